What follows belongs to an exercise in optimizing a design on an open flow for small area; a production flow would make more cautious choices.
RTL that was checked went through simulation tests only; none was proved equivalent to the original.
The runs stand in the order in which they began. Some may have run side by side, so a run need not build on the results above it, and the first need not be the original design.
Not every run is shown, and edits may drop behaviour that the tests do not exercise.
Only the layout flow was run in runs 2 to 4; the RTL was not checked for function there.

==> design/flow/config.mk <==
export PLATFORM = sky130hd
export DESIGN_NAME = fib_table
export DESIGN_NICKNAME = fib_table
export VERILOG_FILES = /design/flow/design.v
export SDC_FILE = /design/flow/constraint.sdc
export NUM_CORES = 8
export LEC_CHECK = 0
export CAP_MARGIN = 20
export CORE_MARGIN = 2
export CORE_UTILIZATION = 40
export SETUP_SLACK_MARGIN = 1.0
export SLEW_MARGIN = 50
==> design/flow/constraint.sdc <==
create_clock -name core_clock -period 7.0 [get_ports {clk}]
set_input_delay 1.4000 -clock core_clock [delete_from_list [all_inputs] [get_ports {clk}]]
set_output_delay 1.4000 -clock core_clock [all_outputs]
set_load 0.01 [all_outputs]
==> design/flow/design.v <==
module hash(data, hash, clk, rst);
input [63:0]data;
input rst;
input clk;
output reg [5:0]hash;
parameter reset = 0, hashing = 1;
reg state;
reg next_state;
integer ii;
always @* begin
	next_state = state;
	case(state)
		reset: begin
			hash = 10'd0;
			next_state = hashing;
		end
		hashing: begin
			hash = 10'd0;
			if(data[0]) begin
					hash = hash ^ 6'b101001;
			end
			if(data[1]) begin
					hash = hash ^ 6'b011011;
			end
			if(data[2]) begin
					hash = hash ^ 6'b000010;
			end
			if(data[3]) begin
					hash = hash ^ 6'b010110;
			end
			if(data[4]) begin
					hash = hash ^ 6'b000100;
			end
			if(data[5]) begin
					hash = hash ^ 6'b100101;
			end
			if(data[6]) begin
					hash = hash ^ 6'b010100;
			end
			if(data[7]) begin
					hash = hash ^ 6'b110011;
			end
			if(data[8]) begin
					hash = hash ^ 6'b100111;
			end
			if(data[9]) begin
					hash = hash ^ 6'b001011;
			end
			if(data[10]) begin
					hash = hash ^ 6'b110111;
			end
			if(data[11]) begin
					hash = hash ^ 6'b111010;
			end
			if(data[12]) begin
					hash = hash ^ 6'b000101;
			end
			if(data[13]) begin
					hash = hash ^ 6'b011111;
			end
			if(data[14]) begin
					hash = hash ^ 6'b101111;
			end
			if(data[15]) begin
					hash = hash ^ 6'b001101;
			end
			if(data[16]) begin
					hash = hash ^ 6'b100100;
			end
			if(data[17]) begin
					hash = hash ^ 6'b101100;
			end
			if(data[18]) begin
					hash = hash ^ 6'b101010;
			end
			if(data[19]) begin
					hash = hash ^ 6'b011010;
			end
			if(data[20]) begin
					hash = hash ^ 6'b110000;
			end
			if(data[21]) begin
					hash = hash ^ 6'b100001;
			end
			if(data[22]) begin
					hash = hash ^ 6'b101010;
			end
			if(data[23]) begin
					hash = hash ^ 6'b000111;
			end
			if(data[24]) begin
					hash = hash ^ 6'b111111;
			end
			if(data[25]) begin
					hash = hash ^ 6'b011111;
			end
			if(data[26]) begin
					hash = hash ^ 6'b101001;
			end
			if(data[27]) begin
					hash = hash ^ 6'b001101;
			end
			if(data[28]) begin
					hash = hash ^ 6'b001111;
			end
			if(data[29]) begin
					hash = hash ^ 6'b001111;
			end
			if(data[30]) begin
					hash = hash ^ 6'b011001;
			end
			if(data[31]) begin
					hash = hash ^ 6'b011111;
			end
			if(data[32]) begin
					hash = hash ^ 6'b001100;
			end
			if(data[33]) begin
					hash = hash ^ 6'b000110;
			end
			if(data[34]) begin
					hash = hash ^ 6'b001101;
			end
			if(data[35]) begin
					hash = hash ^ 6'b011000;
			end
			if(data[36]) begin
					hash = hash ^ 6'b010010;
			end
			if(data[37]) begin
					hash = hash ^ 6'b011111;
			end
			if(data[38]) begin
					hash = hash ^ 6'b101001;
			end
			if(data[39]) begin
					hash = hash ^ 6'b001010;
			end
			if(data[40]) begin
					hash = hash ^ 6'b010000;
			end
			if(data[41]) begin
					hash = hash ^ 6'b100111;
			end
			if(data[42]) begin
					hash = hash ^ 6'b001100;
			end
			if(data[43]) begin
					hash = hash ^ 6'b101011;
			end
			if(data[44]) begin
					hash = hash ^ 6'b111010;
			end
			if(data[45]) begin
					hash = hash ^ 6'b110101;
			end
			if(data[46]) begin
					hash = hash ^ 6'b101111;
			end
			if(data[47]) begin
					hash = hash ^ 6'b100010;
			end
			if(data[48]) begin
					hash = hash ^ 6'b001011;
			end
			if(data[49]) begin
					hash = hash ^ 6'b110010;
			end
			if(data[50]) begin
					hash = hash ^ 6'b101000;
			end
			if(data[51]) begin
					hash = hash ^ 6'b100000;
			end
			if(data[52]) begin
					hash = hash ^ 6'b000110;
			end
			if(data[53]) begin
					hash = hash ^ 6'b100000;
			end
			if(data[54]) begin
					hash = hash ^ 6'b110101;
			end
			if(data[55]) begin
					hash = hash ^ 6'b100100;
			end
			if(data[56]) begin
					hash = hash ^ 6'b000100;
			end
			if(data[57]) begin
					hash = hash ^ 6'b001011;
			end
			if(data[58]) begin
					hash = hash ^ 6'b001000;
			end
			if(data[59]) begin
					hash = hash ^ 6'b100001;
			end
			if(data[60]) begin
					hash = hash ^ 6'b010110;
			end
			if(data[61]) begin
					hash = hash ^ 6'b001010;
			end
			if(data[62]) begin
					hash = hash ^ 6'b111010;
			end
			if(data[63]) begin
					hash = hash ^ 6'b001000;
			end
		end
		default: begin
			hash = 10'd0;
			next_state = hashing;
		end
	endcase
end
always @(posedge clk, posedge rst) begin
	if(rst) begin	
		state <= reset;
	end
	else begin
		state <= next_state;
	end
end
endmodule
module fib_table(
    input [63:0] pit_in_prefix,
    input [7:0] pit_in_metadata,
    input rejected,
    input fib_out_bit,
    input start_send_to_pit,
    input [7:0] data_PIT_to_FIB,
    input RX_valid,
    input [7:0] data_SPI_to_FIB,
    input clk,
    input rst,
    output reg [63:0] pit_out_prefix,
    output reg prefix_ready,
    output reg [7:0] pit_out_metadata,
    output reg [7:0] data_FIB_to_PIT,
    output reg FIB_to_SPI_data_flag,  
    output reg [7:0] data_FIB_to_SPI
);
localparam HIGH = 1, LOW = 0;
reg [63:0] hashTable[63:0];
reg [63:0] hash_prefix_in;
reg [5:0] saved_hash_in;
wire [5:0] hash_value_in;
hash HASH_INCOMING(hash_prefix_in, hash_value_in, clk, rst);
parameter wait_state = 0, receive_metadata = 1, receive_prefix = 2, receive_data = 3, wait_for_response = 4, pass_data_to_pit = 5, get_hash_to_save_to_fib = 6, save_data_to_fib = 7;
reg [2:0] incoming_data_state;
reg [2:0] incoming_data_next_state;
reg [63:0] prefix_from_SPI;
reg [7:0] metadata_from_SPI;
reg [255:0] data_from_SPI;
reg isInterestPacket;
reg [2:0] prefix_byte_count;
reg [4:0] data_byte_count;
always @* begin
    incoming_data_next_state = 0;
    hash_prefix_in = 0;
    case (incoming_data_state)
        wait_state: begin
            if (RX_valid) begin
                incoming_data_next_state = receive_metadata;
            end
            else begin
                incoming_data_next_state = wait_state;
            end
        end 
        receive_metadata: begin
            incoming_data_next_state = receive_prefix;
        end
        receive_prefix: begin
            if(prefix_byte_count == 0) begin
                if (isInterestPacket) begin
                    incoming_data_next_state = get_hash_to_save_to_fib;
                end	
                else begin
                    incoming_data_next_state = receive_data;
                end
            end
            else begin
                incoming_data_next_state = receive_prefix;  
            end
        end
        receive_data: begin
            if(data_byte_count == 0) begin
                incoming_data_next_state = wait_for_response;
            end
            else begin
                incoming_data_next_state = receive_data;
            end
        end
        wait_for_response: begin
            if (rejected) begin
                incoming_data_next_state = get_hash_to_save_to_fib;
            end
            else if (start_send_to_pit) begin
                incoming_data_next_state = pass_data_to_pit;
            end
            else begin
                incoming_data_next_state = wait_for_response;
            end
        end
        pass_data_to_pit: begin
            if (data_byte_count == 0) begin
                incoming_data_next_state = get_hash_to_save_to_fib;
            end
            else begin
                incoming_data_next_state = pass_data_to_pit;
            end
        end
        get_hash_to_save_to_fib: begin
            hash_prefix_in = prefix_from_SPI;
            incoming_data_next_state = save_data_to_fib;
        end
        save_data_to_fib: begin
            incoming_data_next_state = wait_state;
        end
        default: begin
            incoming_data_next_state = wait_state;
        end
    endcase
end
integer i;
always@(posedge clk, posedge rst) begin
    if (rst) begin
        for (i=0; i<64; i=i+1) 
            hashTable[i] <= 10'b0000000000;
        incoming_data_state <= wait_state;
        prefix_from_SPI <= 0;
        metadata_from_SPI <= 0;
        data_from_SPI <= 0;
        prefix_byte_count <= 0;
        data_byte_count <= 0;
        isInterestPacket <= 0;
        saved_hash_in <= 0;
        prefix_ready <= 0;
        pit_out_metadata <= 0;
        pit_out_prefix <= 0;
        data_FIB_to_PIT <= 0;
    end
    else begin
        case (incoming_data_state)
            wait_state: begin
                prefix_byte_count <= 7;
                data_byte_count <= 31;
                isInterestPacket <= LOW;  
                incoming_data_state <= incoming_data_next_state;
            end
			receive_metadata: begin
				metadata_from_SPI <= data_SPI_to_FIB;
                isInterestPacket <= data_SPI_to_FIB[6];  
				incoming_data_state <= incoming_data_next_state;
			end
			receive_prefix: begin
                if(prefix_byte_count == 0) begin
                    if (isInterestPacket) begin
                        prefix_ready <= HIGH;
                        pit_out_metadata <= metadata_from_SPI;
                        pit_out_prefix <= (prefix_from_SPI << 8) + data_SPI_to_FIB;  
                    end	
                end
                prefix_from_SPI <= (prefix_from_SPI << 8) + data_SPI_to_FIB;
                prefix_byte_count <= prefix_byte_count - 1;
                incoming_data_state <= incoming_data_next_state;
			end
			receive_data: begin
                if (data_byte_count == 0) begin
                    prefix_ready <= HIGH;
                    pit_out_metadata <= metadata_from_SPI;
                    pit_out_prefix <= prefix_from_SPI;
                end
                data_from_SPI <= (data_from_SPI << 8) + data_SPI_to_FIB;
                data_byte_count <= data_byte_count - 1;
                incoming_data_state <= incoming_data_next_state;
			end 
            wait_for_response: begin
                prefix_ready <= LOW;
                incoming_data_state <= incoming_data_next_state;
                data_byte_count <= 31;
            end
            pass_data_to_pit: begin
                data_FIB_to_PIT <= data_from_SPI[255:248];
                data_from_SPI <= data_from_SPI << 8;
                data_byte_count <= data_byte_count - 1;
                incoming_data_state <= incoming_data_next_state;
            end
            get_hash_to_save_to_fib: begin
                prefix_ready <= LOW;
                saved_hash_in <= hash_value_in;
                incoming_data_state <= incoming_data_next_state;
            end
            save_data_to_fib: begin
                hashTable[metadata_from_SPI[5:0]][saved_hash_in] <= HIGH;
                incoming_data_state <= incoming_data_next_state;
            end
            default: begin
                incoming_data_state <= incoming_data_next_state;
            end
        endcase
    end
end
reg [63:0] hash_prefix_out;
reg [5:0] saved_hash_out;
wire [5:0] hash_value_out;
hash HASH_OUTGOING(hash_prefix_out, hash_value_out, clk, rst);
parameter get_hash = 1, check_for_valid_prefix = 2, send_meta_data_to_spi = 3, send_total_prefix_to_spi = 4, send_longest_prefix_to_spi = 5, receive_data_from_PIT = 6, send_data_to_spi = 7;
reg [2:0] outgoing_state;
reg [2:0] outgoing_next_state;
reg [63:0] prefix;
reg [5:0] length_of_prefix;
reg [7:0] metadata;
reg hashtable_value;
reg [63:0] total_prefix;
reg [2:0] longest_matching_prefix_count;
reg [2:0] total_prefix_count;
reg [255:0] data_to_send;
reg data_packet;
reg [4:0] pit_input_byte_counter;
reg [4:0] fib_to_spi_data_count;
always @* begin
    hashtable_value = 0;
    outgoing_next_state = 0;
    hash_prefix_out = 0;
    case (outgoing_state)
        wait_state: begin
            if (fib_out_bit && !start_send_to_pit) begin
                outgoing_next_state = get_hash;
            end
            else if(fib_out_bit && start_send_to_pit) begin
                outgoing_next_state = receive_data_from_PIT;
            end
            else begin
                outgoing_next_state = wait_state;
            end
        end
        get_hash: begin
            hash_prefix_out = prefix;
            outgoing_next_state = check_for_valid_prefix;
        end
        check_for_valid_prefix: begin
            hashtable_value = hashTable[length_of_prefix][saved_hash_out];
            if (hashtable_value) begin
                outgoing_next_state = send_meta_data_to_spi;
            end
            else if (length_of_prefix == 0) begin
                outgoing_next_state = send_meta_data_to_spi;
            end 
            else begin
                outgoing_next_state = get_hash;
            end
        end
        send_meta_data_to_spi: begin
            outgoing_next_state = send_total_prefix_to_spi;
        end
        send_total_prefix_to_spi: begin
            if (total_prefix_count == 0) begin
                if (data_packet) begin
                    outgoing_next_state = send_data_to_spi;
                end
                else begin
                    outgoing_next_state = send_longest_prefix_to_spi; 
                end 
            end
            else begin
                outgoing_next_state = send_total_prefix_to_spi;
            end
        end
        send_longest_prefix_to_spi: begin
            if (longest_matching_prefix_count == 0) begin
                outgoing_next_state = wait_state;
            end
            else begin
                outgoing_next_state = send_longest_prefix_to_spi;
            end
        end
        receive_data_from_PIT: begin
            if (pit_input_byte_counter == 0) begin
                outgoing_next_state = send_meta_data_to_spi;
            end
            else begin
                outgoing_next_state = receive_data_from_PIT;
            end
        end
        send_data_to_spi: begin
            if (fib_to_spi_data_count == 0) begin
                outgoing_next_state = wait_state;
            end
            else begin
                outgoing_next_state = send_data_to_spi;
            end
        end
        default: begin
            outgoing_next_state = wait_state;
        end
    endcase
end
always @(posedge clk, posedge rst) begin
	if (rst) begin
		outgoing_state <= LOW;
        prefix <= LOW;
        metadata <= LOW;
        saved_hash_out <= LOW;
        total_prefix <= LOW;
        total_prefix_count <= LOW;
        longest_matching_prefix_count <= LOW;
        data_packet <= LOW;
        data_to_send <= LOW;
        pit_input_byte_counter <= LOW;
        fib_to_spi_data_count <= LOW;
        FIB_to_SPI_data_flag <= LOW;
        length_of_prefix <= LOW;
        data_FIB_to_SPI <= LOW;
    end
    else begin
        case (outgoing_state)
            wait_state: begin
                prefix <= pit_in_prefix;
                length_of_prefix <= pit_in_metadata[5:0];
                outgoing_state <= outgoing_next_state;
                total_prefix <= pit_in_prefix;
                metadata <= pit_in_metadata;
                total_prefix_count <= 7;
                longest_matching_prefix_count <= 7;
                data_packet <= LOW;
                pit_input_byte_counter <= 31;
                fib_to_spi_data_count <= 31;
            end
            get_hash: begin
                saved_hash_out <= hash_value_out;
                outgoing_state <= outgoing_next_state;
            end
            check_for_valid_prefix: begin
                if (outgoing_next_state != send_meta_data_to_spi) begin
                    prefix[length_of_prefix] <= 0;
                    length_of_prefix <= length_of_prefix - 1;
                    outgoing_state <= outgoing_next_state;
                end
                else begin
                    FIB_to_SPI_data_flag <= HIGH;
                    outgoing_state <= outgoing_next_state;
                end
            end
            send_meta_data_to_spi: begin
                FIB_to_SPI_data_flag <= LOW;
                data_FIB_to_SPI <= metadata;
                outgoing_state <= outgoing_next_state;
            end
            send_total_prefix_to_spi: begin
                data_FIB_to_SPI <= total_prefix[63:56];  
                total_prefix <= total_prefix << 8;
                outgoing_state <= outgoing_next_state;
                total_prefix_count <= total_prefix_count - 1;
            end
            send_longest_prefix_to_spi: begin
                data_FIB_to_SPI <= prefix[63:56];  
                prefix <= prefix << 8;
                outgoing_state <= outgoing_next_state;
                longest_matching_prefix_count <= longest_matching_prefix_count - 1;
            end
            receive_data_from_PIT: begin
                if (pit_input_byte_counter == 0) begin
                    FIB_to_SPI_data_flag <= HIGH;
                end
                data_packet <= HIGH;
                data_to_send <= (data_to_send << 8) + data_PIT_to_FIB;
                outgoing_state <= outgoing_next_state;
                pit_input_byte_counter <= pit_input_byte_counter - 1;
            end
            send_data_to_spi: begin
                data_FIB_to_SPI <= data_to_send[255:248];     
                data_to_send <= data_to_send << 8;
                outgoing_state <= outgoing_next_state;
                fib_to_spi_data_count <= fib_to_spi_data_count - 1;
            end
            default: begin
                outgoing_state <= outgoing_next_state;
            end
    endcase
    end
end
endmodule
==> design/flow/run.sh <==
#!/bin/bash
# synth_recipe.tcl (not shown) runs the flow's synth.tcl, then flattens the netlist and writes it again
# the make line also repeats each setting of config.mk as NAME=value (left out here)
make -C /OpenROAD-flow-scripts/flow DESIGN_CONFIG=/design/flow/config.mk WORK_HOME=/design/flow/orfs CLKGATE_MAP_FILE= SYNTH_SCRIPT=/design/flow/synth_recipe.tcl finish
==> summary.txt, run 1 <==
Route
  – DRC: 0
  – Via count: around 170k
  – Drt initial violations: approximately 29,000
  – Routed len/inst: between 40 and 50 um
  – Routed Antenna Nets: 0
  – Drt total wl: about 990 mm
  – Vias/cell: roughly 7.0
  – Drt pass-1 iters: 9

STA
  – Rel. slew slack: 39.2%
  – Worst-Margin Slew: 0.888 ns
  – Fmax: around 160 MHz
  – Final Cycle Share: approximately 90%
  – Final setup margin: a little over 0.7 ns
  – RSZ-0062 raised after global routing: false
  – Layout Skew: approximately 0.081 ns
  – Final Hold Fails: 0
  – Crit path time final: approximately 6.3 ns
  – Final setup viols: 0
  – Final Max Tran Viols: 0

Min path
  – Min-Delay Startpoint: data_from_SPI[156]
  – Hold Path Depth: 2
  – Hold path endpoint: data_from_SPI[164]
  – Hold/Removal Path Class: reg2reg

Setup path
  – WP data required: 7.98 ns
  – CP peak stage delay: approximately 0.66 ns
  – CP arrival: slightly above 7 ns
  – R2R Setup Slk: 0.72 ns
  – Reg2reg end: prefix[61]
  – RR Startpoint: length_of_prefix[0]
  – Worst Path Max Fanout: 63
  – Setup crit start kind: flop
  – Worst Reg-to-Reg Cells: 17
  – Crit-path cells: inv_1, ha_2, buf_4, and2_4, buf_6, and3_1, a2111oi_1, nand3_1, or4_4, nor4_4, o21bai_1, a311oi_1, o32ai_2, a311o_2, or2_2, buf_12, a31o_2
  – CP Capture Type: flop
  – Crit path max-delay cell type: or4_4
  – WS Path Type: reg2reg

Layout
  – Nets: 17,325
  – Share of layout cells above drive strength 1: 14.6%
  – Commonest non-fill, non-tap cell in the layout: dfrtp_1
  – Most frequent cells in the layout: 4,946 x dfrtp_1, 2,756 x a21o_1, 1,410 x a22oi_1
  – Area growth syn-to-layout: 18.4%
  – Final core utilization: between 40% and 50%

Clock network
  – Cts-stage hold buffer count: 0
  – Sink Count: 4,957
  – TritonCTS clock tree: built
  – Clock Latency Late Sink: between 1 and 1.5 ns
  – Htree depth: 6
  – Num CTS Buffers: 536
  – Clock root cell: clkbuf_16
  – CTS Buffer Depth: 4
  – Worst-path clk slew: approximately 0.06 ns

Synth
  – Sequential share of the synthesized area: between 60 and 70%
  – Compound-gate portion of the synthesized area: 24.4%
  – Yosys warns: 3
  – Post-Syn Area per Cell: roughly 12 um^2
  – EDFF count, synth: 0
  – Post-synthesis mux area share: 2.50%
  – Mapped Cells: approximately 17,000
  – Largest family of logic cells by synthesized area: compound AO/OA/AOI/OAI gates
  – XOR/XNOR share of the synthesized area: 1.06%
  – Distinct cells, synth: 88
  – Syn Std Cell Area: about 0.2 mm^2
  – Post-Synth Simple-Gate Area: 7.53%
  – Ys flop type: dfrtp_1
  – Async SR Flop Fraction: 100%
  – Synth Register Bits: between 4,000 and 5,000
  – Synthesized-area fraction occupied by adder cells: less than 1%
  – Mapped Nets: ~17,000

Run status
  – Status: complete, no violations

Global routing
  – Vias in the first global route: 160,338
  – First-pass GRT wire length: around 1400 mm
  – Largest net degree at the start of global routing: 138
  – Global route overflow: 0
  – Initial antenna violation count: ~110
  – Gr usage total: between 30% and 40%

Place
  – Post-Place Setup Slack: approximately 0.33 ns
  – Port buffer count: about 180
  – GP Congestion: ~1
  – Hpwl dp: 596 mm

Floorplan
  – Io pins: 184
  – DIE HEIGHT: just over 700 um
  – Die X: between 700 and 800 um
  – Core region area: between 0.5 and 0.6 mm^2
  – Die area: 0.512 mm^2
  – Starting density of the core: about two fifths
  – Num rows: 261

Run
  – Max-cap viol count: 0
## worst max path at each step
stage / from / end / slack [ns]
finish: length_of_prefix[0] / prefix[61] / 0.72
global route: length_of_prefix[0] / prefix[62] / 0.99
CTS: length_of_prefix[0] / prefix[61] / 1.01
detailed placement: length_of_prefix[0] / prefix[61] / 0.33
global placement: length_of_prefix[5] / prefix[60] / -0.17
floorplan: rst / FIB_to_SPI_data_flag / -63.53
## cell usage after synthesis, types with 223 or more instances
cell type / number / share of area [%]
dfrtp_1: 4957 / 61
nand3_1: 438 / 1.1
o21bai_1: 1339 / 5.0
nand4_1: 286 / 0.88
a21o_1: 2760 / 10
clkbuf_1: 1357 / 2.5
and3_1: 370 / 1.1
a22oi_1: 1410 / 5.2
mux2_2: 357 / 2.0
o21ai_0: 223 / 0.55
nor2_1: 347 / 0.64
nand2_1: 1375 / 2.5
## per-stage QoR
stage,hold WS [ns],TNS (ns),cell area (um^2),cells
after floorplan,0.420,-,202000,17110
after global placement,0.429,-9.46,216000,23168
after detailed placement,0.435,0,221000,23355
after CTS,0.428,0,239000,24296
after global routing,0.455,0,239000,24322
final,0.434,0,240000,24467
## logic make-up (layout without fill, tap and decap cells)
kind of cell | Yosys count | in the layout
simple gates | 3196 | 3196
compound gates | 6618 | 6618
xor+xnor | 241 | 241
mux | 461 | 461
fa+ha+maj | 18 | 18
other cells | 1 | 151
flops | 4957 | 4957
buf+inv | 1618 | 2119
## routing by layer
layer | GRT usage (%) | share of wire, % | up-vias
met4 | 26.8 | 9.0 | 52
met2 | 50.4 | 39 | 17366
met3 | 17.6 | 17 | 4995
met1 | 48.2 | 35 | 86891
met5 | 1.01 | 0.092 | -
li1 | - | - | 62794
## state kept, by name, summed over array words and instances (netlist names), 64 cells and up
signal / cells
total_prefix: 64
data_to_send: 256
pit_out_prefix: 64
prefix: 64
hashTable: 4096
data_from_SPI: 256
prefix_from_SPI: 64
## critical path: cells and delay by family (launching register included)
family | cells | cell delay (ns)
AND/OR/NAND/NOR | 6 | 2.29
flip-flops | 1 | 0.45
buffers and inverters | 4 | 0.96
AO/OA/AOI/OAI | 6 | 2.02
adder cells (fa/ha/maj) | 1 | 0.37
## what timing repair did
| item | 4_1_cts | 5_1_grt |
|---|---|---|
| endpoints found under the setup margin | 71 | 71 |
| buffers inserted | 5 | 5 |
| gates resized for setup | 36 | 31 |
| gates cloned | 0 | 0 |
| pin swaps | 3 | 3 |
## final cells by class
type	instances	area, um^2
clock buffers	785	15800
fillers	44939	265000
well taps	6706	8390
flip-flops and latches	4957	124000
repair buffers	1140	14100
multi-input cells	10535	74800
diodes	150	375
clock inverters	151	2020
inverters	43	165
Power of run 1 is not shown: the default activity estimate is doubtful for this run.
==> inputs of run 2 (changes only) <==
==> design/flow/design.v (replaced) <==
module hash(data, hash);
input [63:0] data;
output [5:0] hash;
assign hash[0] = data[0] ^ data[1] ^ data[5] ^ data[7] ^ data[8] ^ data[9] ^ data[10] ^ data[12] ^ data[13] ^ data[14] ^ data[15] ^ data[21] ^ data[23] ^ data[24] ^ data[25] ^ data[26] ^ data[27] ^ data[28] ^ data[29] ^ data[30] ^ data[31] ^ data[34] ^ data[37] ^ data[38] ^ data[41] ^ data[43] ^ data[45] ^ data[46] ^ data[48] ^ data[54] ^ data[57] ^ data[59];
assign hash[1] = data[1] ^ data[2] ^ data[3] ^ data[7] ^ data[8] ^ data[9] ^ data[10] ^ data[11] ^ data[13] ^ data[14] ^ data[18] ^ data[19] ^ data[22] ^ data[23] ^ data[24] ^ data[25] ^ data[28] ^ data[29] ^ data[31] ^ data[33] ^ data[36] ^ data[37] ^ data[39] ^ data[41] ^ data[43] ^ data[44] ^ data[46] ^ data[47] ^ data[48] ^ data[49] ^ data[52] ^ data[57] ^ data[60] ^ data[61] ^ data[62];
assign hash[2] = data[3] ^ data[4] ^ data[5] ^ data[6] ^ data[8] ^ data[10] ^ data[12] ^ data[13] ^ data[14] ^ data[15] ^ data[16] ^ data[17] ^ data[23] ^ data[24] ^ data[25] ^ data[27] ^ data[28] ^ data[29] ^ data[31] ^ data[32] ^ data[33] ^ data[34] ^ data[37] ^ data[41] ^ data[42] ^ data[45] ^ data[46] ^ data[52] ^ data[54] ^ data[55] ^ data[56] ^ data[60];
assign hash[3] = data[0] ^ data[1] ^ data[9] ^ data[11] ^ data[13] ^ data[14] ^ data[15] ^ data[17] ^ data[18] ^ data[19] ^ data[22] ^ data[24] ^ data[25] ^ data[26] ^ data[27] ^ data[28] ^ data[29] ^ data[30] ^ data[31] ^ data[32] ^ data[34] ^ data[35] ^ data[37] ^ data[38] ^ data[39] ^ data[42] ^ data[43] ^ data[44] ^ data[46] ^ data[48] ^ data[50] ^ data[57] ^ data[58] ^ data[61] ^ data[62] ^ data[63];
assign hash[4] = data[1] ^ data[3] ^ data[6] ^ data[7] ^ data[10] ^ data[11] ^ data[13] ^ data[19] ^ data[20] ^ data[24] ^ data[25] ^ data[30] ^ data[31] ^ data[35] ^ data[36] ^ data[37] ^ data[40] ^ data[44] ^ data[45] ^ data[49] ^ data[54] ^ data[60] ^ data[62];
assign hash[5] = data[0] ^ data[5] ^ data[7] ^ data[8] ^ data[10] ^ data[11] ^ data[14] ^ data[16] ^ data[17] ^ data[18] ^ data[20] ^ data[21] ^ data[22] ^ data[24] ^ data[26] ^ data[38] ^ data[41] ^ data[43] ^ data[44] ^ data[45] ^ data[46] ^ data[47] ^ data[49] ^ data[50] ^ data[51] ^ data[53] ^ data[54] ^ data[55] ^ data[59] ^ data[62];
endmodule
module hash_const(idx, val);
input [5:0] idx;
output reg [5:0] val;
always @* begin
    case (idx)
        6'd0: val = 6'b101001;
        6'd1: val = 6'b011011;
        6'd2: val = 6'b000010;
        6'd3: val = 6'b010110;
        6'd4: val = 6'b000100;
        6'd5: val = 6'b100101;
        6'd6: val = 6'b010100;
        6'd7: val = 6'b110011;
        6'd8: val = 6'b100111;
        6'd9: val = 6'b001011;
        6'd10: val = 6'b110111;
        6'd11: val = 6'b111010;
        6'd12: val = 6'b000101;
        6'd13: val = 6'b011111;
        6'd14: val = 6'b101111;
        6'd15: val = 6'b001101;
        6'd16: val = 6'b100100;
        6'd17: val = 6'b101100;
        6'd18: val = 6'b101010;
        6'd19: val = 6'b011010;
        6'd20: val = 6'b110000;
        6'd21: val = 6'b100001;
        6'd22: val = 6'b101010;
        6'd23: val = 6'b000111;
        6'd24: val = 6'b111111;
        6'd25: val = 6'b011111;
        6'd26: val = 6'b101001;
        6'd27: val = 6'b001101;
        6'd28: val = 6'b001111;
        6'd29: val = 6'b001111;
        6'd30: val = 6'b011001;
        6'd31: val = 6'b011111;
        6'd32: val = 6'b001100;
        6'd33: val = 6'b000110;
        6'd34: val = 6'b001101;
        6'd35: val = 6'b011000;
        6'd36: val = 6'b010010;
        6'd37: val = 6'b011111;
        6'd38: val = 6'b101001;
        6'd39: val = 6'b001010;
        6'd40: val = 6'b010000;
        6'd41: val = 6'b100111;
        6'd42: val = 6'b001100;
        6'd43: val = 6'b101011;
        6'd44: val = 6'b111010;
        6'd45: val = 6'b110101;
        6'd46: val = 6'b101111;
        6'd47: val = 6'b100010;
        6'd48: val = 6'b001011;
        6'd49: val = 6'b110010;
        6'd50: val = 6'b101000;
        6'd51: val = 6'b100000;
        6'd52: val = 6'b000110;
        6'd53: val = 6'b100000;
        6'd54: val = 6'b110101;
        6'd55: val = 6'b100100;
        6'd56: val = 6'b000100;
        6'd57: val = 6'b001011;
        6'd58: val = 6'b001000;
        6'd59: val = 6'b100001;
        6'd60: val = 6'b010110;
        6'd61: val = 6'b001010;
        6'd62: val = 6'b111010;
        6'd63: val = 6'b001000;
        default: val = 6'b000000;
    endcase
end
endmodule
module fib_table(
    input [63:0] pit_in_prefix,
    input [7:0] pit_in_metadata,
    input rejected,
    input fib_out_bit,
    input start_send_to_pit,
    input [7:0] data_PIT_to_FIB,
    input RX_valid,
    input [7:0] data_SPI_to_FIB,
    input clk,
    input rst,
    output reg [63:0] pit_out_prefix,
    output reg prefix_ready,
    output reg [7:0] pit_out_metadata,
    output reg [7:0] data_FIB_to_PIT,
    output FIB_to_SPI_data_flag,
    output reg [7:0] data_FIB_to_SPI
);
reg [4095:0] table_bits;
wire         table_we;
wire [5:0]   table_wrow;
wire [5:0]   table_wcol;
integer ti;
always @(posedge clk) begin
    for (ti = 0; ti < 4096; ti = ti + 1)
        table_bits[ti] <= (table_bits[ti] & ~rst) |
                          (table_we && table_wrow == ti[11:6] && table_wcol == ti[5:0]);
end
localparam I_WAIT = 3'd0, I_META = 3'd1, I_PFX = 3'd2, I_DATA = 3'd3,
           I_RESP = 3'd4, I_PASS = 3'd5, I_HASH = 3'd6, I_SAVE = 3'd7;
reg [2:0]   ist;
reg [4:0]   icnt;           
reg [7:0]   meta_in;        
reg [63:0]  pfx_ring;       
reg [255:0] din_ring;       
reg [4:0]   din_ptr;        
reg [5:0]   hash_in;
wire icnt_end = (icnt == 5'd7);
wire [5:0] hash_in_value;
hash HASH_INCOMING(.data(pit_out_prefix), .hash(hash_in_value));
assign table_we   = (ist == I_SAVE);
assign table_wrow = pit_out_metadata[5:0];
assign table_wcol = hash_in;
always @(posedge clk, posedge rst) begin
    if (rst) begin
        ist <= I_WAIT;
        prefix_ready <= 1'b0;
        pit_out_prefix <= 64'd0;
        pit_out_metadata <= 8'd0;
        data_FIB_to_PIT <= 8'd0;
    end
    else begin
        prefix_ready <= icnt_end && ((ist == I_PFX && meta_in[6]) || ist == I_DATA);
        if (icnt_end && ist == I_PFX && meta_in[6]) begin
            pit_out_metadata <= meta_in;
            pit_out_prefix <= {pfx_ring[55:0], data_SPI_to_FIB};
        end
        if (icnt_end && ist == I_DATA) begin
            pit_out_metadata <= meta_in;
            pit_out_prefix <= {pfx_ring[55:0], pfx_ring[63:56]};
        end
        if (ist == I_PASS)
            data_FIB_to_PIT <= din_ring[din_ptr*8 +: 8];
        case (ist)
            I_WAIT: if (RX_valid) ist <= I_META;
            I_META: ist <= I_PFX;
            I_PFX:  if (icnt_end) ist <= meta_in[6] ? I_HASH : I_DATA;
            I_DATA: if (icnt_end) ist <= I_RESP;
            I_RESP: if (rejected) ist <= I_HASH;
                    else if (start_send_to_pit) ist <= I_PASS;
            I_PASS: if (icnt_end) ist <= I_HASH;
            I_HASH: ist <= I_SAVE;
            default: ist <= I_WAIT;
        endcase
    end
end
always @(posedge clk) begin
    if (ist == I_WAIT)
        icnt <= 5'd0;
    else if (ist == I_PFX || ist == I_DATA || ist == I_PASS)
        icnt <= icnt + 5'd1;
    if (ist == I_META)
        meta_in <= data_SPI_to_FIB;
    pfx_ring <= {pfx_ring[55:0], (ist == I_PFX) ? data_SPI_to_FIB : pfx_ring[63:56]};
    din_ring <= {(ist == I_DATA) ? data_SPI_to_FIB : din_ring[7:0], din_ring[255:8]};
    if (ist == I_DATA)
        din_ptr <= 5'd0;
    else if (ist == I_RESP)
        din_ptr <= din_ptr - 5'd1;
    if (ist == I_HASH)
        hash_in <= hash_in_value;
end
localparam O_WAIT = 3'd0, O_GETHASH = 3'd1, O_CHECK = 3'd2, O_META = 3'd3,
           O_TOTAL = 3'd4, O_LONGEST = 3'd5, O_RECV = 3'd6, O_DATA = 3'd7;
reg [2:0]   ost;
reg [4:0]   ocnt;           
reg [63:0]  req_prefix;     
reg [7:0]   req_meta;
reg [5:0]   len;            
reg [5:0]   hash_out;       
reg         data_packet;
reg [255:0] dout_ring;      
assign FIB_to_SPI_data_flag = (ost == O_META);
wire [5:0] hash_req_value;
hash HASH_OUTGOING(.data(pit_in_prefix), .hash(hash_req_value));
wire [5:0] hash_bit_value;
hash_const HASH_BIT(.idx(len), .val(hash_bit_value));
wire hit = table_bits[{len, hash_out}];
wire search_done = hit || (len == 6'd0);
wire [2:0] byte_idx = ~ocnt[2:0];
wire [7:0] req_byte = req_prefix[byte_idx*8 +: 8];
reg [7:0] short_byte;
integer bj;
always @* begin
    for (bj = 0; bj < 8; bj = bj + 1)
        short_byte[bj] = req_byte[bj] &
                         ~(({byte_idx, bj[2:0]} > len) && ({byte_idx, bj[2:0]} <= req_meta[5:0]));
end
always @(posedge clk, posedge rst) begin
    if (rst) begin
        ost <= O_WAIT;
        data_FIB_to_SPI <= 8'd0;
    end
    else begin
        case (ost)
            O_WAIT:    if (fib_out_bit) ost <= start_send_to_pit ? O_RECV : O_GETHASH;
            O_GETHASH: ost <= O_CHECK;
            O_CHECK:   ost <= search_done ? O_META : O_GETHASH;
            O_META:    ost <= O_TOTAL;
            O_TOTAL:   if (ocnt[2:0] == 3'd7) ost <= data_packet ? O_DATA : O_LONGEST;
            O_LONGEST: if (ocnt[2:0] == 3'd7) ost <= O_WAIT;
            O_RECV:    if (ocnt == 5'd31) ost <= O_META;
            default:   if (ocnt == 5'd7) ost <= O_WAIT;
        endcase
        case (ost)
            O_META:    data_FIB_to_SPI <= req_meta;
            O_TOTAL:   data_FIB_to_SPI <= req_byte;
            O_LONGEST: data_FIB_to_SPI <= short_byte;
            O_DATA:    data_FIB_to_SPI <= dout_ring[23*8 +: 8];
            default:   ;
        endcase
    end
end
always @(posedge clk) begin
    if (ost == O_WAIT) begin
        req_prefix <= pit_in_prefix;
        req_meta <= pit_in_metadata;
        data_packet <= 1'b0;
    end
    else if (ost == O_RECV)
        data_packet <= 1'b1;
    if (ost == O_WAIT)
        ocnt <= 5'd0;
    else if (ost == O_TOTAL || ost == O_LONGEST || ost == O_RECV || ost == O_DATA)
        ocnt <= ocnt + 5'd1;
    if (ost == O_WAIT) begin
        len <= pit_in_metadata[5:0];
        hash_out <= hash_req_value;
    end
    else if (ost == O_CHECK && !search_done) begin
        len <= len - 6'd1;
        hash_out <= hash_out ^ (req_prefix[len] ? hash_bit_value : 6'd0);
    end
    dout_ring <= {(ost == O_RECV) ? data_PIT_to_FIB : dout_ring[7:0], dout_ring[255:8]};
end
endmodule
==> run 2 against run 1 <==
  * Still clean on timing, DRC and antenna
  * Design area down 11%
  * Flip-flop and latch count shrank 70
  * Clock skew shrank 0.031 ns
  * First-iteration DRC count is 34% lower
  * Fmax grew 2.1%
  * Highest routed layer unchanged
==> summary.txt, run 2 <==
Setup path
  – WS Path Type: reg2reg
  – WP data required: 7.94 ns (-0.04 ns)
  – CP arrival: 7.09 ns (-0.16 ns)
  – Worst Reg-to-Reg Cells: 20 (+3)
  – Crit path max-delay cell type: edfxtp_1
  – Crit-path cells: buf_4, nor2b_4, buf_8, buf_12, a31oi_1, a41oi_1, buf_4, a211o_1, nor4_4, a221oi_2, buf_4, nor2_4, or2_1, mux2_4, nand2_4, ha_1, xnor2_1, nor3_1, or4_1, o2111a_1
  – Setup crit start kind: flop
  – RR Startpoint: hash_out[4]
  – Worst Path Max Fanout: 16 (-75%)
  – CP most frequent cell: buf_4
  – CP peak stage delay: 0.80 ns (+0.14 ns)
  – Setup crit start: hash_out[4]
  – CP Capture Type: flop

Layout
  – Nets: 14,035 (-19%)
  – Leading registers by flop count: table_bits: 4096 flops, din_ring: 256 flops, dout_ring: 256 flops
  – Commonest non-fill, non-tap cell in the layout: dfxtp_1
  – # fillers: 40,003 (-11%)
  – Most frequent cells in the layout: 4,691 x dfxtp_1, 4,097 x o2bb2ai_1, 1,040 x mux4_2
  – Max FFs per register: 4,096 (unchanged)
  – Final Cell Area: 0.212 mm^2 (-11%)
  – Most flops, register: table_bits
  – Share of layout cells above drive strength 1: 20.7% (+6.1 points)
  – Area growth syn-to-layout: 15.6%

Global routing
  – Largest net degree at the start of global routing: 165 (+20%)
  – Initial antenna violation count: 54 (-53%)
  – First-pass GRT wire length: 980 mm (-28%)
  – Vias in the first global route: 127,264 (-21%)
  – Gr usage total: 28.9% (-9.0 points)
  – Global route overflow: 0 (unchanged)

Place
  – Port buffer count: 183 (unchanged)
  – GP Congestion: 0.918 (-7.9%)
  – Placed Area: 0.194 mm^2 (-12%)
  – Hpwl dp: 403 mm (-32%)

Synth
  – Synthesized-area fraction occupied by adder cells: 0.170% (+0.059 points)
  – Sequential share of the synthesized area: 54.0% (-7.3 points)
  – Synth cell count leaders: 4,694 x dfxtp_1, 4,097 x o2bb2ai_1, 1,389 x clkbuf_1, 1,040 x mux4_2, 389 x nand2_1
  – Synth area leaders: dfxtp_1 51%, o2bb2ai_1 20%, mux4_2 13%
  – XOR/XNOR share of the synthesized area: 1.05% (-0.0080 points)
  – Post-Synth Simple-Gate Area: 2.23% (-5.3 points)
  – Largest area contributor in the netlist: dfxtp_1
  – Synth Register Bits: 4,887 (-1.4%)
  – Post-Syn Area per Cell: 13.0 um^2 (+9.5%)
  – Yosys warns: 2 (-1)
  – Syn Std Cell Area: 0.184 mm^2 (-9.2%)
  – Compound-gate portion of the synthesized area: 22.7% (-1.7 points)
  – Async SR Flop Fraction: 1.94% (-98 points)
  – EDFF count, synth: 98 (+98)
  – Yosys top cell area share: 51.1% (-10 points)
  – Ys flop type: dfxtp_1
  – Largest family of logic cells by synthesized area: compound AO/OA/AOI/OAI gates
  – Mapped Nets: 14,310 (-17%)
  – Mapped Cells: 14,191 (-17%)
  – Most common cell in the synthesized netlist: dfxtp_1
  – Post-synthesis mux area share: 15.5% (+13 points)
  – Distinct cells, synth: 97 (+10%)

Min path
  – Hold/Removal Path Class: reg2reg
  – Min-Delay Startpoint: dout_ring[115]
  – Hold Path Depth: 0 (-2)

Route
  – Drt pass-1 iters: 6 (-3)
  – Drt initial violations: 19,104 (-34%)
  – DRC: 0 (unchanged)
  – Drt total wl: 697 mm (-30%)
  – Routed Antenna Nets: 0 (unchanged)
  – Vias/cell: 6.56 (-6.8%)
  – Via count: 134,135 (-22%)
  – Routed len/inst: 34.1 um (-16%)

Floorplan
  – Die area: 0.465 mm^2 (-9.1%)
  – Num rows: 248 (-5.0%)
  – DIE HEIGHT: 682 um (-4.7%)
  – Io pins: 184 (unchanged)
  – Core region area: 0.457 mm^2 (-9.5%)
  – Die X: 682 um (-4.7%)
  – Starting density of the core: 40.2% (+0.12 points)

STA
  – Rel. slew slack: 43.3% (+4.0 points)
  – Worst-Margin Slew: 0.847 ns (-0.0411 ns)
  – Layout Skew: 0.0509 ns (-0.0305 ns)
  – Final setup viols: 0 (unchanged)
  – Fmax: 163 MHz (+2.1%)
  – RSZ-0062 raised after global routing: true
  – Final Hold Fails: 0 (unchanged)
  – Final Max Tran Viols: 0 (unchanged)
  – Crit path time final: 6.14 ns (-0.132 ns)
  – Final Cycle Share: 87.8% (-1.9 points)

Clock network
  – Num CTS Buffers: 520 (-3.0%)
  – Clock Latency Late Sink: 1.08 ns (-0.05 ns)
  – Sink Count: 4,887 (-1.4%)
  – Worst-path clk slew: 0.06 ns (about the same)
  – Htree depth: 6 (unchanged)
  – CTS Buffer Depth: 4 (unchanged)
  – TritonCTS clock tree: built
  – Clock root cell: clkbuf_16

Run
  – Max-cap viol count: 0 (unchanged)

Run status
  – Status: complete, no violations
==> run 2: worst max-delay path, delay by kind of cell, from the launching register on <==
kind	cells	cell delay, ns
mux	1	0.33
compound gates	5	1.25
xor+xnor	1	0.15
buf+inv	5	1.44
fa+ha+maj	1	0.26
flops	1	0.80
simple gates	7	1.59
==> run 2: kinds of logic after synthesis <==
family          after synthesis
simple gates                881
xor+xnor                    220
flops                      4887
fa+ha+maj                    25
compound gates             4900
mux                        1533
buf+inv                    1745
==> run 2: final cells by class <==
class	instances	area (um^2)	area share, %
Sequential cell	4887	99300	46.7
Multi-Input combinational cell	7559	78000	36.7
Clock buffer	761	15200	7.13
Timing Repair Buffer	911	10000	4.72
Tap cell	6125	7660	3.61
Clock inverter	158	2050	0.967
Inverter	37	188	0.0883
Antenna cell	23	57.6	0.0271
==> run 2: final timing paths <==
kind	endpoint	slack [ns]
setup / recovery	hash_bit_value[2]	0.86
hold / removal	dout_ring[107]	0.31
hold reg to reg	dout_ring[107]	0.31
max in group asynchronous	data_FIB_to_SPI[6]	4.37
min in group asynchronous	pit_out_metadata[6]	1.64
setup reg to reg	hash_bit_value[2]	0.86
==> run 2: metal layers <==
layer | global-route usage (%) | wire length [um] | up-vias
met5 | 0 | 191 | -
met4 | 13.6 | 38100 | 24
met3 | 7.12 | 79000 | 1780
met2 | 42.4 | 298000 | 8185
met1 | 39.8 | 282000 | 68523
li1 | - | - | 55623
==> run 2: timing repair <==
action / CTS / global route
setup endpoints to repair: 7 / 6
pin swaps: 5 / 10
hold buffers: 0 / 0
gates resized for setup: 36 / 52
cloned: 11 / 4
setup buffers: 21 / 9
==> run 2: stage by stage <==
stage               setup WS, ns  setup TNS (ns)  std cells  utilization (%)  hold WS, ns
global route               0.962               0      20441             46.5        0.318
finish                     0.857               0      20461             46.5        0.315
CTS                         1.00               0      20418             46.3        0.314
global placement          -0.340           -1.39      19414             42.0        0.310
floorplan                   1.15               0      14191                -        0.310
detailed placement       -0.0447         -0.0626      19467             42.4        0.312
Power of run 2 is not shown: the default activity estimate is doubtful for this run.
==> inputs of run 3 (changes only) <==
--- a/design/flow/design.v
+++ b/design/flow/design.v
@@ -101,3 +101,3 @@
 );
-reg [4095:0] table_bits;
+reg [4095:0] table_empty;
 wire         table_we;
@@ -108,4 +108,4 @@
     for (ti = 0; ti < 4096; ti = ti + 1)
-        table_bits[ti] <= (table_bits[ti] & ~rst) |
-                          (table_we && table_wrow == ti[11:6] && table_wcol == ti[5:0]);
+        table_empty[ti] <= (table_empty[ti] | rst) &
+                           ~(table_we && table_wrow == ti[11:6] && table_wcol == ti[5:0]);
 end
@@ -190,3 +190,13 @@
 hash_const HASH_BIT(.idx(len), .val(hash_bit_value));
-wire hit = table_bits[{len, hash_out}];
+reg  [63:0] rd_col_sel, rd_row_sel, rd_row_hit;
+integer ri, rj;
+always @* begin
+    for (rj = 0; rj < 64; rj = rj + 1) begin
+        rd_col_sel[rj] = (hash_out == rj[5:0]);
+        rd_row_sel[rj] = (len == rj[5:0]);
+    end
+    for (ri = 0; ri < 64; ri = ri + 1)
+        rd_row_hit[ri] = |(~table_empty[ri*64 +: 64] & rd_col_sel);
+end
+wire hit = |(rd_row_hit & rd_row_sel);
 wire search_done = hit || (len == 6'd0);
--- a/design/flow/config.mk
+++ b/design/flow/config.mk
@@ -7,6 +7,7 @@
 export LEC_CHECK = 0
-export CAP_MARGIN = 20
+export CAP_MARGIN = 10
 export CORE_MARGIN = 2
-export CORE_UTILIZATION = 40
-export SETUP_SLACK_MARGIN = 1.0
-export SLEW_MARGIN = 50
+export CORE_UTILIZATION = 55
+export CTS_BUF_LIST = sky130_fd_sc_hd__clkbuf_4 sky130_fd_sc_hd__clkbuf_8
+export SETUP_SLACK_MARGIN = 0
+export SLEW_MARGIN = 10
==> run 3 against run 2 <==
  * Now fails the layout checks on negative setup slack
  * Area after synthesis decreased by 5.0%
  * Die area decreased by 31%
  * Clock skew increased by 0.028 ns
  * Core utilization increased by 17 points
  * Global-route usage increased by 23 points
  * Design area decreased by 6.1%
==> summary.txt, run 3 <==
Run status
  – Status: failed layout checks
  – Checks failing in the layout checks: negative setup slack

Layout
  – Area growth syn-to-layout: 14.3%
  – Max FFs per register: 4,032 (-1.6%)
  – Final core utilization: 63.3% (+17 points)
  – Share of layout cells above drive strength 1: 14.8% (-5.9 points)
  – Commonest non-fill, non-tap cell in the layout: dfxtp_1
  – Most frequent cells in the layout: 4,628 x dfxtp_1, 2,221 x nor2_1, 2,109 x o22a_1
  – Nets: 17,830 (+27%)
  – Leading registers by flop count: table_empty: 4032 flops, din_ring: 256 flops, dout_ring: 256 flops
  – Final Non-Filler Cells: 22,549 (+10%)
  – Most flops, register: table_empty

STA
  – Worst hold margin: 0.311 ns (-0.00360 ns)
  – Final Max Tran Viols: 0 (unchanged)
  – Worst-Margin Slew: 1.45 ns (+0.599 ns)
  – Crit path time final: 7.37 ns (+1.23 ns)
  – TNS Setup: -1.59 ns (-1.59 ns)
  – Layout Skew: 0.0788 ns (+0.0280 ns)
  – Final setup margin: -0.368 ns (-1.23 ns)
  – Final Hold Fails: 0 (unchanged)
  – Final setup viols: 6 (+6)
  – Fmax: 136 MHz (-17%)
  – Final Cycle Share: 105% (+18 points)
  – RSZ-0062 raised after global routing: false
  – Rel. slew slack: 2.84% (-40 points)

Clock network
  – CTS Buffer Depth: 4 (unchanged)
  – Clock root cell: clkbuf_8
  – Clock Latency Late Sink: 1.39 ns (+0.31 ns)
  – Worst-path clk slew: 0.06 ns (about the same)
  – TritonCTS clock tree: built
  – Htree depth: 6 (unchanged)
  – Num CTS Buffers: 758 (+46%)
  – Sink Count: 4,823 (-1.3%)

Route
  – Via count: 167,037 (+25%)
  – Routed len/inst: 38.9 um (+14%)
  – Drt initial violations: 36,328 (+90%)
  – Routed Antenna Nets: 0 (unchanged)
  – Drt total wl: 878 mm (+26%)
  – Vias/cell: 7.41 (+13%)
  – Drt pass-1 iters: 9 (+3)
  – DRC: 0 (unchanged)

Global routing
  – Largest net degree at the start of global routing: 214 (+30%)
  – Initial antenna violation count: 102 (+89%)
  – Global route overflow: 0 (unchanged)
  – Gr usage total: 51.8% (+23 points)
  – Vias in the first global route: 147,097 (+16%)
  – First-pass GRT wire length: 1180 mm (+20%)

Synth
  – Synth area leaders: dfxtp_1 53%, o22a_1 11%, a21oi_1 5.9%
  – Syn Std Cell Area: 0.175 mm^2 (-5.0%)
  – EDFF count, synth: 98 (unchanged)
  – Post-Syn Area per Cell: 9.76 um^2 (-25%)
  – Synth Register Bits: 4,823 (-1.3%)
  – Yosys top cell area share: 53.1% (+2.0 points)
  – Largest area contributor in the netlist: dfxtp_1
  – Most common cell in the synthesized netlist: dfxtp_1
  – Yosys warns: 2 (unchanged)
  – Mapped Cells: 17,891 (+26%)
  – Synth cell count leaders: 4,630 x dfxtp_1, 2,322 x nor2_1, 2,109 x o22a_1, 2,062 x a21oi_1, 1,384 x clkbuf_1
  – Distinct cells, synth: 102 (+5.2%)
  – Mapped Nets: 18,010 (+26%)
  – Sequential share of the synthesized area: 56.1% (+2.1 points)
  – Ys flop type: dfxtp_1
  – Async SR Flop Fraction: 1.97% (+0.026 points)

Setup path
  – Setup crit start kind: flop
  – Worst Path Buf+Inv: 6 (+1)
  – Crit-path cells: buf_12, nor2_4, buf_4, nand2_4, buf_4, o22ai_1, nor4_1, nand3_1, o31ai_1, o2111ai_1, nor3_4, buf_4, o311a_2, a21oi_2, mux2i_1, inv_1, ha_1, inv_1, or4_1, o31ai_1, a2111oi_0, o31a_1
  – CP Capture Type: flop
  – Crit path max-delay cell type: o31ai_1
  – Worst Path Max Fanout: 41 (+25)
  – WP data required: 8.21 ns (+0.27 ns)
  – CP most frequent cell: buf_4
  – WS Path Type: reg2reg
  – CP delay by family, top: simple AND/OR/NAND/NOR gates
  – CP arrival: 8.58 ns (+1.49 ns)
  – CP peak stage delay: 0.66 ns (-0.14 ns)

Floorplan
  – Starting density of the core: 55.3% (+15 points)
  – Die area: 0.322 mm^2 (-31%)
  – Num rows: 206 (-17%)
  – Io pins: 184 (unchanged)
  – Die X: 567 um (-17%)
  – Core region area: 0.315 mm^2 (-31%)
  – DIE HEIGHT: 567 um (-17%)

Place
  – Placed insts: 21,105 (+8.4%)
  – Port buffer count: 183 (unchanged)
  – Hpwl dp: 515 mm (+28%)
  – GP Congestion: 0.984 (+7.2%)

Min path
  – Hold/Removal Path Class: reg2reg

Run
  – Max-cap viol count: 0 (unchanged)
==> run 3: changes by cell type in the layout (fill, tap and decap cells not counted), sizes merged, moves of 189 or more <==
| cell | before | now |
|---|---|---|
| o22a | 8 | 2109 |
| nor3 | 55 | 1109 |
| nor4 | 18 | 442 |
| mux2i | 373 | 153 |
| a21oi | 122 | 2062 |
| o22ai | 79 | 1229 |
| a22oi | 192 | 3 |
| nor2 | 145 | 2323 |
| clkbuf | 766 | 1240 |
| mux4 | 1040 | 105 |
| o2bb2ai | 4097 | 4 |
==> run 3: cells by family (layout without fill, tap and decap cells) <==
group | after synthesis | in the layout | share of synthesized area (%)
DFF | 4823 | 4823 | 56.1
xor gates and xnor gates | 213 | 213 | 1.08
other | 0 | 98 | 0
and+or+nand+nor | 4751 | 4753 | 12.6
buffers and inverters | 1938 | 2336 | 4.47
adders and majority gates | 25 | 25 | 0.179
AOI/OAI and AO/OA | 5763 | 5763 | 22.5
muxes | 378 | 378 | 3.01
==> run 3: final timing paths <==
check | slack, ns | from | end | cells past startpoint
worst max-delay path | -0.37 | hash_out[0] | hash_bit_value[1] | 22
worst min-delay path | 0.31 | dout_ring[129] | dout_ring[121] | 0
worst max register to register | -0.37 | hash_out[0] | hash_bit_value[1] | 22
worst min register to register | 0.31 | dout_ring[129] | dout_ring[121] | 0
max in group asynchronous | 4.84 | rst | data_FIB_to_SPI[3] | 3
min in group asynchronous | 0.85 | rst | data_FIB_to_PIT[2] | 2
==> run 3: area by class of cell <==
class                   instances  area [um^2]
flip-flops and latches       4823        98000
clock buffers                1240        15100
well taps                    4160         5200
diodes                         98          245
repair buffers                963         9110
clock inverters               100         1020
inverters                      33          134
multi-input cells           11132        70800
fillers                     26848       116000
==> run 3: per-layer routing <==
layer	vias to the layer above	global-route usage [%]	wire length, um
met1	81267	67.7	318000
met3	4109	22.7	151000
met4	53	35.4	74000
met2	15918	67.9	334000
met5	-	0.178	544
li1	65690	-	-
==> run 3: what timing repair did <==
action | CTS | global route
endpoints found under the hold margin | 0 | 0
gates resized for setup | 1 | 10
hold buffers | 0 | 0
setup endpoints to repair | 6 | 6
gates cloned | 0 | 2
buffers inserted | 0 | 4
pin swaps | 0 | 2
==> run 3: metrics by stage <==
| stage | setup WS, ns | instance area [um^2] |
|---|---|---|
| final | -0.368 | 200000 |
| after global routing | 0.0140 | 199000 |
| after CTS | 0.0602 | 199000 |
| after detailed placement | -0.332 | 183000 |
| after global placement | -0.278 | 183000 |
| after floorplan | 1.61 | 175000 |
Power of run 3 is not shown: the default activity estimate is doubtful for this run.
==> inputs of run 4 (changes only) <==
--- a/design/flow/design.v
+++ b/design/flow/design.v
@@ -12,72 +12,15 @@
 input [5:0] idx;
-output reg [5:0] val;
-always @* begin
-    case (idx)
-        6'd0: val = 6'b101001;
-        6'd1: val = 6'b011011;
-        6'd2: val = 6'b000010;
-        6'd3: val = 6'b010110;
-        6'd4: val = 6'b000100;
-        6'd5: val = 6'b100101;
-        6'd6: val = 6'b010100;
-        6'd7: val = 6'b110011;
-        6'd8: val = 6'b100111;
-        6'd9: val = 6'b001011;
-        6'd10: val = 6'b110111;
-        6'd11: val = 6'b111010;
-        6'd12: val = 6'b000101;
-        6'd13: val = 6'b011111;
-        6'd14: val = 6'b101111;
-        6'd15: val = 6'b001101;
-        6'd16: val = 6'b100100;
-        6'd17: val = 6'b101100;
-        6'd18: val = 6'b101010;
-        6'd19: val = 6'b011010;
-        6'd20: val = 6'b110000;
-        6'd21: val = 6'b100001;
-        6'd22: val = 6'b101010;
-        6'd23: val = 6'b000111;
-        6'd24: val = 6'b111111;
-        6'd25: val = 6'b011111;
-        6'd26: val = 6'b101001;
-        6'd27: val = 6'b001101;
-        6'd28: val = 6'b001111;
-        6'd29: val = 6'b001111;
-        6'd30: val = 6'b011001;
-        6'd31: val = 6'b011111;
-        6'd32: val = 6'b001100;
-        6'd33: val = 6'b000110;
-        6'd34: val = 6'b001101;
-        6'd35: val = 6'b011000;
-        6'd36: val = 6'b010010;
-        6'd37: val = 6'b011111;
-        6'd38: val = 6'b101001;
-        6'd39: val = 6'b001010;
-        6'd40: val = 6'b010000;
-        6'd41: val = 6'b100111;
-        6'd42: val = 6'b001100;
-        6'd43: val = 6'b101011;
-        6'd44: val = 6'b111010;
-        6'd45: val = 6'b110101;
-        6'd46: val = 6'b101111;
-        6'd47: val = 6'b100010;
-        6'd48: val = 6'b001011;
-        6'd49: val = 6'b110010;
-        6'd50: val = 6'b101000;
-        6'd51: val = 6'b100000;
-        6'd52: val = 6'b000110;
-        6'd53: val = 6'b100000;
-        6'd54: val = 6'b110101;
-        6'd55: val = 6'b100100;
-        6'd56: val = 6'b000100;
-        6'd57: val = 6'b001011;
-        6'd58: val = 6'b001000;
-        6'd59: val = 6'b100001;
-        6'd60: val = 6'b010110;
-        6'd61: val = 6'b001010;
-        6'd62: val = 6'b111010;
-        6'd63: val = 6'b001000;
-        default: val = 6'b000000;
-    endcase
-end
+output [5:0] val;
+wire [63:0] col0 = 64'h0a416a64ffa0f7a3;
+wire [63:0] col1 = 64'h7213dab2b3cc6f8e;
+wire [63:0] col2 = 64'h11d06627bb83f578;
+wire [63:0] col3 = 64'he6055cedff4eea03;
+wire [63:0] col4 = 64'h50423138c3182cca;
+wire [63:0] col5 = 64'h48eefa4005774da1;
+assign val[0] = col0[idx];
+assign val[1] = col1[idx];
+assign val[2] = col2[idx];
+assign val[3] = col3[idx];
+assign val[4] = col4[idx];
+assign val[5] = col5[idx];
 endmodule
@@ -101,3 +44,3 @@
 );
-reg [4095:0] table_empty;
+reg [4095:64] table_empty;
 wire         table_we;
@@ -107,3 +50,3 @@
 always @(posedge clk) begin
-    for (ti = 0; ti < 4096; ti = ti + 1)
+    for (ti = 64; ti < 4096; ti = ti + 1)
         table_empty[ti] <= (table_empty[ti] | rst) &
@@ -119,3 +62,2 @@
 reg [4:0]   din_ptr;        
-reg [5:0]   hash_in;
 wire icnt_end = (icnt == 5'd7);
@@ -125,3 +67,3 @@
 assign table_wrow = pit_out_metadata[5:0];
-assign table_wcol = hash_in;
+assign table_wcol = hash_in_value;    
 always @(posedge clk, posedge rst) begin
@@ -172,4 +114,2 @@
         din_ptr <= din_ptr - 5'd1;
-    if (ist == I_HASH)
-        hash_in <= hash_in_value;
 end
@@ -190,13 +130,17 @@
 hash_const HASH_BIT(.idx(len), .val(hash_bit_value));
-reg  [63:0] rd_col_sel, rd_row_sel, rd_row_hit;
+reg  [63:0] rd_col_sel;
+reg  [63:1] rd_row_sel, rd_row_hit;
 integer ri, rj;
 always @* begin
-    for (rj = 0; rj < 64; rj = rj + 1) begin
+    for (rj = 0; rj < 64; rj = rj + 1)
         rd_col_sel[rj] = (hash_out == rj[5:0]);
-        rd_row_sel[rj] = (len == rj[5:0]);
-    end
-    for (ri = 0; ri < 64; ri = ri + 1)
+    for (ri = 1; ri < 64; ri = ri + 1) begin
+        rd_row_sel[ri] = (len == ri[5:0]);
         rd_row_hit[ri] = |(~table_empty[ri*64 +: 64] & rd_col_sel);
-end
-wire hit = |(rd_row_hit & rd_row_sel);
+    end
+end
+reg hit;
+always @(posedge clk)
+    hit <= |(rd_row_hit & rd_row_sel) ||
+           (table_we && table_wrow == len && table_wcol == hash_out);
 wire search_done = hit || (len == 6'd0);
==> design/flow/flow/run.sh (new file) <==
#!/bin/bash
# Layout flow: the standard flow (standard.sh) with two changes:
#  - ABC maps the logic for area (flow/abc_area.script) instead of for speed;
#    everything else in synthesis is synth_recipe.tcl unchanged;
#  - clock tree synthesis without dummy loads, with larger sink clusters.
# Each tool's output stays in ORFS's own logs under orfs/logs; make's output
# goes to standard.log.
set -euo pipefail
W=$PWD
{ head -n 1 synth_recipe.tcl
  echo "proc abc {args} { set i [lsearch -exact \$args -script]; if {\$i >= 0} { lset args [expr {\$i + 1}] $W/flow/abc_area.script }; yosys abc {*}\$args }"
  tail -n +2 synth_recipe.tcl; } > area_synth.tcl
bash standard.sh SYNTH_SCRIPT=$W/area_synth.tcl \
  "CTS_ARGS=-sink_clustering_enable -repair_clock_nets -dont_use_dummy_load -sink_clustering_size 14 -sink_clustering_max_diameter 50 -buf_list sky130_fd_sc_hd__clkbuf_8" \
  finish > standard.log 2>&1
==> design/flow/flow/abc_area.script (new file) <==
&get -n
&st
&syn2
&dch -f
&nf -a -R 1000
&put
==> design/flow/standard.sh (new file) <==
#!/bin/bash
# synth_recipe.tcl (not shown) runs the flow's synth.tcl, then flattens the netlist and writes it again
# the make line also repeats each setting of config.mk as NAME=value (left out here)
make -C /OpenROAD-flow-scripts/flow DESIGN_CONFIG=/design/flow/config.mk WORK_HOME=/design/flow/orfs CLKGATE_MAP_FILE= SYNTH_SCRIPT=/design/flow/synth_recipe.tcl "${@:-finish}"
--- a/design/flow/config.mk
+++ b/design/flow/config.mk
@@ -9,5 +9,4 @@
 export CORE_MARGIN = 2
-export CORE_UTILIZATION = 55
-export CTS_BUF_LIST = sky130_fd_sc_hd__clkbuf_4 sky130_fd_sc_hd__clkbuf_8
-export SETUP_SLACK_MARGIN = 0
+export CORE_UTILIZATION = 45
+export SETUP_SLACK_MARGIN = 0.2
 export SLEW_MARGIN = 10
removed: design/flow/run.sh
==> run 4 against run 3 <==
  * Worst setup slack better by 1.1 ns
  * Worst hold slack worse by 0.022 ns
  * The layout fails its checks (max-capacitance violations, max-slew violations)
  * Largest cell class unchanged
  * Area after synthesis decreased by 8.2%
==> summary.txt, run 4 <==
Global routing
  – Most utilized layer in the global route result: met2
  – Gr usage total: 39.2% (-13 points)
  – Initial antenna violation count: 54 (-47%)
  – Global route overflow: 0 (unchanged)
  – Vias in the first global route: 131,203 (-11%)
  – Met2 Usage GRT: 55.2% (-13 points)
  – Largest net degree at the start of global routing: 229 (+7.0%)
  – First-pass GRT wire length: 1020 mm (-13%)
  – Met3 Resource Use GR: 11.8% (-11 points)
  – Met1 Track Usage GR: 52.4% (-15 points)

Synth
  – Distinct cells, synth: 52 (-49%)
  – Mapped Nets: 15,107 (-16%)
  – Yosys warns: 1 (-1)
  – Async SR Flop Fraction: 1.97% (+0.0045 points)
  – Post-Syn Area per Cell: 10.7 um^2 (+9.6%)
  – Yosys top cell area share: 57.8% (+4.7 points)
  – XOR/XNOR share of the synthesized area: 1.12% (+0.034 points)
  – Largest family of logic cells by synthesized area: compound AO/OA/AOI/OAI gates
  – Synthesized-area fraction occupied by adder cells: 0.211% (+0.032 points)
  – Synth cell count leaders: 4,625 x dfxtp_1, 2,270 x nor2_1, 2,115 x o22a_1, 2,046 x a21oi_1, 1,904 x o22ai_1
  – Sequential share of the synthesized area: 61.0% (+4.9 points)
  – EDFF count, synth: 92 (-6.1%)
  – Post-Synth Simple-Gate Area: 9.05% (-3.6 points)
  – Most common cell in the synthesized netlist: dfxtp_1
  – Compound-gate portion of the synthesized area: 26.6% (+4.0 points)
  – Synth Register Bits: 4,812 (-0.23%)
  – Largest area contributor in the netlist: dfxtp_1
  – Post-synthesis mux area share: 1.99% (-1.0 points)
  – Mapped Cells: 14,986 (-16%)
  – Ys flop type: dfxtp_1
  – Synth area leaders: dfxtp_1 58%, o22a_1 12%, o22ai_1 7.4%
  – Syn Std Cell Area: 0.160 mm^2 (-8.2%)

Floorplan
  – Die area: 0.361 mm^2 (+12%)
  – Starting density of the core: 45.1% (-10 points)
  – Num rows: 219 (+6.3%)
  – DIE HEIGHT: 601 um (+5.9%)
  – Io pins: 184 (unchanged)
  – Core region area: 0.355 mm^2 (+13%)
  – Die X: 601 um (+5.9%)

STA
  – Final setup viols: 0 (-6)
  – Crit path time final: 6.25 ns (-1.12 ns)
  – Final Hold Fails: 0 (unchanged)
  – Final Cycle Share: 89.3% (-16 points)
  – Final Max Tran Viols: 2 (+2)
  – Layout Skew: 0.143 ns (+0.0638 ns)
  – RSZ-0062 raised after global routing: false
  – Rel. slew slack: -5.91% (-8.7 points)
  – TNS Setup: 0 ns (+1.59 ns)
  – Fmax: 160 MHz (+18%)
  – Worst-Margin Slew: 1.57 ns (+0.128 ns)

Clock network
  – Clock root cell: clkbuf_8
  – # Post-CTS Setup Buffers: 0 (unchanged)
  – TritonCTS clock tree: built
  – CTS Buffer Depth: 4 (unchanged)
  – Htree depth: 5 (-1)
  – Clock Latency Late Sink: 1.26 ns (-0.13 ns)
  – Sink Count: 4,812 (-0.23%)
  – Cts-stage hold buffer count: 0 (unchanged)
  – Num CTS Buffers: 463 (-39%)
  – Post_cts resized: 0 (-1)
  – Worst-path clk slew: 0.09 ns (+0.03 ns)

Run
  – Max-cap viol count: 1 (+1)

Route
  – DRC: 0 (unchanged)
  – Via count: 147,436 (-12%)
  – Drt total wl: 745 mm (-15%)
  – Routed Antenna Nets: 0 (unchanged)
  – Routed len/inst: 35.5 um (-8.8%)
  – Drt initial violations: 27,316 (-25%)
  – Drt pass-1 iters: 9 (unchanged)
  – Vias/cell: 7.02 (-5.2%)

Setup path
  – CP delay by family, top: simple AND/OR/NAND/NOR gates
  – R2R Setup Slk: 0.75 ns (+1.12 ns)
  – Crit-path cells: nor2b_1, buf_4, and3b_1, nand3_4, buf_4, o22ai_1, nor4_1, nand4_1, nor3_1, nor3_1, nor3_1, nand4_1, nor3_1, nand2_1
  – RR Startpoint: hash_out[4]
  – Worst Path Max Fanout: 25 (-39%)
  – WP data required: 8.12 ns (-0.09 ns)
  – Crit path max-delay cell type: nor3_1
  – CP arrival: 7.37 ns (-1.21 ns)
  – Setup crit start kind: flop
  – CP Capture Type: flop
  – Worst Reg-to-Reg Cells: 14 (-36%)
  – CP peak stage delay: 1.04 ns (+0.38 ns)
  – CP most frequent cell: nor3_1
  – WS Path Type: reg2reg
  – Reg2reg end: hit
  – Worst Path Buf+Inv: 2 (-4)

Min path
  – Hold path endpoint: pfx_ring[32]
  – Hold/Removal Path Class: reg2reg
  – Hold Path Depth: 0 (unchanged)
  – Min-Delay Startpoint: pfx_ring[24]

Place
  – Port buffer count: 183 (unchanged)
  – GP Congestion: 0.943 (-4.1%)
  – Hpwl dp: 446 mm (-13%)

Layout
  – Share of layout cells above drive strength 1: 8.63% (-6.2 points)
  – Max FFs per register: 4,032 (unchanged)
  – # fillers: 32,977 (+23%)
  – Most frequent cells in the layout: 4,622 x dfxtp_1, 2,172 x nor2_1, 2,115 x o22a_1
  – Area growth syn-to-layout: 13.3%
  – Most flops, register: table_empty
  – Nets: 16,331 (-8.4%)
  – Commonest non-fill, non-tap cell in the layout: dfxtp_1
  – Leading registers by flop count: table_empty: 4032 flops, din_ring: 256 flops, dout_ring: 256 flops

Run status
  – Status: failed layout checks
  – Checks failing in the layout checks: max-capacitance violations, max-slew violations
-- run 4: worst max-delay path by stage --
stage / from / endpoint / slack (ns) / depth (start not counted)
2_1_floorplan: ost[0] / hash_out[5] / 1.61 / 3
3_3_place_gp: hash_out[4] / hit / 1.15 / 14
3_5_place_dp: hash_out[4] / hit / 1.23 / 14
4_1_cts: hash_out[4] / hit / 1.26 / 14
5_1_grt: hash_out[4] / hit / 1.04 / 14
6_report: hash_out[4] / hit / 0.75 / 14
-- run 4: cells by family (layout without fill, tap and decap cells) --
kind of cell,count (synthesis),count (layout)
flip-flops,4812,4812
multiplexers,199,199
other,0,43
AND/OR/NAND/NOR,3380,3380
adder cells (fa/ha/maj),27,27
XOR/XNOR,203,203
AO/OA/AOI/OAI,6326,6326
buffers and inverters,39,1261
-- run 4: cell type report --
| class | instances | area (um^2) | area share [%] |
|---|---|---|---|
| Timing Repair Buffer | 759 | 7300 | 4.02 |
| Sequential cell | 4812 | 97700 | 53.8 |
| Inverter | 39 | 149 | 0.0820 |
| Antenna cell | 43 | 108 | 0.0593 |
| Clock buffer | 463 | 6370 | 3.51 |
| Tap cell | 4751 | 5940 | 3.28 |
| Multi-Input combinational cell | 10135 | 63900 | 35.2 |
-- run 4: metal layers --
layer  vias to the layer above  wire (um)
met5                         -        342
met4                        26      53700
met3                      2565     104000
met2                     11491     303000
met1                     72905     284000
li1                      60449          -
-- run 4: per-stage QoR --
step	cell area (um^2)	hold WS, ns	cells	worst slack (ns)	utilization (%)
5_1_grt	181000	0.305	20966	1.04	51.1
2_1_floorplan	160000	0.310	14986	1.61	-
4_1_cts	181000	0.291	20958	1.26	51.1
6_report	182000	0.289	21002	0.748	51.1
3_5_place_dp	175000	0.312	20495	1.23	49.3
3_3_place_gp	175000	0.310	20492	1.15	49.3
Power of run 4 is not shown: the default activity estimate is doubtful for this run.
==> inputs of run 5 (changes only) <==
--- a/design/flow/design.v
+++ b/design/flow/design.v
@@ -48,7 +48,8 @@
 wire [5:0]   table_wcol;
-integer ti;
+wire [63:0]  table_wmask = 64'd1 << table_wcol;
+integer tr;
 always @(posedge clk) begin
-    for (ti = 64; ti < 4096; ti = ti + 1)
-        table_empty[ti] <= (table_empty[ti] | rst) &
-                           ~(table_we && table_wrow == ti[11:6] && table_wcol == ti[5:0]);
+    for (tr = 1; tr < 64; tr = tr + 1)
+        table_empty[tr*64 +: 64] <= (table_empty[tr*64 +: 64] | {64{rst}}) &
+                                    ~({64{table_we && table_wrow == tr[5:0]}} & table_wmask);
 end
@@ -130,8 +131,6 @@
 hash_const HASH_BIT(.idx(len), .val(hash_bit_value));
-reg  [63:0] rd_col_sel;
+wire [63:0] rd_col_sel = 64'd1 << hash_out;
 reg  [63:1] rd_row_sel, rd_row_hit;
-integer ri, rj;
+integer ri;
 always @* begin
-    for (rj = 0; rj < 64; rj = rj + 1)
-        rd_col_sel[rj] = (hash_out == rj[5:0]);
     for (ri = 1; ri < 64; ri = ri + 1) begin
--- a/design/flow/config.mk
+++ b/design/flow/config.mk
@@ -7,3 +7,3 @@
 export LEC_CHECK = 0
-export CAP_MARGIN = 10
+export CAP_MARGIN = 30
 export CORE_MARGIN = 2
@@ -11,2 +11,2 @@
 export SETUP_SLACK_MARGIN = 0.2
-export SLEW_MARGIN = 10
+export SLEW_MARGIN = 30
==> run 5 against run 4 <==
  * Now clean on timing, DRC and antenna
  * Non-clock buffer count shrank 26
  * Wire length is 0.17% higher
  * Fmax down 2.5%
  * Synthesized cell count up 0.25%
  * Critical path depth grew 1
  * Core utilization up 0.18 points
  * Critical path type unchanged
==> summary.txt, run 5 <==
Run status
  – Status: complete, no violations

Layout
  – Final core utilization: 51.3% (+0.18 points)
  – Leading registers by flop count: table_empty: 4032 flops, din_ring: 256 flops, dout_ring: 256 flops
  – Most flops, register: table_empty
  – Max FFs per register: 4,032 (unchanged)
  – Nets: 16,350 (+0.12%)
  – Most frequent cells in the layout: 4,622 x dfxtp_1, 2,264 x o22a_1, 2,222 x nor2_1
  – Share of layout cells above drive strength 1: 8.63% (about the same)
  – Commonest non-fill, non-tap cell in the layout: dfxtp_1
  – Final Non-Filler Cells: 21,024 (+0.10%)
  – Area growth syn-to-layout: 13.5%

STA
  – Layout Skew: 0.162 ns (+0.0198 ns)
  – Crit path time final: 6.41 ns (+0.163 ns)
  – Final setup viols: 0 (unchanged)
  – Rel. slew slack: 21.2% (+27 points)
  – Final Hold Fails: 0 (unchanged)
  – RSZ-0062 raised after global routing: false
  – TNS Setup: 0 ns (unchanged)
  – Fmax: 156 MHz (-2.5%)
  – Worst-Margin Slew: 1.18 ns (-0.393 ns)
  – Final Cycle Share: 91.6% (+2.3 points)
  – Final setup margin: 0.585 ns (-0.163 ns)
  – Final Max Tran Viols: 0 (-2)

Route
  – Vias/cell: 7.03 (+0.14%)
  – Routed Antenna Nets: 0 (unchanged)
  – DRC: 0 (unchanged)
  – Via count: 147,795 (+0.24%)
  – Drt total wl: 747 mm (+0.17%)
  – Drt pass-1 iters: 8 (-1)
  – Routed len/inst: 35.5 um (about the same)
  – Drt initial violations: 27,460 (+0.53%)

Global routing
  – Largest net degree at the start of global routing: 232 (+1.3%)
  – Gr usage total: 39.2% (+0.078 points)
  – Global route overflow: 0 (unchanged)
  – Initial antenna violation count: 46 (-15%)
  – First-pass GRT wire length: 1030 mm (+0.25%)
  – Vias in the first global route: 132,325 (+0.86%)

Run
  – Max-cap viol count: 0 (-1)

Synth
  – Largest area contributor in the netlist: dfxtp_1
  – Post-Syn Area per Cell: 10.7 um^2 (+0.16%)
  – Synth area leaders: dfxtp_1 58%, o22a_1 12%, a21oi_1 6.3%
  – EDFF count, synth: 92 (unchanged)
  – Distinct cells, synth: 52 (unchanged)
  – Mapped Cells: 15,023 (+0.25%)
  – Async SR Flop Fraction: 1.97% (unchanged)
  – Ys flop type: dfxtp_1
  – Synth Register Bits: 4,812 (unchanged)
  – Mapped Nets: 15,144 (+0.24%)
  – Synth cell count leaders: 4,625 x dfxtp_1, 2,324 x nor2_1, 2,264 x o22a_1, 2,036 x a21oi_1, 1,604 x o22ai_1
  – Yosys warns: 1 (unchanged)
  – Syn Std Cell Area: 0.161 mm^2 (+0.40%)
  – Sequential share of the synthesized area: 60.7% (-0.25 points)
  – Yosys top cell area share: 57.5% (-0.23 points)
  – Most common cell in the synthesized netlist: dfxtp_1

Setup path
  – Setup crit start kind: flop
  – CP peak stage delay: 0.81 ns (-0.23 ns)
  – Worst Path Buf+Inv: 2 (unchanged)
  – CP Capture Type: flop
  – CP arrival: 7.50 ns (+0.13 ns)
  – WS Path Type: reg2reg
  – WP data required: 8.08 ns (-0.04 ns)
  – Crit path max-delay cell type: o21ai_0
  – Crit-path cells: nor2b_1, buf_4, and3_1, nand2_4, buf_12, o22ai_1, or4_1, nor4_1, nand4_1, nor3_1, o221ai_1, o21ai_0, nand4_1, nor3_1, o41ai_1
  – Worst Path Max Fanout: 27 (+8.0%)
  – CP delay by family, top: simple AND/OR/NAND/NOR gates

Floorplan
  – Starting density of the core: 45.2% (+0.078 points)
  – DIE HEIGHT: 602 um (+0.20%)
  – Io pins: 184 (unchanged)
  – Core region area: 0.356 mm^2 (+0.23%)
  – Die X: 602 um (+0.20%)
  – Die area: 0.362 mm^2 (+0.40%)
  – Num rows: 219 (unchanged)

Place
  – GP Congestion: 0.951 (+0.81%)
  – Post-Place Setup Slack: 1.23 ns (+0.000800 ns)
  – Hpwl dp: 440 mm (-1.4%)
  – Port buffer count: 183 (unchanged)
  – Placed insts: 20,499 (+0.020%)

Clock network
  – Htree depth: 5 (unchanged)
  – Worst-path clk slew: 0.10 ns (about the same)
  – Num CTS Buffers: 471 (+1.7%)
  – Sink Count: 4,812 (unchanged)
  – CTS Buffer Depth: 4 (unchanged)
  – # Post-CTS Setup Buffers: 0 (unchanged)
  – Clock Latency Late Sink: 1.30 ns (+0.04 ns)
  – Clock root cell: clkbuf_8
  – Cts-stage hold buffer count: 0 (unchanged)
  – TritonCTS clock tree: built
  – Post_cts resized: 0 (unchanged)

Min path
  – Hold/Removal Path Class: reg2reg
[run 5: final cells by class]
class	instances	area, um^2
multi-input cells	10181	64900
diodes	46	115
repair buffers	733	7260
clock buffers	471	6480
flip-flops and latches	4812	97700
inverters	30	115
well taps	4751	5940
fillers	32505	173000
[run 5: metal layers]
metal  wire length [um]  vias up  part of all wire [%]  track usage (%)
met5                342        -                 0.046            0.132
met4              54500       38                   7.3             24.5
met3             107000     2726                    14             12.3
li1                   -    60438                     -                -
met1             285000    72870                    38             52.6
met2             299000    11723                    40             54.6
[run 5: cell families (layout without fill, tap and decap cells)]
group,after synthesis,in the layout,share of synthesized area [%]
DFF,4812,4812,60.7
other,0,46,0
and+or+nand+nor,3438,3438,9.01
adders and majority gates,27,27,0.210
xor gates and xnor gates,211,211,1.15
muxes,200,200,1.99
AOI/OAI and AO/OA,6305,6305,26.8
buffers and inverters,30,1234,0.0700
[run 5: final timing paths]
check | startpoint | to | slack [ns] | depth (start not counted)
max | hash_out[3] | hit | 0.59 | 15
max reg2reg | hash_out[3] | hit | 0.59 | 15
min | dout_ring[136] | dout_ring[128] | 0.26 | 0
min in group asynchronous | rst | data_FIB_to_PIT[5] | 0.75 | 2
min reg2reg | dout_ring[136] | dout_ring[128] | 0.26 | 0
max in group asynchronous | rst | pit_out_metadata[0] | 5.09 | 3
[run 5: through the flow]
stage / hold slack (ns) / cell area, um^2
after floorplan: 0.310 / 161000
after global placement: 0.310 / 175000
after detailed placement: 0.312 / 176000
after CTS: 0.267 / 182000
after global routing: 0.279 / 182000
final: 0.257 / 183000
Power of run 5 is not shown: default switching activity piles up to over one toggle a cycle in this logic, so the estimate is an artifact.
==> inputs of run 6 (changes only) <==
--- a/design/flow/config.mk
+++ b/design/flow/config.mk
@@ -10,2 +10,3 @@
 export CORE_UTILIZATION = 45
+export PLACE_DENSITY = 0.7
 export SETUP_SLACK_MARGIN = 0.2
==> run 6 against run 5 <==
  * Design area shrank 0.36%
  * Highest routed layer unchanged
  * Register-to-register slack lost 0.03 ns
  * Die area is the same
  * First-iteration DRC count grew 13%
  * Still clean
  * Global-route usage shrank 1.8 points
  * Area after synthesis is the same
  * Via count grew 1.5%
  * Clock-buffer cell count shrank 47
  * Largest cell class unchanged
  * Sequential share of layout area grew 0.19 points
  * Critical path type unchanged
  * Worst setup slack lost 0.025 ns
  * Worst hold slack gained 0.035 ns
==> summary.txt, run 6 <==
Clock network
  – Htree depth: 5 (unchanged)
  – Cts-stage hold buffer count: 0 (unchanged)
  – Num CTS Buffers: 424 (-10%)
  – # Post-CTS Setup Buffers: 0 (unchanged)
  – Clock root cell: clkbuf_8
  – CTS Buffer Depth: 4 (unchanged)
  – Clock Latency Late Sink: 1.26 ns (-0.04 ns)
  – TritonCTS clock tree: built
  – Sink Count: 4,812 (unchanged)
  – Worst-path clk slew: 0.10 ns (about the same)
  – Post_cts resized: 0 (unchanged)

Layout
  – Nets: 16,306 (-0.27%)
  – Max FFs per register: 4,032 (unchanged)
  – Most flops, register: table_empty
  – Leading registers by flop count: table_empty: 4032 flops, din_ring: 256 flops, dout_ring: 256 flops
  – Final Non-Filler Cells: 21,001 (-0.11%)
  – Final core utilization: 51.1% (-0.18 points)
  – Area growth syn-to-layout: 13.1%
  – Most frequent cells in the layout: 4,622 x dfxtp_1, 2,264 x o22a_1, 2,225 x nor2_1
  – Share of layout cells above drive strength 1: 8.36% (-0.27 points)
  – Commonest non-fill, non-tap cell in the layout: dfxtp_1

Global routing
  – Gr usage total: 37.4% (-1.8 points)
  – Global route overflow: 0 (unchanged)
  – Vias in the first global route: 133,656 (+1.0%)
  – Initial antenna violation count: 61 (+33%)
  – First-pass GRT wire length: 990 mm (-3.5%)
  – Largest net degree at the start of global routing: 255 (+9.9%)

Floorplan
  – Die area: 0.362 mm^2 (unchanged)
  – Starting density of the core: 45.2% (unchanged)
  – Die X: 602 um (unchanged)
  – Core region area: 0.356 mm^2 (unchanged)
  – Num rows: 219 (unchanged)
  – Io pins: 184 (unchanged)
  – DIE HEIGHT: 602 um (unchanged)

Setup path
  – Crit path max-delay cell type: nor4_1
  – Worst Path Max Fanout: 18 (-33%)
  – R2R Setup Slk: 0.56 ns (-0.03 ns)
  – Crit-path cells: nand2b_1, nor2_1, nand2_4, buf_4, o22ai_1, nor4_1, nand4_1, o21ai_0, o311ai_0, nor4_1, buf_4, nand4_1, nor3_1, o41ai_1
  – CP arrival: 7.53 ns (+0.03 ns)
  – CP Capture Type: flop
  – CP peak stage delay: 0.75 ns (-0.06 ns)
  – Worst Reg-to-Reg Cells: 14 (-1)
  – Worst Path Buf+Inv: 2 (unchanged)
  – RR Startpoint: hash_out[5]
  – WS Path Type: reg2reg
  – Setup crit start kind: flop
  – WP data required: 8.09 ns (about the same)
  – CP delay by family, top: simple AND/OR/NAND/NOR gates
  – Reg2reg end: hit
  – Setup crit start: hash_out[5]

Place
  – Hpwl dp: 422 mm (-4.0%)
  – Port buffer count: 183 (unchanged)
  – Placed insts: 20,505 (+0.029%)
  – GP Congestion: 0.959 (+0.92%)

Min path
  – Hold Path Depth: 0 (unchanged)
  – Hold path endpoint: din_ring[169]
  – Min-Delay Startpoint: din_ring[177]
  – Hold/Removal Path Class: reg2reg

Route
  – Vias/cell: 7.14 (+1.6%)
  – Drt pass-1 iters: 9 (+1)
  – Routed Antenna Nets: 0 (unchanged)
  – Routed len/inst: 34.0 um (-4.3%)
  – DRC: 0 (unchanged)
  – Via count: 149,973 (+1.5%)
  – Drt total wl: 714 mm (-4.4%)
  – Drt initial violations: 31,074 (+13%)

Synth
  – Mapped Nets: 15,144 (unchanged)
  – Largest area contributor in the netlist: dfxtp_1
  – Synth area leaders: dfxtp_1 58%, o22a_1 12%, a21oi_1 6.3%
  – Post-Syn Area per Cell: 10.7 um^2 (unchanged)
  – Distinct cells, synth: 52 (unchanged)
  – Mapped Cells: 15,023 (unchanged)
  – Synth Register Bits: 4,812 (unchanged)
  – Sequential share of the synthesized area: 60.7% (unchanged)
  – Syn Std Cell Area: 0.161 mm^2 (unchanged)
  – EDFF count, synth: 92 (unchanged)
  – Synth cell count leaders: 4,625 x dfxtp_1, 2,324 x nor2_1, 2,264 x o22a_1, 2,036 x a21oi_1, 1,604 x o22ai_1
  – Yosys warns: 1 (unchanged)
  – Ys flop type: dfxtp_1
  – Most common cell in the synthesized netlist: dfxtp_1
  – Yosys top cell area share: 57.5% (unchanged)
  – Async SR Flop Fraction: 1.97% (unchanged)

STA
  – Final Max Tran Viols: 0 (unchanged)
  – Final Cycle Share: 92.0% (+0.36 points)
  – TNS Setup: 0 ns (unchanged)
  – RSZ-0062 raised after global routing: false
  – Crit path time final: 6.44 ns (+0.0255 ns)
  – Fmax: 155 MHz (-0.40%)
  – Worst hold margin: 0.293 ns (+0.0353 ns)
  – Final setup viols: 0 (unchanged)
  – Rel. slew slack: 20.1% (-1.2 points)
  – Final Hold Fails: 0 (unchanged)
  – Layout Skew: 0.120 ns (-0.0421 ns)
  – Worst-Margin Slew: 1.20 ns (+0.0144 ns)

Run status
  – Status: complete, no violations

Run
  – Max-cap viol count: 0 (unchanged)
[run 6: cell counts after synthesis]
Identical to the previous run, type by type.
[run 6: through the flow]
step / setup WS, ns / cell area, um^2
2_1_floorplan: 1.62 / 161000
3_3_place_gp: 1.17 / 175000
3_5_place_dp: 1.27 / 176000
4_1_cts: 1.18 / 182000
5_1_grt: 0.782 / 182000
6_report: 0.560 / 182000
[run 6: logic make-up after synthesis]
group                    Yosys count  synth area share (%)
buffers and inverters             30                0.0700
multiplexers                     200                  1.99
flip-flops                      4812                  60.7
XOR/XNOR                         211                  1.15
AO/OA/AOI/OAI                   6305                  26.8
adder cells (fa/ha/maj)           27                 0.210
AND/OR/NAND/NOR                 3438                  9.01
[run 6: cell type report]
class | count | area [um^2]
well taps | 4751 | 5940
flip-flops and latches | 4812 | 97700
diodes | 67 | 168
repair buffers | 736 | 7410
inverters | 30 | 115
clock buffers | 424 | 5840
fillers | 31940 | 174000
multi-input cells | 10181 | 64700
[run 6: worst max-delay path by stage]
| stage | endpoint | slack (ns) | cells past startpoint |
|---|---|---|---|
| after floorplan | hash_out[4] | 1.62 | 3 |
| after global placement | hit | 1.17 | 13 |
| after detailed placement | hit | 1.27 | 14 |
| after CTS | hit | 1.18 | 14 |
| after global routing | hit | 0.78 | 14 |
| final | hit | 0.56 | 14 |
[run 6: routing by layer]
layer	wire length [um]	global-route usage, %
met5	474	0.132
met4	62200	27.1
met3	118000	15.0
met2	280000	51.0
met1	253000	47.4
Power of run 6 is left out for the same reason.
==> inputs of run 7 (changes only) <==
--- a/design/flow/flow/run.sh
+++ b/design/flow/flow/run.sh
@@ -4,3 +4,4 @@
 #    everything else in synthesis is synth_recipe.tcl unchanged;
-#  - clock tree synthesis without dummy loads, with larger sink clusters.
+#  - clock tree synthesis without dummy loads, with larger sink clusters;
+#  - port buffers use the smallest buffer cell (buf_1).
 # Each tool's output stays in ORFS's own logs under orfs/logs; make's output
@@ -14,2 +15,3 @@
   "CTS_ARGS=-sink_clustering_enable -repair_clock_nets -dont_use_dummy_load -sink_clustering_size 14 -sink_clustering_max_diameter 50 -buf_list sky130_fd_sc_hd__clkbuf_8" \
+  "BUFFER_PORTS_ARGS=-buffer_cell sky130_fd_sc_hd__buf_1" \
   finish > standard.log 2>&1
==> design/flow/flow/abc_area.script (replaced) <==
&get -n
&st
&syn2
&dch -f
&nf -a -R 2000 -C 24
&put
==> run 7 against run 6 <==
  * Still clean on timing, DRC and antenna
  * Core utilization about the same
  * First-iteration DRC count up 11%
  * Sequential share of layout area rose by 0.44 points
  * Design area fell by 0.82%
  * Register-to-register slack improved by 0.05 ns
  * Flip-flop and latch count is the same
  * Die area is 0.63% lower
  * Critical path depth increased by 2
  * Non-clock buffer count is 99 higher
  * Fmax rose by 0.77%
  * Clock skew rose by 0.018 ns
  * Critical path type unchanged
  * Highest routed layer unchanged
==> summary.txt, run 7 <==
Global routing
  – Met2 Usage GRT: 53.1% (+2.1 points)
  – First-pass GRT wire length: 1040 mm (+4.8%)
  – Gr usage total: 40.1% (+2.7 points)
  – Vias in the first global route: 136,656 (+2.2%)
  – Met3 Resource Use GR: 17.7% (+2.6 points)
  – Global route overflow: 0 (unchanged)
  – Largest net degree at the start of global routing: 242 (-5.1%)
  – Met1 Track Usage GR: 50.2% (+2.8 points)
  – Most utilized layer in the global route result: met2
  – Initial antenna violation count: 76 (+25%)

STA
  – RSZ-0062 raised after global routing: false
  – Fmax: 156 MHz (+0.77%)
  – TNS Setup: 0 ns (unchanged)
  – Crit path time final: 6.39 ns (-0.0495 ns)
  – Final Max Tran Viols: 0 (unchanged)
  – Final setup viols: 0 (unchanged)
  – Final Cycle Share: 91.3% (-0.71 points)
  – Final Hold Fails: 0 (unchanged)
  – Layout Skew: 0.139 ns (+0.0183 ns)
  – Worst-Margin Slew: 1.27 ns (+0.0756 ns)
  – Rel. slew slack: 14.9% (-5.2 points)

Min path
  – Min-Delay Startpoint: dout_ring[65]
  – Hold/Removal Path Class: reg2reg

Layout
  – Leading registers by flop count: table_empty: 4032 flops, din_ring: 256 flops, dout_ring: 256 flops
  – Commonest non-fill, non-tap cell in the layout: dfxtp_1
  – Final core utilization: 51.1% (about the same)
  – Most flops, register: table_empty
  – Share of layout cells above drive strength 1: 9.05% (+0.69 points)
  – Area growth syn-to-layout: 12.8%
  – Max FFs per register: 4,032 (unchanged)
  – Final Non-Filler Cells: 20,977 (-0.11%)
  – Final Cell Area: 0.180 mm^2 (-0.82%)
  – Most frequent cells in the layout: 4,623 x dfxtp_1, 2,128 x nor2_1, 2,056 x o22a_1
  – # fillers: 31,865 (-0.23%)
  – Nets: 16,270 (-0.22%)

Synth
  – Ys flop type: dfxtp_1
  – Mapped Cells: 14,895 (-0.85%)
  – Synth area leaders: dfxtp_1 58%, o22a_1 11%, o22ai_1 7.9%
  – EDFF count, synth: 92 (unchanged)
  – Async SR Flop Fraction: 1.97% (unchanged)
  – Yosys top cell area share: 57.9% (+0.37 points)
  – Post-Syn Area per Cell: 10.7 um^2 (+0.22%)
  – Most common cell in the synthesized netlist: dfxtp_1
  – Sequential share of the synthesized area: 61.1% (+0.39 points)
  – Synth cell count leaders: 4,625 x dfxtp_1, 2,229 x nor2_1, 2,056 x o22a_1, 2,024 x a21oi_1, 2,016 x o22ai_1
  – Syn Std Cell Area: 0.160 mm^2 (-0.63%)
  – Largest area contributor in the netlist: dfxtp_1
  – Synth Register Bits: 4,812 (unchanged)
  – Distinct cells, synth: 50 (-3.8%)
  – Mapped Nets: 15,016 (-0.85%)
  – Yosys warns: 1 (unchanged)

Clock network
  – CTS Buffer Depth: 4 (unchanged)
  – TritonCTS clock tree: built
  – Clock Latency Late Sink: 1.24 ns (-0.02 ns)
  – Clock root cell: clkbuf_8
  – Worst-path clk slew: 0.09 ns (about the same)
  – Post_cts resized: 0 (unchanged)
  – Num CTS Buffers: 417 (-1.7%)
  – Sink Count: 4,812 (unchanged)
  – Htree depth: 5 (unchanged)
  – # Post-CTS Setup Buffers: 0 (unchanged)
  – Cts-stage hold buffer count: 0 (unchanged)

Setup path
  – CP delay by family, top: simple AND/OR/NAND/NOR gates
  – WP data required: 8.10 ns (about the same)
  – Setup crit start kind: flop
  – WS Path Type: reg2reg
  – Worst Path Buf+Inv: 3 (+1)
  – Crit path max-delay cell type: a2111oi_1
  – Crit-path cells: nor2b_1, buf_4, and3_1, nand2_4, buf_12, buf_4, o22ai_1, nor4_1, nand4_1, nor2_1, or4_1, o2111ai_1, a2111oi_1, nand2_1, nor4_1, o41ai_1
  – CP peak stage delay: 0.78 ns (+0.03 ns)
  – Worst Path Max Fanout: 19 (+1)
  – Setup crit start: hash_out[3]
  – RR Startpoint: hash_out[3]
  – CP arrival: 7.49 ns (-0.04 ns)
  – CP Capture Type: flop

Floorplan
  – Die X: 600 um (-0.31%)
  – DIE HEIGHT: 600 um (-0.31%)
  – Core region area: 0.353 mm^2 (-0.76%)
  – Io pins: 184 (unchanged)
  – Die area: 0.360 mm^2 (-0.63%)
  – Starting density of the core: 45.3% (+0.060 points)
  – Num rows: 218 (-0.46%)

Place
  – Placed Area: 0.174 mm^2 (-0.87%)
  – Placed insts: 20,454 (-0.25%)
  – GP Congestion: 0.989 (+3.1%)
  – Port buffer count: 183 (unchanged)
  – Hpwl dp: 449 mm (+6.3%)

Route
  – Vias/cell: 7.39 (+3.5%)
  – Routed len/inst: 36.1 um (+6.2%)
  – Drt pass-1 iters: 12 (+3)
  – Routed Antenna Nets: 0 (unchanged)
  – Drt initial violations: 34,567 (+11%)
  – DRC: 0 (unchanged)
  – Via count: 155,036 (+3.4%)
  – Drt total wl: 757 mm (+6.1%)

Run status
  – Status: complete, no violations

Run
  – Max-cap viol count: 0 (unchanged)
## run 7: cell types whose count changed in the layout (fill, tap and decap cells not counted), sizes merged, moves of 14 or more
| cell | before | now |
|---|---|---|
| nand3 | 39 | 25 |
| mux4 | 88 | 104 |
| o221ai | 215 | 11 |
| o22a | 2264 | 2056 |
| o22ai | 1604 | 2016 |
| buf | 553 | 834 |
| nor4 | 257 | 505 |
| nor3 | 276 | 45 |
| clkdlybuf4s50 | 182 | 0 |
| nor2 | 2324 | 2229 |
| diode | 67 | 100 |
## run 7: metrics by stage
step,setup slack (ns),hold slack [ns]
global route,0.983,0.259
global placement,0.757,0.310
detailed placement,0.983,0.312
floorplan,1.59,0.310
CTS,0.939,0.244
finish,0.609,0.260
## run 7: cell type report
cell class | instances | area (um^2) | area share (%)
antenna | 100 | 250 | 0.139
clock buffer | 417 | 5740 | 3.18
inverter | 21 | 81.3 | 0.0451
multi-input combinational | 10062 | 63800 | 35.4
sequential | 4812 | 97700 | 54.2
tap | 4730 | 5920 | 3.28
timing repair buffer | 835 | 6900 | 3.82
## run 7: worst paths after layout
| check | to | slack [ns] | depth (start not counted) |
|---|---|---|---|
| worst min-delay path | dout_ring[57] | 0.26 | 0 |
| worst max register to register | hit | 0.61 | 16 |
| worst min register to register | dout_ring[57] | 0.26 | 0 |
| max in group asynchronous | pit_out_prefix[53] | 4.66 | 4 |
| min in group asynchronous | data_FIB_to_PIT[5] | 1.17 | 3 |
| worst max-delay path | hit | 0.61 | 16 |
## run 7: kinds of logic (layout without fill, tap and decap cells)
family	after synthesis	in the layout	synth area share, %
AO/OA/AOI/OAI	6278	6278	26.3
XOR/XNOR	210	210	1.15
adder cells (fa/ha/maj)	27	27	0.211
buffers and inverters	21	1273	0.0493
flip-flops	4812	4812	61.1
multiplexers	206	206	2.17
other	0	100	0
AND/OR/NAND/NOR	3341	3341	9.04
## run 7: per-layer routing
layer	vias to the layer above	part of all wire [%]
met3	4602	18
met2	16103	38
met1	74039	34
met5	-	0.090
met4	42	9.9
li1	60250	-
Power of run 7 is left out for the same reason.
==> inputs of run 8 (changes only) <==
--- a/design/flow/flow/run.sh
+++ b/design/flow/flow/run.sh
@@ -4,4 +4,3 @@
 #    everything else in synthesis is synth_recipe.tcl unchanged;
-#  - clock tree synthesis without dummy loads, with larger sink clusters;
-#  - port buffers use the smallest buffer cell (buf_1).
+#  - clock tree synthesis without dummy loads, with larger sink clusters.
 # Each tool's output stays in ORFS's own logs under orfs/logs; make's output
@@ -15,3 +14,2 @@
   "CTS_ARGS=-sink_clustering_enable -repair_clock_nets -dont_use_dummy_load -sink_clustering_size 14 -sink_clustering_max_diameter 50 -buf_list sky130_fd_sc_hd__clkbuf_8" \
-  "BUFFER_PORTS_ARGS=-buffer_cell sky130_fd_sc_hd__buf_1" \
   finish > standard.log 2>&1
==> run 8 against run 7 <==
  * Global-route usage down 0.37 points
  * Sequential share of layout area decreased by 0.35 points
  * Clock-buffer cell count is 3 lower
  * Wire length down 1.0%
  * Area after synthesis stayed put
  * Final cell count fell by 0.29%
  * Fmax rose by 1.3%
  * Via count shrank 1.0%
  * Flip-flop and latch count unchanged
  * Register-to-register slack gained 0.08 ns
  * Core utilization grew 0.33 points
  * Die area unchanged
  * Highest routed layer unchanged
==> summary.txt, run 8 <==
Run
  – Max-cap viol count: 0 (unchanged)

Layout
  – Area growth syn-to-layout: 13.6%
  – Nets: 16,219 (-0.31%)
  – Commonest non-fill, non-tap cell in the layout: dfxtp_1
  – Final Cell Area: 0.182 mm^2 (+0.65%)
  – Leading registers by flop count: table_empty: 4032 flops, din_ring: 256 flops, dout_ring: 256 flops
  – Share of layout cells above drive strength 1: 8.80% (-0.25 points)
  – Max FFs per register: 4,032 (unchanged)
  – Final core utilization: 51.4% (+0.33 points)
  – Most frequent cells in the layout: 4,623 x dfxtp_1, 2,126 x nor2_1, 2,056 x o22a_1
  – Most flops, register: table_empty

Route
  – Vias/cell: 7.33 (-0.76%)
  – Drt initial violations: 34,279 (-0.83%)
  – Drt total wl: 749 mm (-1.0%)
  – Drt pass-1 iters: 13 (+1)
  – Via count: 153,415 (-1.0%)
  – Routed len/inst: 35.8 um (-0.75%)
  – Routed Antenna Nets: 0 (unchanged)
  – DRC: 0 (unchanged)

STA
  – Worst-Margin Slew: 1.31 ns (+0.0432 ns)
  – Layout Skew: 0.144 ns (+0.00502 ns)
  – Rel. slew slack: 12.2% (-2.7 points)
  – RSZ-0062 raised after global routing: false
  – Final setup viols: 0 (unchanged)
  – Crit path time final: 6.31 ns (-0.0792 ns)
  – Fmax: 158 MHz (+1.3%)
  – Final Hold Fails: 0 (unchanged)
  – Final Cycle Share: 90.2% (-1.1 points)
  – Final Max Tran Viols: 0 (unchanged)
  – TNS Setup: 0 ns (unchanged)

Clock network
  – Num CTS Buffers: 414 (-0.72%)
  – Worst-path clk slew: 0.09 ns (about the same)
  – # Post-CTS Setup Buffers: 0 (unchanged)
  – TritonCTS clock tree: built
  – Clock root cell: clkbuf_8
  – Clock Latency Late Sink: 1.12 ns (-0.12 ns)
  – CTS Buffer Depth: 4 (unchanged)
  – Post_cts resized: 0 (unchanged)
  – Htree depth: 5 (unchanged)
  – Sink Count: 4,812 (unchanged)
  – Cts-stage hold buffer count: 0 (unchanged)

Setup path
  – Levels on crit path: 14 (-2)
  – CP most frequent cell: nor4_1
  – CP arrival: 7.29 ns (-0.20 ns)
  – Worst Reg-to-Reg Cells: 14 (-2)
  – RR Startpoint: hash_out[0]
  – Reg2reg end: hit
  – CP peak stage delay: 0.75 ns (-0.03 ns)
  – CP Capture Type: flop
  – Crit path max-delay cell type: nor2_1
  – Worst Path Max Fanout: 23 (+4)
  – R2R Setup Slk: 0.69 ns (+0.08 ns)
  – Worst Path Buf+Inv: 2 (-1)
  – Setup crit start: hash_out[0]
  – WS Path Type: reg2reg
  – Setup crit start kind: flop
  – Setup crit end: hit
  – Crit-path cells: nand2b_1, nor2_1, nand2_4, buf_4, o22ai_1, nor4_1, nand4_1, nor2_1, o2111ai_1, nor4_1, buf_4, nand4_1, nor4_1, o41ai_1
  – CP delay by family, top: simple AND/OR/NAND/NOR gates
  – WP data required: 7.98 ns (-0.12 ns)

Synth
  – Largest area contributor in the netlist: dfxtp_1
  – Synth Register Bits: 4,812 (unchanged)
  – Distinct cells, synth: 50 (unchanged)
  – Syn Std Cell Area: 0.160 mm^2 (unchanged)
  – Yosys warns: 1 (unchanged)
  – Post-Syn Area per Cell: 10.7 um^2 (unchanged)
  – EDFF count, synth: 92 (unchanged)
  – Most common cell in the synthesized netlist: dfxtp_1
  – Synth area leaders: dfxtp_1 58%, o22a_1 11%, o22ai_1 7.9%
  – Yosys top cell area share: 57.9% (unchanged)
  – Ys flop type: dfxtp_1
  – Synth cell count leaders: 4,625 x dfxtp_1, 2,229 x nor2_1, 2,056 x o22a_1, 2,024 x a21oi_1, 2,016 x o22ai_1
  – Mapped Cells: 14,895 (unchanged)
  – Sequential share of the synthesized area: 61.1% (unchanged)
  – Mapped Nets: 15,016 (unchanged)
  – Async SR Flop Fraction: 1.97% (unchanged)

Floorplan
  – Io pins: 184 (unchanged)
  – Core region area: 0.353 mm^2 (unchanged)
  – Starting density of the core: 45.3% (unchanged)
  – Num rows: 218 (unchanged)
  – Die area: 0.360 mm^2 (unchanged)
  – Die X: 600 um (unchanged)
  – DIE HEIGHT: 600 um (unchanged)

Min path
  – Hold Path Depth: 0 (unchanged)
  – Hold/Removal Path Class: reg2reg

Global routing
  – Largest net degree at the start of global routing: 232 (-4.1%)
  – Initial antenna violation count: 81 (+6.6%)
  – Vias in the first global route: 135,338 (-0.96%)
  – Global route overflow: 0 (unchanged)
  – First-pass GRT wire length: 1030 mm (-1.0%)
  – Gr usage total: 39.7% (-0.37 points)

Run status
  – Status: complete, no violations

Place
  – Placed Area: 0.176 mm^2 (+0.75%)
  – Port buffer count: 183 (unchanged)
  – Hpwl dp: 439 mm (-2.2%)
  – GP Congestion: 0.994 (+0.55%)
[run 8: layer usage]
metal | global-route usage [%] | vias up | wire (um)
met3 | 17.6 | 4385 | 133000
met1 | 50.2 | 73273 | 259000
met2 | 52.6 | 15542 | 284000
met4 | 30.0 | 70 | 72300
li1 | - | 60145 | -
met5 | 0.468 | - | 714
[run 8: final cells by class]
type                            instances  area, um^2
Sequential cell                      4812       97700
Fill cell                           31528      172000
Multi-Input combinational cell      10062       63800
Timing Repair Buffer                  787        8140
Antenna cell                           90         225
Clock buffer                          414        5700
Tap cell                             4730        5920
Inverter                               21        81.3
[run 8: worst register-to-register path, stage by stage (launching register included)]
cell,delay (ns)
edfxtp_1,0.65
nand2b_1,0.29
nor2_1,0.22
nand2_4,0.73
buf_4,0.54
o22ai_1,0.26
nor4_1,0.36
nand4_1,0.17
nor2_1,0.75
o2111ai_1,0.62
nor4_1,0.62
buf_4,0.21
nand4_1,0.12
nor4_1,0.47
o41ai_1,0.15
[run 8: worst min-delay path by stage]
| stage | startpoint | slack [ns] | end |
|---|---|---|---|
| 2_1_floorplan | dout_ring[8] | 0.31 | dout_ring[0] |
| 3_3_place_gp | dout_ring[247] | 0.31 | dout_ring[239] |
| 3_5_place_dp | dout_ring[105] | 0.31 | dout_ring[97] |
| 4_1_cts | dout_ring[25] | 0.29 | dout_ring[17] |
| 5_1_grt | dout_ring[25] | 0.31 | dout_ring[17] |
| 6_report | pfx_ring[29] | 0.30 | pfx_ring[37] |
[run 8: through the flow]
stage	cells	setup slack, ns	hold WS, ns
floorplan	14895	1.59	0.310
global placement	20379	1.33	0.310
detailed placement	20409	1.47	0.312
CTS	20823	1.40	0.287
global route	20834	0.987	0.311
finish	20916	0.688	0.297
[run 8: kinds of logic (layout without fill, tap and decap cells)]
| family | Yosys count | in the layout | share of synthesized area, % |
|---|---|---|---|
| muxes | 206 | 206 | 2.17 |
| AOI/OAI and AO/OA | 6278 | 6278 | 26.3 |
| DFF | 4812 | 4812 | 61.1 |
| adders and majority gates | 27 | 27 | 0.211 |
| xor gates and xnor gates | 210 | 210 | 1.15 |
| buffers and inverters | 21 | 1222 | 0.0493 |
| other | 0 | 90 | 0 |
| and+or+nand+nor | 3341 | 3341 | 9.04 |
Power of run 8 is left out for the same reason.
==> inputs of run 9 (changes only) <==
--- a/design/flow/flow/run.sh
+++ b/design/flow/flow/run.sh
@@ -1,6 +1,7 @@
 #!/bin/bash
-# Layout flow: the standard flow (standard.sh) with two changes:
+# Layout flow: the standard flow (standard.sh) with three changes:
 #  - ABC maps the logic for area (flow/abc_area.script) instead of for speed;
 #    everything else in synthesis is synth_recipe.tcl unchanged;
-#  - clock tree synthesis without dummy loads, with larger sink clusters.
+#  - clock tree synthesis without dummy loads, with larger sink clusters;
+#  - port buffers use the smallest buffer cell (buf_1).
 # Each tool's output stays in ORFS's own logs under orfs/logs; make's output
@@ -14,2 +15,3 @@
   "CTS_ARGS=-sink_clustering_enable -repair_clock_nets -dont_use_dummy_load -sink_clustering_size 14 -sink_clustering_max_diameter 50 -buf_list sky130_fd_sc_hd__clkbuf_8" \
+  "BUFFER_PORTS_ARGS=-buffer_cell sky130_fd_sc_hd__buf_1" \
   finish > standard.log 2>&1
==> run 9 against run 8 <==
  * Core utilization is 0.33 points lower
  * Worst hold slack worse by 0.037 ns
  * Via count is 1.1% higher
  * Largest cell class unchanged
  * Global-route usage is 0.37 points higher
  * Worst setup slack worse by 0.079 ns
  * Design area is 0.64% lower
  * Highest routed layer unchanged
  * Fmax is 1.2% lower
  * Area after synthesis stayed put
  * Wire length is 1.1% higher
==> summary.txt, run 9 <==
Run status
  – Status: complete, no violations

Synth
  – Mapped Cells: 14,895 (unchanged)
  – Syn Std Cell Area: 0.160 mm^2 (unchanged)
  – Yosys top cell area share: 57.9% (unchanged)
  – EDFF count, synth: 92 (unchanged)
  – Largest area contributor in the netlist: dfxtp_1
  – Most common cell in the synthesized netlist: dfxtp_1
  – Mapped Nets: 15,016 (unchanged)
  – Ys flop type: dfxtp_1
  – Yosys warns: 1 (unchanged)
  – Synth cell count leaders: 4,625 x dfxtp_1, 2,229 x nor2_1, 2,056 x o22a_1, 2,024 x a21oi_1, 2,016 x o22ai_1
  – Synth Register Bits: 4,812 (unchanged)
  – Distinct cells, synth: 50 (unchanged)
  – Sequential share of the synthesized area: 61.1% (unchanged)
  – Async SR Flop Fraction: 1.97% (unchanged)
  – Synth area leaders: dfxtp_1 58%, o22a_1 11%, o22ai_1 7.9%
  – Post-Syn Area per Cell: 10.7 um^2 (unchanged)

STA
  – Final setup viols: 0 (unchanged)
  – Rel. slew slack: 14.9% (+2.7 points)
  – Layout Skew: 0.139 ns (-0.00502 ns)
  – Worst-Margin Slew: 1.27 ns (-0.0432 ns)
  – RSZ-0062 raised after global routing: false
  – Fmax: 156 MHz (-1.2%)
  – TNS Setup: 0 ns (unchanged)
  – Final Max Tran Viols: 0 (unchanged)
  – Final Hold Fails: 0 (unchanged)
  – Crit path time final: 6.39 ns (+0.0792 ns)
  – Final Cycle Share: 91.3% (+1.1 points)

Route
  – Via count: 155,036 (+1.1%)
  – Drt total wl: 757 mm (+1.1%)
  – Vias/cell: 7.39 (+0.76%)
  – Drt initial violations: 34,567 (+0.84%)
  – Routed Antenna Nets: 0 (unchanged)
  – Drt pass-1 iters: 12 (-1)
  – DRC: 0 (unchanged)
  – Routed len/inst: 36.1 um (+0.76%)

Floorplan
  – Num rows: 218 (unchanged)
  – Io pins: 184 (unchanged)
  – DIE HEIGHT: 600 um (unchanged)
  – Die area: 0.360 mm^2 (unchanged)
  – Core region area: 0.353 mm^2 (unchanged)
  – Starting density of the core: 45.3% (unchanged)
  – Die X: 600 um (unchanged)

Global routing
  – Gr usage total: 40.1% (+0.37 points)
  – Initial antenna violation count: 76 (-6.2%)
  – Vias in the first global route: 136,656 (+0.97%)
  – Global route overflow: 0 (unchanged)
  – Largest net degree at the start of global routing: 242 (+4.3%)
  – First-pass GRT wire length: 1040 mm (+1.0%)

Clock network
  – Sink Count: 4,812 (unchanged)
  – Post_cts resized: 0 (unchanged)
  – Num CTS Buffers: 417 (+0.72%)
  – CTS Buffer Depth: 4 (unchanged)
  – Clock root cell: clkbuf_8
  – Cts-stage hold buffer count: 0 (unchanged)
  – Worst-path clk slew: 0.09 ns (about the same)
  – Clock Latency Late Sink: 1.24 ns (+0.12 ns)
  – TritonCTS clock tree: built
  – # Post-CTS Setup Buffers: 0 (unchanged)
  – Htree depth: 5 (unchanged)

Setup path
  – WS Path Type: reg2reg
  – WP data required: 8.10 ns (+0.12 ns)
  – Worst Reg-to-Reg Cells: 16 (+2)
  – Reg2reg end: hit
  – CP arrival: 7.49 ns (+0.20 ns)
  – R2R Setup Slk: 0.61 ns (-0.08 ns)
  – CP Capture Type: flop
  – Worst Path Max Fanout: 19 (-17%)
  – Setup crit start kind: flop
  – RR Startpoint: hash_out[3]

Layout
  – Leading registers by flop count: table_empty: 4032 flops, din_ring: 256 flops, dout_ring: 256 flops
  – # fillers: 31,865 (+1.1%)
  – Area growth syn-to-layout: 12.8%
  – Nets: 16,270 (+0.31%)
  – Most flops, register: table_empty
  – Max FFs per register: 4,032 (unchanged)
  – Most frequent cells in the layout: 4,623 x dfxtp_1, 2,128 x nor2_1, 2,056 x o22a_1
  – Commonest non-fill, non-tap cell in the layout: dfxtp_1
  – Share of layout cells above drive strength 1: 9.05% (+0.25 points)

Place
  – Hpwl dp: 449 mm (+2.2%)
  – Port buffer count: 183 (unchanged)
  – GP Congestion: 0.989 (-0.54%)

Min path
  – Hold Path Depth: 0 (unchanged)
  – Hold path endpoint: dout_ring[57]
  – Min-Delay Startpoint: dout_ring[65]
  – Hold/Removal Path Class: reg2reg

Run
  – Max-cap viol count: 0 (unchanged)
-- run 9: per-stage QoR --
stage               util, %  cell area (um^2)  setup slack, ns  hold slack, ns  cells
detailed placement     49.3            174000            0.983           0.312  20454
finish                 51.1            180000            0.609           0.260  20977
floorplan                 -            160000             1.59           0.310  14895
global placement       49.2            174000            0.757           0.310  20444
global route           51.0            180000            0.983           0.259  20890
CTS                    50.9            180000            0.939           0.244  20871
-- run 9: layout make-up --
cell class | count | area [um^2] | share of cell area [%]
Tap cell | 4730 | 5920 | 3.28
Timing Repair Buffer | 835 | 6900 | 3.82
Multi-Input combinational cell | 10062 | 63800 | 35.4
Sequential cell | 4812 | 97700 | 54.2
Antenna cell | 100 | 250 | 0.139
Clock buffer | 417 | 5740 | 3.18
Inverter | 21 | 81.3 | 0.0451
-- run 9: metal layers --
metal | wire length (um) | GRT usage (%)
met2 | 289000 | 53.1
met5 | 683 | 0.949
met1 | 259000 | 50.2
met4 | 74700 | 31.4
met3 | 134000 | 17.7
-- run 9: how the worst max path moves through the flow --
stage | from | end | slack (ns) | cells after the start
floorplan | ost[0] | hash_out[0] | 1.59 | 3
global placement | hash_out[5] | hit | 0.76 | 13
detailed placement | hash_out[4] | hit | 0.98 | 12
CTS | hash_out[4] | hit | 0.94 | 12
global route | hash_out[3] | hit | 0.98 | 16
finish | hash_out[3] | hit | 0.61 | 16
-- run 9: critical path: stages (launching register included) --
cell	delay, ns
edfxtp_1	0.60
nor2b_1	0.23
buf_4	0.24
and3_1	0.33
nand2_4	0.43
buf_12	0.33
buf_4	0.37
o22ai_1	0.12
nor4_1	0.68
nand4_1	0.28
nor2_1	0.37
or4_1	0.46
o2111ai_1	0.18
a2111oi_1	0.78
nand2_1	0.14
nor4_1	0.50
o41ai_1	0.16
-- run 9: kinds of logic (layout without fill, tap and decap cells) --
group	after synthesis	count (layout)	share of synthesized area [%]
AOI/OAI and AO/OA	6278	6278	26.3
DFF	4812	4812	61.1
and+or+nand+nor	3341	3341	9.04
xor gates and xnor gates	210	210	1.15
muxes	206	206	2.17
adders and majority gates	27	27	0.211
buffers and inverters	21	1273	0.0493
other	0	100	0
Power of run 9 is left out for the same reason.
==> inputs of run 10 (changes only) <==
--- a/design/flow/flow/run.sh
+++ b/design/flow/flow/run.sh
@@ -14,3 +14,3 @@
 bash standard.sh SYNTH_SCRIPT=$W/area_synth.tcl \
-  "CTS_ARGS=-sink_clustering_enable -repair_clock_nets -dont_use_dummy_load -sink_clustering_size 14 -sink_clustering_max_diameter 50 -buf_list sky130_fd_sc_hd__clkbuf_8" \
+  "CTS_ARGS=-sink_clustering_enable -repair_clock_nets -dont_use_dummy_load -sink_clustering_size 8 -sink_clustering_max_diameter 35 -buf_list sky130_fd_sc_hd__clkbuf_4" \
   "BUFFER_PORTS_ARGS=-buffer_cell sky130_fd_sc_hd__buf_1" \
==> run 10 against run 9 <==
  * Non-clock buffer count increased by 77
  * Clock skew increased by 0.072 ns
  * Final cell count increased by 1.8%
  * Worst hold slack got worse by 0.24 ns
  * Design area increased by 0.21%
  * Critical path type unchanged
==> summary.txt, run 10 <==
Synth
  – Most common cell in the synthesized netlist: dfxtp_1
  – Syn Std Cell Area: 0.160 mm^2 (unchanged)
  – Yosys warns: 1 (unchanged)
  – Post-synthesis mux area share: 2.17% (unchanged)
  – Mapped Cells: 14,895 (unchanged)
  – Async SR Flop Fraction: 1.97% (unchanged)
  – Compound-gate portion of the synthesized area: 26.3% (unchanged)
  – Synth area leaders: dfxtp_1 58%, o22a_1 11%, o22ai_1 7.9%
  – Largest area contributor in the netlist: dfxtp_1
  – Yosys top cell area share: 57.9% (unchanged)
  – Sequential share of the synthesized area: 61.1% (unchanged)
  – Ys flop type: dfxtp_1
  – Largest family of logic cells by synthesized area: compound AO/OA/AOI/OAI gates
  – EDFF count, synth: 92 (unchanged)
  – Distinct cells, synth: 50 (unchanged)
  – Synth Register Bits: 4,812 (unchanged)
  – Synth cell count leaders: 4,625 x dfxtp_1, 2,229 x nor2_1, 2,056 x o22a_1, 2,024 x a21oi_1, 2,016 x o22ai_1
  – Synthesized-area fraction occupied by adder cells: 0.211% (unchanged)
  – Post-Syn Area per Cell: 10.7 um^2 (unchanged)
  – Post-Synth Simple-Gate Area: 9.04% (unchanged)
  – XOR/XNOR share of the synthesized area: 1.15% (unchanged)
  – Mapped Nets: 15,016 (unchanged)

Layout
  – Most frequent cells in the layout: 4,623 x dfxtp_1, 2,129 x nor2_1, 2,056 x o22a_1
  – # fillers: 31,852 (-0.041%)
  – Most flops, register: table_empty
  – Multi-input gate area: 0.0638 mm^2 (about the same)
  – Area growth syn-to-layout: 13.1%
  – Max FFs per register: 4,032 (unchanged)
  – Share of layout cells above drive strength 1: 10.6% (+1.6 points)
  – Reg area: 0.0977 mm^2 (unchanged)
  – Leading registers by flop count: table_empty: 4032 flops, din_ring: 256 flops, dout_ring: 256 flops
  – Nets: 16,638 (+2.3%)
  – Commonest non-fill, non-tap cell in the layout: dfxtp_1

STA
  – Final Hold Fails: 0 (unchanged)
  – Crit path time final: 6.60 ns (+0.213 ns)
  – Worst-Margin Slew: 1.29 ns (+0.0154 ns)
  – Rel. slew slack: 13.9% (-1.0 points)
  – Final Max Tran Viols: 0 (unchanged)
  – Final Cycle Share: 94.3% (+3.0 points)
  – Final setup viols: 0 (unchanged)
  – RSZ-0062 raised after global routing: false
  – Fmax: 151 MHz (-3.2%)
  – TNS Setup: 0 ns (unchanged)
  – Layout Skew: 0.211 ns (+0.0719 ns)

Clock network
  – Post_cts resized: 0 (unchanged)
  – Sink Count: 4,812 (unchanged)
  – TritonCTS clock tree: built
  – # Post-CTS Setup Buffers: 0 (unchanged)
  – Htree depth: 6 (+1)
  – Worst-path clk slew: 0.09 ns (about the same)
  – Num CTS Buffers: 708 (+70%)
  – Clock root cell: clkbuf_4
  – CTS Buffer Depth: 4 (unchanged)
  – Clock Latency Late Sink: 1.82 ns (+0.58 ns)

Place
  – Port buffer count: 183 (unchanged)
  – Hpwl dp: 449 mm (unchanged)
  – GP Congestion: 0.989 (unchanged)

Global routing
  – Global route overflow: 0 (unchanged)
  – Vias in the first global route: 139,378 (+2.0%)
  – Gr usage total: 40.4% (+0.29 points)
  – First-pass GRT wire length: 1050 mm (+0.83%)
  – Largest net degree at the start of global routing: 242 (unchanged)
  – Initial antenna violation count: 76 (unchanged)

Setup path
  – Worst Path Max Fanout: 19 (unchanged)
  – CP Capture Type: flop
  – WP data required: 8.69 ns (+0.59 ns)
  – CP arrival: 8.29 ns (+0.80 ns)
  – Setup crit start kind: flop
  – WS Path Type: reg2reg

Floorplan
  – Starting density of the core: 45.3% (unchanged)
  – Io pins: 184 (unchanged)
  – Die area: 0.360 mm^2 (unchanged)
  – Die X: 600 um (unchanged)
  – DIE HEIGHT: 600 um (unchanged)
  – Num rows: 218 (unchanged)
  – Core region area: 0.353 mm^2 (unchanged)

Route
  – Via count: 157,123 (+1.3%)
  – Drt pass-1 iters: 17 (+5)
  – DRC: 0 (unchanged)
  – Drt total wl: 764 mm (+0.91%)
  – Routed Antenna Nets: 0 (unchanged)
  – Drt initial violations: 35,330 (+2.2%)
  – Routed len/inst: 35.8 um (-0.86%)
  – Vias/cell: 7.36 (-0.43%)

Run status
  – Status: complete, no violations

Min path
  – Hold/Removal Path Class: in2reg

Run
  – Max-cap viol count: 0 (unchanged)
run 10: cell count changes in the layout (fill, tap and decap cells not counted), sizes merged:
cell	delta
buf	+1
clkbuf	+291
dlygate4sd3	+76
diode	+7
run 10: final timing paths:
kind                               startpoint                 end  slack, ns  depth (start not counted)
max                               hash_out[3]                 hit       0.40                         16
max reg2reg                       hash_out[3]                 hit       0.40                         16
max in group asynchronous                 rst  pit_out_prefix[51]       5.24                          4
min                        pit_in_metadata[5]         req_meta[5]       0.02                          1
min in group asynchronous                 rst  data_FIB_to_PIT[4]       0.61                          3
min reg2reg                     dout_ring[76]       dout_ring[68]       0.24                          0
run 10: worst max-delay path: stages, from the launching register on:
cell       delay [ns]
edfxtp_1         0.60
nor2b_1          0.23
buf_4            0.23
and3_1           0.33
nand2_4          0.49
buf_12           0.29
buf_4            0.40
o22ai_1          0.13
nor4_1           0.61
nand4_1          0.26
nor2_1           0.37
or4_1            0.46
o2111ai_1        0.19
a2111oi_1        1.01
nand2_1          0.15
nor4_1           0.53
o41ai_1          0.15
run 10: repair_timing:
item | 4_1_cts | 5_1_grt
hold buffers | 75 | 1
endpoints found under the setup margin | 0 | 0
hold endpoints to repair | 80 | 1
run 10: cell families after synthesis:
family	count (synthesis)
AO/OA/AOI/OAI	6278
XOR/XNOR	210
adder cells (fa/ha/maj)	27
buffers and inverters	21
flip-flops	4812
multiplexers	206
AND/OR/NAND/NOR	3341
run 10: per-layer routing:
metal	global-route usage (%)	part of all wire (%)	wire length, um	vias to the layer above
met3	18.4	18	138000	4607
met2	54.1	38	291000	16453
met1	50.3	34	260000	74774
met5	0.428	0.085	649	-
met4	30.3	9.7	73700	52
li1	-	-	-	61237
run 10: cell type report:
type / count / share of cell area (%)
clock buffer: 708 / 2.94
tap: 4730 / 3.27
multi-input combinational: 10062 / 35.3
timing repair buffer: 912 / 4.25
sequential: 4812 / 54.1
antenna: 107 / 0.148
inverter: 21 / 0.0450
run 10: metrics by stage:
stage	cell area, um^2	utilization (%)	hold WS, ns	setup slack (ns)	std cells
3_5_place_dp	174000	49.3	0.312	0.983	20454
3_3_place_gp	174000	49.2	0.310	0.757	20444
5_1_grt	181000	51.1	0.0410	0.883	21260
6_report	181000	51.2	0.0154	0.396	21352
2_1_floorplan	160000	-	0.310	1.59	14895
4_1_cts	180000	51.0	0.00462	0.958	21237
Power of run 10 is left out for the same reason.

==> afterwards: timing with drivers on the ports <==
The flow's constraints put no driver on any port. The routed layouts listed below were extracted and timed again, unchanged, in two steps. Step 1, drivers: a clkbuf_16 drives clk and a buf_2 each remaining input, both assumed. Step 2 also shifts input and output timing later by t, the mid clock arrival at the registers, as if the neighbouring blocks saw the same clock. a / b / c = ideal / step 1 / step 2; a / b = the first two.
run	t (ns)	slack for setup (ns)	hold WS [ns]	latest minus earliest clock arrival (ns)	worst register clock-pin slew, ns
run 1	1.223	0.725 / 0.725 / 0.725	0.434 / 0.434 / 0.434	0.091 / 0.091	0.07 / 0.07
run 2	1.175	0.857 / 0.857 / 0.857	0.315 / 0.315 / 0.315	0.056 / 0.057	0.07 / 0.07
run 3	1.463	-0.368 / -0.368 / -0.368	0.311 / 0.311 / 0.311	0.079 / 0.079	0.07 / 0.07
run 4	1.294	0.748 / 0.748 / 0.748	0.289 / 0.289 / 0.289	0.146 / 0.146	0.10 / 0.10
run 5	1.309	0.585 / 0.585 / 0.585	0.257 / 0.257 / 0.257	0.212 / 0.212	0.10 / 0.10
run 6	1.285	0.560 / 0.560 / 0.560	0.293 / 0.293 / 0.293	0.166 / 0.167	0.10 / 0.10
run 7	1.296	0.609 / 0.609 / 0.609	0.260 / 0.260 / 0.260	0.173 / 0.173	0.10 / 0.10
run 8	1.183	0.688 / 0.688 / 0.688	0.297 / 0.297 / 0.297	0.192 / 0.193	0.10 / 0.10
run 9	1.296	0.609 / 0.609 / 0.609	0.260 / 0.260 / 0.260	0.173 / 0.173	0.10 / 0.10
run 10	1.836	0.396 / 0.396 / 0.396	0.015 / -0.066 / 0.244	0.230 / 0.230	0.10 / 0.10
